Source: an optimization exercise on an open RTL-to-GDS flow (aim: small area). Production flows keep margins and buffers that such runs may drop.
Only simulation tests tie the RTL to the original design; equivalence was not proved.
Order is by start time. A run may have started before the one above it ended, and the first run may already hold edits.
Some runs may be left out. An edit can pass the tests and still lose a function that they never use.
No driver is modelled on the clock port, so clocking that relies on it looks cheaper here than on a real chip.
Power and IR drop assume default switching activity.

`flow/config.mk`:
```
export PLATFORM = sky130hd
export DESIGN_NAME = part3_core
export DESIGN_NICKNAME = part3_core
export VERILOG_FILES = /design/flow/design.v
export SDC_FILE = /design/flow/constraint.sdc
export NUM_CORES = 4
export LEC_CHECK = 0
export CAP_MARGIN = 20
export CORE_MARGIN = 2
export CORE_UTILIZATION = 40
export PLACE_DENSITY = 0.6
export SLEW_MARGIN = 20
```
`flow/constraint.sdc`:
```
create_clock -name core_clock -period 10.0 [get_ports {CLOCK_50}]
set_input_delay 2.0000 -clock core_clock [delete_from_list [all_inputs] [get_ports {CLOCK_50}]]
set_output_delay 2.0000 -clock core_clock [all_outputs]
set_load 0.01 [all_outputs]
```
`flow/design.v`:
```
module fifo_ctrl #(parameter ADDR_WIDTH=4)
                 (clk, reset, rd, wr, empty, full, w_addr, r_addr);
	input  logic clk, reset, rd, wr;
	output logic empty, full;
	output logic [ADDR_WIDTH-1:0] w_addr, r_addr;
	logic [ADDR_WIDTH-1:0] rd_ptr, rd_ptr_next;
	logic [ADDR_WIDTH-1:0] wr_ptr, wr_ptr_next;
	logic empty_next, full_next;
	assign w_addr = wr_ptr;
	assign r_addr = rd_ptr;
	always_ff @(posedge clk) begin
		if (reset)
			begin
				wr_ptr <= 0;
				rd_ptr <= 0;
				full   <= 0;
				empty  <= 1;
			end
		else
			begin
				wr_ptr <= wr_ptr_next;
				rd_ptr <= rd_ptr_next;
				full   <= full_next;
				empty  <= empty_next;
			end
	end   
	always_comb begin
		rd_ptr_next = rd_ptr;
		wr_ptr_next = wr_ptr;
		empty_next = empty;
		full_next = full;
		case ({rd, wr})
			2'b11:   
				begin
					rd_ptr_next = rd_ptr + 1'b1;
					wr_ptr_next = wr_ptr + 1'b1;
				end
			2'b10:   
				if (~empty)
					begin
						rd_ptr_next = rd_ptr + 1'b1;
						if (rd_ptr_next == wr_ptr)
							empty_next = 1;
						full_next = 0;
					end
			2'b01:   
				if (~full)
					begin
						wr_ptr_next = wr_ptr + 1'b1;
						empty_next = 0;
						if (wr_ptr_next == rd_ptr)
							full_next = 1;
					end
			2'b00: ;  
		endcase
	end   
endmodule   
module reg_file #(parameter DATA_WIDTH=8, ADDR_WIDTH=2)
                (clk, w_data, w_en, full, w_addr, r_addr, r_data);
	input  logic clk, w_en, full;
	input  logic [ADDR_WIDTH-1:0] w_addr, r_addr;
	input  logic [DATA_WIDTH-1:0] w_data;
	output logic [DATA_WIDTH-1:0] r_data;
	logic [DATA_WIDTH-1:0] array_reg [0:2**ADDR_WIDTH-1];
	always_ff @(posedge clk) begin
	   if (w_en)
		   array_reg[w_addr] <= w_data;
		if (full)
			r_data <= array_reg[r_addr];
		else
			r_data <= 0;
	end  
endmodule   
module fifo #(parameter DATA_WIDTH=24, ADDR_WIDTH=3)
            (clk, reset, rd, wr, empty, full, w_data, r_data);
	input  logic clk, reset, rd, wr;
	output logic empty, full;
	input  logic [DATA_WIDTH-1:0] w_data;
	output logic [DATA_WIDTH-1:0] r_data;
	logic [ADDR_WIDTH-1:0] w_addr, r_addr;
	logic w_en;
	assign w_en = wr & (~full | rd);
	fifo_ctrl #(ADDR_WIDTH) c_unit (.*);
	reg_file #(DATA_WIDTH, ADDR_WIDTH) r_unit (.*);
endmodule   
module accumulator(clk, reset, en, r_data, w_data, q);
	input logic clk, reset, en; 			 
	input logic [23:0] r_data, w_data;	 
	output logic [23:0] q;
	always_ff @(posedge clk) begin
		if (reset)
			q <= 0;
		else if (en)
			q <= q + r_data * -1 + w_data;
		else
			q <= q;
	end  
endmodule  
module part3_core (CLOCK_50, reset, SW, LEDR, read_ready, write_ready,
                   readdata_left, readdata_right, read, write,
                   writedata_left, writedata_right, rom_address, rom_q);
	parameter N = 5;
	input logic CLOCK_50;
	input logic reset;                               
	input logic [9:0] SW;
	output logic [9:0] LEDR;
	input logic read_ready, write_ready;
	input logic [23:0] readdata_left, readdata_right;
	output logic read, write;
	output logic [23:0] writedata_left, writedata_right;
	output logic [15:0] rom_address;
	input logic [23:0] rom_q;
	wire [23:0] unfiltered_L, unfiltered_R;		 
	wire [23:0] fifo_in_L, fifo_in_R;				 
	wire [23:0] fifo_out_L, fifo_out_R;				 
	wire [23:0] filtered_L, filtered_R;				 
	assign LEDR[9] = SW[9];
	assign LEDR[8] = SW[8];
	assign LEDR[7:4] = 4'b0;
	assign writedata_left = SW[8] ? filtered_L : unfiltered_L;
	assign unfiltered_L 	 = SW[9] ? sound : readdata_left;
	assign fifo_in_L		 = {{N{unfiltered_L[23]}}, unfiltered_L[23:N]};
	assign writedata_right = SW[8] ? filtered_R : unfiltered_R;
	assign unfiltered_R	  = SW[9] ? sound : readdata_right;
	assign fifo_in_R		  = {{N{unfiltered_R[23]}}, unfiltered_R[23:N]};
	assign read = read_ready & write_ready;
	assign write = read_ready & write_ready;
	logic [15:0] current;	 
	logic [23:0] sound;		 
	assign rom_address = current;
	assign sound = rom_q;
	always_ff @(posedge CLOCK_50) begin
		if (current == 16'd47999 | reset)
			current <= 0;
		else if (write)
			current <= current + 1;
		else
		    current <= current;
	end  
	fifo #(24, N) bufferL(.clk(CLOCK_50), .reset, .rd(LEDR[1] & write), .wr(SW[8] & write), .empty(LEDR[0]), .full(LEDR[1]), .w_data(fifo_in_L), .r_data(fifo_out_L));
	fifo #(24, N) bufferR(.clk(CLOCK_50), .reset, .rd(LEDR[3] & write), .wr(SW[8] & write), .empty(LEDR[2]), .full(LEDR[3]), .w_data(fifo_in_R), .r_data(fifo_out_R));
	accumulator accumulateL(.clk(CLOCK_50), .reset, .w_data(fifo_in_L), .r_data(fifo_out_L), .q(filtered_L), .en(SW[8] & write));
	accumulator accumulateR(.clk(CLOCK_50), .reset, .w_data(fifo_in_R), .r_data(fifo_out_R), .q(filtered_R), .en(SW[8] & write));
endmodule  
```
`flow/run.sh`:
```
#!/bin/bash
# synth_recipe.tcl (not shown) runs the flow's synth.tcl, then flattens the netlist and writes it again
# the make line also repeats each setting of config.mk as NAME=value (left out here)
make -C /OpenROAD-flow-scripts/flow DESIGN_CONFIG=/design/flow/config.mk WORK_HOME=/design/flow/orfs CLKGATE_MAP_FILE= SYNTH_SCRIPT=/design/flow/synth_recipe.tcl finish
```
==> results of run 1 <==
## power breakdown
part / internal (mW) / switching, mW / leakage [nW] / total, mW
combinational: 0.348 / 0.592 / 10.5 / 0.940
sequential: 6.17 / 0.0235 / 11.8 / 6.20
clock: 2.99 / 2.26 / 2.28 / 5.26
total: 9.51 / 2.88 / 24.6 / 12.4
## cells in the final DEF (no fill, tap or decap), drive strengths merged, types with 5 or more instances in the layout
| cell | count |
|---|---|
| mux2 | 30 |
| o31ai | 5 |
| fa | 233 |
| maj3 | 6 |
| nor2b | 43 |
| a211oi | 18 |
| o21ai | 85 |
| nor4 | 5 |
| ha | 208 |
| nand3b | 7 |
| xnor2 | 69 |
| inv | 405 |
| buf | 95 |
| o21bai | 6 |
| bufinv | 10 |
| o21a | 7 |
| nand4 | 15 |
| clkdlybuf4s50 | 146 |
| and2 | 9 |
| xor2 | 57 |
| nor2 | 140 |
| a21oi | 81 |
| mux2i | 54 |
| a31oi | 7 |
| a21o | 24 |
| nor3 | 12 |
| nand3 | 23 |
| nand2 | 142 |
| clkinv | 62 |
| dfxtp | 126 |
| edfxtp | 1216 |
| clkbuf | 179 |
| mux4 | 375 |
## worst max-delay path: cells and delay by family
| kind | cells | cell delay (ns) |
|---|---|---|
| fa+ha+maj | 6 | 2.93 |
| compound gates | 5 | 1.76 |
| buf+inv | 3 | 1.05 |
| simple gates | 3 | 0.47 |
## area by class of cell
class | instances | area share [%]
repair buffers | 241 | 3.06
multi-input cells | 1712 | 30.4
flip-flops and latches | 1342 | 54.4
well taps | 2044 | 3.56
clock inverters | 85 | 1.18
diodes | 2 | 0.00697
clock buffers | 179 | 5.29
inverters | 394 | 2.06
## logic make-up (layout without fill, tap and decap cells)
group                      Yosys count  count (layout)  share of synthesized area [%]
DFF                               1342            1342                           62.5
buffers and inverters              547             899                           3.47
muxes                              459             459                           14.9
adders and majority gates          447             447                           11.7
and+or+nand+nor                    419             419                           3.05
AOI/OAI and AO/OA                  257             257                           2.51
xor gates and xnor gates           126             126                           1.77
other                                1               6                        0.00601
## per-stage QoR
stage	setup WS, ns	cells	power [mW]
6_report	2.35	5999	12.4
5_1_grt	2.00	5997	12.8
4_1_cts	2.47	5997	12.5
3_5_place_dp	1.61	5733	7.26
3_3_place_gp	1.68	5733	7.25
2_1_floorplan	1.35	3601	6.90
## routing by layer
layer | routed length (um) | track usage (%)
met1 | 67500 | 27.8
met2 | 76200 | 33.0
met3 | 8870 | 2.70
met4 | 2300 | 4.14
met5 | 0 | 0
## path summary, 6_finish.rpt
kind | to | cells past startpoint
hold reg to reg | accumulateL.q[19] | 2
setup reg to reg | accumulateL.q[22] | 18
hold / removal | accumulateL.q[19] | 2
setup / recovery | accumulateL.q[22] | 17
==> results.json, run 1 <==
{
  "status": "timing/DRC/antenna clean",
  "finalSetupViolCount": 0,
  "antenna_left": 0,
  "hold_class": "reg -> reg",
  "h-tree-depth": 4,
  "crit_type": "in -> reg",
  "slowest_delay_ns": 0.89,
  "synth_area_mm2": 0.0624,
  "required_ns": 10.66,
  "via_per_inst": 5.33,
  "post_dp_cell_area_mm2": 0.0671,
  "cts_hold_buf": 0,
  "clock-root-buffer": "clkbuf_16",
  "io_buffers": 149,
  "cp.arrival_ns": 8.31,
  "synth_top_cells_by_area": "edfxtp_1 (58%), mux4_2 (14%), fa_1 (7.5%)",
  "drt_iter0_markers": 3019,
  "initial_core_util_pct": 40.4,
  "grt_max_degree": 102,
  "synthCells": 3598,
  "cts_made_buffers": 144,
  "path_clk_slew_ns": 0.06,
  "ir_drop_uv": 182,
  "synth.most_common_cell": "edfxtp_1",
  "end_kind": "register",
  "antenna_found_initial": 9,
  "synth-main-ff-cell": "edfxtp_1",
  "fill_cells": 13200,
  "start_kind": "primary input",
  "r2r_setup_slack_ns": 2.61,
  "drtPass1Iterations": 7,
  "grt_pass1_wl_um": 227000,
  "fin_crit_ns": 7.65,
  "globalplace.congestion": 0.807,
  "path_cells": "buf_4, nand2_1, o21ai_2, inv_1, fa_1, fa_1, fa_1, fa_1, fa_1, inv_1, ha_1, a21o_1, a2111oi_0, nor4_1, a31o_2, a21oi_1, nand3_1",
  "stdcell_area_mm2": 0.0718,
  "worstSkewPairLatency_ns": 0.77,
  "startpoint": "SW[9]",
  "ys_seq_area_share_pct": 62.5,
  "power_leakage_nw": 24.6,
  "worstMarginPinSlew_ns": 1.05,
  "synth_area_per_cell_um2": 17.4,
  "fin_util_pct": 46.4,
  "syn2layout_area_growth_pct": 15.0,
  "synth_area_leader_cell": "edfxtp_1",
  "synth_edf_count": 1216,
  "drc": 0,
  "slew_headroom_pct": 30.0,
  "cts_tree": "done",
  "wl_um": 155000,
  "critPathSlowestCell": "a2111oi_0",
  "max_freq_mhz": 131,
  "powerDensity_mw_per_mm2": 173,
  "yosysWarnings": 4,
  "fin_nets": 4362,
  "fin_hold_ws_ns": 0.458,
  "cts_setup_buffers": 0,
  "num_vias": 32000,
  "synth-async-reset-ratio_pct": 0,
  "die_area_mm2": 0.159,
  "placementRows": 144,
  "die_h_um": 399,
  "wl_per_cell_um": 25.8,
  "r2r_start": "bufferL.r_unit.r_data[0]",
  "ys_ff_latch": 1342,
  "min_period_over_period_pct": 76.5,
  "dpl.hpwl_um": 98000,
  "rsz0062_at_grt": "false",
  "synth_common_cells": "edfxtp_1 (1216), inv_1 (393), mux4_2 (375)",
  "grt-ovfl-total": 0,
  "clock_sinks": 1342,
  "synth.top_cell.area_share_pct": 58.5,
  "grt_use_total_pct": 19.8,
  "path_max_fanout": 50,
  "register_area_mm2": 0.0391,
  "critPathMostFrequentCell": "fa_1",
  "clk_path_buf_depth": 3,
  "die_w_um": 399,
  "multi_input_area_mm2": 0.0218,
  "drive_gt1_share_pct": 21.2,
  "ys_types": 63,
  "first_global_vias": 33300,
  "fp.coreArea_mm2": 0.155,
  "fin_tns_setup_ns": 0,
  "holdCritStartpoint": "accumulateL.q[19]",
  "cts_resized": 0,
  "finClkSkew_ns": 0.0259,
  "cap_viol_max_count": 0,
  "ioPinCount": 162,
  "finalHoldViolations": 0,
  "drv_slew": 0
}
==> run 2, diff against run 1 <==
==> flow/design.v (replaced) <==
module fifo_ctrl #(parameter ADDR_WIDTH=5)
                 (clk, reset, w, en, empty, full);
	input  logic clk, reset, w, en;
	output logic empty, full;
	logic [ADDR_WIDTH:0] count;
	assign full  = count[ADDR_WIDTH];
	assign empty = (count == 0);
	always_ff @(posedge clk) begin
		if (reset)
			count <= 0;
		else if (full) begin
			if (w & ~en)
				count <= count - 1'b1;    
		end
		else if (en)
			count <= count + 1'b1;        
	end
endmodule   
module fifo #(parameter DATA_WIDTH=19, ADDR_WIDTH=5)
            (clk, en, w_data, r_data);
	input  logic clk, en;
	input  logic [DATA_WIDTH-1:0] w_data;
	output logic [DATA_WIDTH-1:0] r_data;
	logic [DATA_WIDTH-1:0] sr [0:2**ADDR_WIDTH-1];
	always_ff @(posedge clk) begin
		if (en) begin
			sr[0] <= w_data;
			for (int i = 1; i < 2**ADDR_WIDTH; i++)
				sr[i] <= sr[i-1];
		end
	end
	assign r_data = sr[2**ADDR_WIDTH-1];
endmodule   
module accumulator #(parameter W=19)
                   (clk, reset, en, full, head, w_data, q);
	input  logic clk, reset, en, full;
	input  logic [W-1:0] head, w_data;
	output logic [23:0] q;
	logic [W-1:0] r;
	always_ff @(posedge clk)
		r <= full ? head : '0;
	always_ff @(posedge clk) begin
		if (reset)
			q <= 0;
		else if (en)
			q <= q - {{(24-W){r[W-1]}}, r} + {{(24-W){w_data[W-1]}}, w_data};
	end
endmodule  
module part3_core (CLOCK_50, reset, SW, LEDR, read_ready, write_ready,
                   readdata_left, readdata_right, read, write,
                   writedata_left, writedata_right, rom_address, rom_q);
	parameter N = 5;
	input logic CLOCK_50;
	input logic reset;                               
	input logic [9:0] SW;
	output logic [9:0] LEDR;
	input logic read_ready, write_ready;
	input logic [23:0] readdata_left, readdata_right;
	output logic read, write;
	output logic [23:0] writedata_left, writedata_right;
	output logic [15:0] rom_address;
	input logic [23:0] rom_q;
	logic w, en;                        
	logic empty, full;                  
	logic [23:0] unfiltered_L, unfiltered_R;
	logic [23:0] filtered_L, filtered_R;
	logic [23-N:0] head_L, head_R;    
	assign w  = read_ready & write_ready;
	assign en = SW[8] & w;
	assign read  = w;
	assign write = w;
	assign LEDR[9] = SW[9];
	assign LEDR[8] = SW[8];
	assign LEDR[7:4] = 4'b0;
	assign LEDR[0] = empty;
	assign LEDR[1] = full;
	assign LEDR[2] = empty;
	assign LEDR[3] = full;
	assign unfiltered_L = SW[9] ? rom_q : readdata_left;
	assign unfiltered_R = SW[9] ? rom_q : readdata_right;
	assign writedata_left  = SW[8] ? filtered_L : unfiltered_L;
	assign writedata_right = SW[8] ? filtered_R : unfiltered_R;
	logic [15:0] current;
	assign rom_address = current;
	always_ff @(posedge CLOCK_50) begin
		if (current == 16'd47999 | reset)
			current <= 0;
		else if (w)
			current <= current + 1'b1;
	end
	fifo_ctrl #(N) ctrl (.clk(CLOCK_50), .reset, .w, .en, .empty, .full);
	fifo #(24-N, N) bufferL (.clk(CLOCK_50), .en, .w_data(unfiltered_L[23:N]), .r_data(head_L));
	fifo #(24-N, N) bufferR (.clk(CLOCK_50), .en, .w_data(unfiltered_R[23:N]), .r_data(head_R));
	accumulator #(24-N) accumulateL (.clk(CLOCK_50), .reset, .en, .full, .head(head_L), .w_data(unfiltered_L[23:N]), .q(filtered_L));
	accumulator #(24-N) accumulateR (.clk(CLOCK_50), .reset, .en, .full, .head(head_R), .w_data(unfiltered_R[23:N]), .q(filtered_R));
endmodule  
==> run 2 against run 1 <==
Still clean on timing, DRC and antenna. Die area shrank 27%. Via count shrank 38%. Clock power shrank 9.3%. Synthesized area shrank 28%. Critical path depth shrank 9. Routed wire length shrank 54%. Clock skew shrank 0.0080 ns. Worst hold slack lost 0.051 ns. Non-clock buffer count shrank 71. Worst setup slack gained 1.0 ns. Final cell count shrank 30%. Critical endpoint is now writedata_left[11]. Largest cell class unchanged. Highest routed layer unchanged.
==> results.json, run 2 <==
{
  "path_max_fanout": 61,
  "rsz0062_at_grt": "false",
  "n_antenna_cell": 0,
  "clock-root-buffer": "clkbuf_16",
  "initial_core_util_pct": 40.2,
  "wl_um": 71400,
  "hold_class": "reg -> reg",
  "worstSkewPairLatency_ns": 0.71,
  "slew_headroom_pct": 26.0,
  "cts_tree": "done",
  "num_vias": 19900,
  "drt_iter0_markers": 2007,
  "finalHoldViolations": 0,
  "fin_tns_setup_ns": 0,
  "synth.most_common_cell": "edfxtp_1",
  "synth_area_leader_cell": "edfxtp_1",
  "globalplace.congestion": 0.846,
  "antenna_left": 0,
  "drc": 0,
  "ys_types": 71,
  "grt_pass1_wl_um": 112000,
  "drv_slew": 0,
  "ys_seq_area_share_pct": 85.6,
  "die_area_mm2": 0.116,
  "wl_per_cell_um": 16.9,
  "die_w_um": 340,
  "path_clk_slew_ns": 0.06,
  "cts_hold_buf": 0,
  "ir_drop_uv": 149,
  "cap_viol_max_count": 0,
  "h-tree-depth": 4,
  "die_h_um": 340,
  "top_usage_layer": "met1",
  "cts_made_buffers": 130,
  "fp.coreArea_mm2": 0.112,
  "syn2layout_area_growth_pct": 16.9,
  "io_buffers": 149,
  "fin_crit_ns": 6.62,
  "start_kind": "primary input",
  "synth_edf_count": 1216,
  "via_per_inst": 4.70,
  "ys_ff_latch": 1324,
  "grt_use_met2_pct": 15.8,
  "layout_common_cells": "edfxtp_1 (1216), inv_1 (225), clkdlybuf4s50_1 (146)",
  "status": "timing/DRC/antenna clean",
  "first_global_vias": 19400,
  "worstMarginPinSlew_ns": 1.11,
  "dpl.hpwl_um": 41300,
  "synth_common_cells": "edfxtp_1 (1216), inv_1 (225), a21oi_1 (116)",
  "cts_resized": 0,
  "cts_setup_buffers": 0,
  "drive_gt1_share_pct": 8.75,
  "clock_sinks": 1324,
  "grt_use_total_pct": 12.4,
  "required_ns": 8.00,
  "cp.arrival_ns": 4.62,
  "synth_area_per_cell_um2": 19.1,
  "grt-ovfl-total": 0,
  "fin_nets": 2801,
  "power_leakage_nw": 17.9,
  "powerDensity_mw_per_mm2": 225,
  "use_met3_pct": 3.14,
  "final_common_cell": "edfxtp_1",
  "synth-main-ff-cell": "edfxtp_1",
  "min_period_over_period_pct": 66.2,
  "finalSetupViolCount": 0,
  "placementRows": 123,
  "yosysWarnings": 5,
  "finClkSkew_ns": 0.0178,
  "synth.top_cell.area_share_pct": 80.8,
  "fin_hold_ws_ns": 0.407,
  "crit_type": "in -> out",
  "end_kind": "output port",
  "drtPass1Iterations": 5,
  "grt_max_degree": 213,
  "clk_path_buf_depth": 3,
  "synth_area_mm2": 0.0452,
  "synthCells": 2364,
  "synth_top_cells_by_area": "edfxtp_1 (81%), dfxtp_1 (4.8%), fa_1 (2.0%)",
  "antenna_found_initial": 1,
  "ioPinCount": 162,
  "use_met1_pct": 20.2,
  "max_freq_mhz": 151,
  "synth-async-reset-ratio_pct": 0,
  "power_mw": 11.9,
  "fin_util_pct": 47.0
}
run 2: final cells by class:
| cell class | instances | area (um2) |
|---|---|---|
| tap | 1500 | 1880 |
| fill | 9390 | 59500 |
| multi-input combinational | 762 | 5440 |
| clock buffer | 166 | 3480 |
| clock inverter | 71 | 779 |
| inverter | 227 | 860 |
| sequential | 1324 | 38700 |
| timing repair buffer | 170 | 1720 |
run 2: power breakdown:
part           switching, mW  internal [mW]
combinational          0.561          0.334
sequential            0.0435           6.17
clock                   2.06           2.72
run 2: layer usage:
metal | share of wire, % | wire length, um
met4 | 2.4 | 1740
met1 | 51 | 36800
met2 | 39 | 28000
met5 | 0 | 0
met3 | 6.9 | 4950
run 2: logic make-up after synthesis:
| kind of cell | synth area share (%) |
|---|---|
| flops | 85.6 |
| simple gates | 3.07 |
| compound gates | 3.88 |
| buf+inv | 2.47 |
| fa+ha+maj | 3.53 |
| xor+xnor | 1.12 |
| mux | 0.365 |
| other cells | 0.00829 |
run 2: path summary, 6_finish.rpt:
| check | startpoint | endpoint | slack, ns | depth (start not counted) |
|---|---|---|---|---|
| setup / recovery | SW[9] | writedata_left[11] | 3.38 | 8 |
| hold / removal | bufferR.sr[4][9] | bufferR.sr[5][9] | 0.41 | 0 |
| setup reg to reg | accumulateL.q[1] | accumulateL.q[16] | 6.50 | 11 |
| hold reg to reg | bufferR.sr[4][9] | bufferR.sr[5][9] | 0.41 | 0 |
run 2: critical path: stages:
cell and delay (ns):
buf_2 0.16, buf_4 0.57, nand2_1 0.13, o21ai_0 0.15
buf_4 0.22, nor2_1 0.05, a21oi_1 0.58, clkdlybuf4s50_1 0.67
run 2: stage by stage:
step	area, um2	std cells	setup slack, ns
after global routing	52800	4220	3.30
final	52800	4220	3.38
after floorplan	45200	2367	0.869
after global placement	48500	3982	3.50
after detailed placement	48500	3982	3.48
after CTS	52800	4219	3.46
==> run 3, diff against run 2 <==
--- a/flow/design.v
+++ b/flow/design.v
@@ -32,17 +32,42 @@
 	assign r_data = sr[2**ADDR_WIDTH-1];
 endmodule   
-module accumulator #(parameter W=19)
+module accumulator #(parameter W=19, SPLIT=14)
                    (clk, reset, en, full, head, w_data, q);
 	input  logic clk, reset, en, full;
 	input  logic [W-1:0] head, w_data;
 	output logic [23:0] q;
-	logic [W-1:0] r;
+	logic [W-1:0] rn;    
+	logic [23:0] a, b, s, c, y, sum;
+	logic [24:0] cy, cy0, cy1;
+	logic [23:0] sum0, sum1;
 	always_ff @(posedge clk)
-		r <= full ? head : '0;
+		rn <= ~(full ? head : '0);
+	assign a = {{(24-W){rn[W-1]}}, rn};
+	assign b = {{(24-W){w_data[W-1]}}, w_data};
+	assign s = q ^ a ^ b;
+	assign c = (q & a) | (q & b) | (a & b);
+	assign y = {c[22:0], 1'b1};
+	always_comb begin
+		cy = '0; cy0 = '0; cy1 = '0;
+		sum = '0; sum0 = '0; sum1 = '0;
+		for (int i = 0; i < SPLIT; i++) begin
+			sum[i]  = s[i] ^ y[i] ^ cy[i];
+			cy[i+1] = (s[i] & y[i]) | (s[i] & cy[i]) | (y[i] & cy[i]);
+		end
+		cy0[SPLIT] = 1'b0;
+		cy1[SPLIT] = 1'b1;
+		for (int i = SPLIT; i < 24; i++) begin
+			sum0[i]  = s[i] ^ y[i] ^ cy0[i];
+			cy0[i+1] = (s[i] & y[i]) | (s[i] & cy0[i]) | (y[i] & cy0[i]);
+			sum1[i]  = s[i] ^ y[i] ^ cy1[i];
+			cy1[i+1] = (s[i] & y[i]) | (s[i] & cy1[i]) | (y[i] & cy1[i]);
+			sum[i]   = cy[SPLIT] ? sum1[i] : sum0[i];
+		end
+	end
 	always_ff @(posedge clk) begin
 		if (reset)
 			q <= 0;
 		else if (en)
-			q <= q - {{(24-W){r[W-1]}}, r} + {{(24-W){w_data[W-1]}}, w_data};
+			q <= sum;
 	end
 endmodule  
==> flow/flow/run.sh (new file) <==
#!/bin/bash
# Standard ORFS layout (standard.sh) with smaller port buffers, a
# clock tree of small buffers without dummy loads, and power recovery
# (downsizing) after global route.
set -euo pipefail
bash standard.sh \
  "BUFFER_PORTS_ARGS=-buffer_cell sky130_fd_sc_hd__buf_1" \
  "CTS_ARGS=-sink_clustering_enable -repair_clock_nets -dont_use_dummy_load -buf_list sky130_fd_sc_hd__clkbuf_4 -sink_clustering_size 10 -sink_clustering_max_diameter 30" \
  "RECOVER_POWER=100" \
  finish > flow_make.log 2>&1
==> flow/standard.sh (new file) <==
#!/bin/bash
# synth_recipe.tcl (not shown) runs the flow's synth.tcl, then flattens the netlist and writes it again
# the make line also repeats each setting of config.mk as NAME=value (left out here)
make -C /OpenROAD-flow-scripts/flow DESIGN_CONFIG=/design/flow/config.mk WORK_HOME=/design/flow/orfs CLKGATE_MAP_FILE= SYNTH_SCRIPT=/design/flow/synth_recipe.tcl "${@:-finish}"
--- a/flow/config.mk
+++ b/flow/config.mk
@@ -8,5 +8,5 @@
 export CAP_MARGIN = 20
 export CORE_MARGIN = 2
-export CORE_UTILIZATION = 40
-export PLACE_DENSITY = 0.6
+export CORE_UTILIZATION = 60
+export PLACE_DENSITY = 0.72
 export SLEW_MARGIN = 20
removed: flow/run.sh
==> run 3 against run 2 <==
The layout now fails its checks (max-capacitance violations, max-slew violations). Sequential share of layout area increased by 9.2 points. Largest cell class unchanged. Sequential power about the same. First-iteration DRC count decreased by 16%. Highest routed layer unchanged. Via count decreased by 8.9%. Critical endpoint is now accumulateL.q[22]. Final cell count decreased by 21%. Combinational power decreased by 42%. Register-to-register slack got worse by 4.9 ns.
==> results.json, run 3 <==
{
  "synth_area_mm2": 0.0437,
  "antenna_found_initial": 11,
  "yosysWarnings": 5,
  "fin_nets": 2543,
  "crit_path_end": "accumulateL.q[22]",
  "rsz0062_at_grt": "false",
  "clock-root-buffer": "clkbuf_4",
  "final_common_cell": "edfxtp_1",
  "grt_use_total_pct": 17.8,
  "start_kind": "primary input",
  "synth_area_leader_cell": "edfxtp_1",
  "worstSkewPairLatency_ns": 1.03,
  "startpoint": "SW[9]",
  "fp.coreArea_mm2": 0.0719,
  "initial_core_util_pct": 60.8,
  "synth_area_per_cell_um2": 21.7,
  "synth.top_cell.area_share_pct": 83.5,
  "die_w_um": 274,
  "fill_cells": 4778,
  "critPathSlowestCell": "fa_1",
  "r2r_end": "accumulateL.q[22]",
  "finalHoldViolations": 0,
  "num_vias": 18100,
  "cp.depth": 26,
  "synth_top_cells_by_area": "edfxtp_1 (84%), dfxtp_1 (4.9%), fa_1 (3.3%)",
  "crit_type": "in -> reg",
  "ir_drop_uv": 133,
  "dpl.hpwl_um": 36800,
  "synth_common_cells": "edfxtp_1 (1216), nand2_1 (141), dfxtp_1 (108)",
  "first_global_vias": 18200,
  "clk_path_buf_depth": 3,
  "cts_tree": "done",
  "cts_made_buffers": 192,
  "grt_pass1_wl_um": 99800,
  "synth_edf_count": 1216,
  "slew_headroom_pct": -201,
  "grt-ovfl-total": 0,
  "finalSetupViolCount": 0,
  "cts_resized": 0,
  "antenna_left": 0,
  "r2r_start": "accumulateL.rn[1]",
  "io_buffers": 149,
  "ys_seq_area_share_pct": 88.5,
  "drive_gt1_share_pct": 10.1,
  "worstMarginPinSlew_ns": 4.51,
  "required_ns": 10.91,
  "stdcell_area_mm2": 0.0470,
  "cp.arrival_ns": 10.47,
  "holdCritStartpoint": "bufferL.sr[8][3]",
  "fin_util_pct": 65.4,
  "critPathMostFrequentCell": "fa_1",
  "post_dp_cell_area_mm2": 0.0457,
  "cap_viol_max_count": 12,
  "synth-main-ff-cell": "edfxtp_1",
  "path_buf_inv": 4,
  "fin_cells": 3317,
  "wl_per_cell_um": 19.5,
  "die_area_mm2": 0.0750,
  "slowest_delay_ns": 0.49,
  "grt_max_degree": 228,
  "cts_setup_buffers": 0,
  "critical_path.top_delay_family": "adder cells",
  "hold_class": "reg -> reg",
  "synth.most_common_cell": "edfxtp_1",
  "ys_types": 50,
  "via_per_inst": 5.45,
  "globalplace.congestion": 0.782,
  "checkFailReasons": "max-capacitance violations, max-slew violations",
  "min_period_over_period_pct": 95.6,
  "layout_common_cells": "edfxtp_1 (1216), clkbuf_4 (195), buf_1 (145)",
  "drv_slew": 1034,
  "synth-async-reset-ratio_pct": 0,
  "drtPass1Iterations": 5,
  "syn2layout_area_growth_pct": 7.42,
  "ys_ff_latch": 1324,
  "powerDensity_mw_per_mm2": 196,
  "fin_crit_ns": 9.56,
  "end_kind": "register",
  "drt_iter0_markers": 1684,
  "clock_sinks": 1324,
  "synthCells": 2018,
  "place_inst": 3116,
  "placementRows": 98,
  "r2r_setup_slack_ns": 1.65,
  "ioPinCount": 162,
  "r2r_cells": 22,
  "path_clk_slew_ns": 0.10,
  "path_max_fanout": 6,
  "finClkSkew_ns": 0.118,
  "cts_hold_buf": 0,
  "status": "failed layout checks",
  "die_h_um": 274,
  "max_freq_mhz": 105,
  "power_leakage_nw": 15.1,
  "wl_um": 64700,
  "h-tree-depth": 4,
  "drc": 0
}
-- run 3: cell types whose count changed after synthesis, moves of 7 or more --
cell,change
nor2_1,-45
nand4_1,-7
a21o_1,-15
o21ai_0,-17
mux2_2,+36
a22o_1,-16
ha_1,-30
fa_1,+26
and2_1,-37
nand2_1,+44
a21oi_1,-67
xnor2_1,-13
inv_1,-166
-- run 3: area by class of cell --
cell class	count	area, um2	area share [%]
multi-input cells	589	4610	9.82
clock buffers	192	1440	3.07
diodes	8	20.0	0.0426
flip-flops and latches	1324	38700	82.4
well taps	950	1190	2.53
repair buffers	195	797	1.70
inverters	59	229	0.488
-- run 3: routing by layer --
| metal | track usage, % | share of wire (%) |
|---|---|---|
| met1 | 26.9 | 46 |
| met2 | 24.4 | 44 |
| met3 | 4.75 | 6.9 |
| met4 | 8.30 | 3.2 |
| met5 | 0 | 0 |
-- run 3: power by group --
part / internal (mW) / switching (mW) / leakage, nW
Clock: 0.877 / 1.58 / 0.883
Sequential: 6.17 / 0.0516 / 12.0
Combinational: 0.190 / 0.327 / 2.22
-- run 3: worst reg2reg max path, delay by kind of cell, from the launching register on --
family                     cells  cell delay [ns]
and+or+nand+nor                4             0.90
adders and majority gates     14             6.19
AOI/OAI and AO/OA              2             0.58
DFF                            1             0.43
buffers and inverters          2             0.16
-- run 3: how the worst min path moves through the flow --
| stage | to | slack [ns] | cells after the start |
|---|---|---|---|
| 6_report | bufferL.sr[9][3] | 0.33 | 0 |
| 5_1_grt | bufferL.sr[25][16] | 0.32 | 0 |
| 4_1_cts | bufferL.sr[25][16] | 0.31 | 0 |
| 3_5_place_dp | accumulateR.rn[11] | 0.40 | 1 |
| 3_3_place_gp | accumulateR.rn[15] | 0.39 | 1 |
| 2_1_floorplan | accumulateL.rn[18] | 0.39 | 1 |
-- run 3: cell families (layout without fill, tap and decap cells) --
kind of cell	count (synthesis)	in the layout	synth area share [%]
compound gates	141	141	1.87
xor+xnor	39	39	0.781
fa+ha+maj	96	96	3.98
buf+inv	108	446	1.02
flops	1324	1324	88.5
mux	50	50	1.26
other cells	1	12	0.00858
simple gates	259	259	2.62
-- run 3: stage by stage --
stage	hold WS, ns	power, mW	setup WS [ns]	TNS, ns
after floorplan	0.387	6.71	0.0229	0
after global placement	0.394	6.83	-0.361	-1.33
after detailed placement	0.398	6.87	-0.530	-2.24
after CTS	0.311	9.32	0.562	0
after global routing	0.318	9.60	0.132	0
final	0.332	9.19	0.439	0
==> run 4, diff against run 3 <==
==> flow/flow/run.sh (replaced) <==
#!/bin/bash
# Standard ORFS layout (standard.sh) with smaller port buffers and a
# clock tree of small buffers without dummy loads.
set -euo pipefail
bash standard.sh \
  "BUFFER_PORTS_ARGS=-buffer_cell sky130_fd_sc_hd__buf_1" \
  "CTS_ARGS=-sink_clustering_enable -repair_clock_nets -dont_use_dummy_load -buf_list sky130_fd_sc_hd__clkbuf_4 -sink_clustering_size 10 -sink_clustering_max_diameter 30" \
  finish > flow_make.log 2>&1
==> run 4 against run 3 <==
Now clean on timing, DRC and antenna. Total power barely moved. Synthesized area did not move. Worst hold slack improved by 0.0042 ns. Clock power barely moved. Sequential share of layout area fell by 0.33 points. Combinational power rose by 3%. Routed wire length rose by 0.12%. Critical endpoint unchanged. Synthesized cell count did not move. Largest power group unchanged. Highest routed layer unchanged. Global-route usage did not move. Critical path type unchanged.
==> results.json, run 4 <==
{
  "status": "timing/DRC/antenna clean",
  "cap_viol_max_count": 0,
  "h-tree-depth": 4,
  "fin_crit_ns": 9.54,
  "clock-root-buffer": "clkbuf_4",
  "ioPinCount": 162,
  "muxShareOfSynthArea_pct": 1.26,
  "slew_headroom_pct": 27.8,
  "clk_path_buf_depth": 3,
  "dpl.hpwl_um": 36800,
  "synth_compound_area_share_pct": 1.87,
  "synth_common_cells": "edfxtp_1 (1216), nand2_1 (141), dfxtp_1 (108)",
  "initial_core_util_pct": 60.8,
  "synthCells": 2018,
  "first_global_vias": 18200,
  "synth_edf_count": 1216,
  "synth_top_cells_by_area": "edfxtp_1 (84%), dfxtp_1 (4.9%), fa_1 (3.3%)",
  "synth_fa_ha_area_share_pct": 3.98,
  "synth-main-ff-cell": "edfxtp_1",
  "startpoint": "SW[9]",
  "synth_area_mm2": 0.0437,
  "drtPass1Iterations": 5,
  "grt_use_total_pct": 17.8,
  "drc": 0,
  "wl_um": 64800,
  "drv_slew": 0,
  "antenna_left": 0,
  "max_freq_mhz": 105,
  "multi_input_area_mm2": 0.00461,
  "die_h_um": 274,
  "layout_setup_ws_ns": 0.458,
  "worstMarginPinSlew_ns": 1.07,
  "finClkSkew_ns": 0.117,
  "globalplace.congestion": 0.782,
  "grt_max_degree": 228,
  "placementRows": 98,
  "register_area_mm2": 0.0387,
  "min_period_over_period_pct": 95.4,
  "powerDensity_mw_per_mm2": 195,
  "drive_gt1_share_pct": 12.3,
  "finalHoldViolations": 0,
  "required_ns": 10.92,
  "synth-async-reset-ratio_pct": 0,
  "holdCritStartpoint": "bufferL.sr[8][3]",
  "die_area_mm2": 0.0750,
  "grt-ovfl-total": 0,
  "worstSkewPairLatency_ns": 1.03,
  "fin_hold_ws_ns": 0.336,
  "path_max_fanout": 6,
  "cts_resized": 0,
  "power_leakage_nw": 15.3,
  "fp.coreArea_mm2": 0.0719,
  "fin_nets": 2543,
  "die_w_um": 274,
  "ys_seq_area_share_pct": 88.5,
  "fin_tns_setup_ns": 0,
  "cts_tree": "done",
  "cts_made_buffers": 192,
  "synthSimpleGateAreaFrac_pct": 2.62,
  "hold_class": "reg -> reg",
  "grt_pass1_wl_um": 99800,
  "wl_per_cell_um": 19.5,
  "path_clk_slew_ns": 0.10,
  "power_mw": 9.20,
  "synth_xor_area_share_pct": 0.781,
  "cts_hold_buf": 0,
  "cp.arrival_ns": 10.46,
  "r2r_start": "accumulateL.rn[1]",
  "pre_cts_ws_ns": -0.530,
  "rsz0062_at_grt": "false",
  "via_per_inst": 5.46,
  "syn2layout_area_growth_pct": 7.85,
  "fill_cells": 4724,
  "drt_iter0_markers": 1629,
  "synth_area_per_cell_um2": 21.7,
  "clock_sinks": 1324,
  "start_kind": "primary input",
  "synth.top_cell.area_share_pct": 83.5,
  "ir_drop_uv": 131,
  "io_buffers": 149,
  "synth.most_common_cell": "edfxtp_1",
  "antenna_found_initial": 11,
  "layout_common_cells": "edfxtp_1 (1216), clkbuf_4 (193), buf_1 (146)",
  "critPathSlowestCell": "fa_1",
  "cts_setup_buffers": 0,
  "synth_top_family_by_area": "adder cells",
  "slowest_delay_ns": 0.49,
  "ys_types": 50,
  "critPathMostFrequentCell": "fa_1",
  "synth_area_leader_cell": "edfxtp_1",
  "final_common_cell": "edfxtp_1",
  "ys_ff_latch": 1324,
  "crit_type": "in -> reg",
  "yosysWarnings": 5,
  "num_vias": 18100,
  "end_kind": "register",
  "finalSetupViolCount": 0
}
run 4: path summary, 6_finish.rpt:
kind                        to  slack [ns]  cells past startpoint
min reg2reg   bufferL.sr[9][3]        0.34                      0
max          accumulateL.q[22]        0.46                     25
min           bufferL.sr[9][3]        0.34                      0
max reg2reg  accumulateL.q[22]        1.64                     22
run 4: logic make-up after synthesis:
family | after synthesis
multiplexers | 50
adder cells (fa/ha/maj) | 96
other | 1
XOR/XNOR | 39
AND/OR/NAND/NOR | 259
AO/OA/AOI/OAI | 141
flip-flops | 1324
buffers and inverters | 108
run 4: where the power goes:
part | switching, mW | leakage (nW) | internal, mW | total (mW)
Sequential | 0.0515 | 12.0 | 6.16 | 6.21
Clock | 1.58 | 0.883 | 0.878 | 2.46
Combinational | 0.329 | 2.36 | 0.201 | 0.530
Total | 1.96 | 15.3 | 7.24 | 9.20
run 4: layout make-up:
class,instances,share of cell area (%)
timing repair buffer,195,2.08
clock buffer,192,3.06
multi-input combinational,589,9.79
tap,950,2.52
inverter,59,0.486
antenna,8,0.0425
sequential,1324,82.0
run 4: per-stage QoR:
| step | instance area [um2] | util, % | std cells |
|---|---|---|---|
| after floorplan | 43700 | - | 2021 |
| after global placement | 45700 | 63.5 | 3116 |
| after detailed placement | 45700 | 63.5 | 3116 |
| after CTS | 47100 | 65.6 | 3308 |
| after global routing | 47200 | 65.6 | 3316 |
| final | 47200 | 65.6 | 3317 |
run 4: layer usage:
| layer | GRT usage (%) | up-vias | wire (um) |
|---|---|---|---|
| li1 | - | 8286 | - |
| met1 | 26.9 | 9107 | 29700 |
| met2 | 24.4 | 565 | 28200 |
| met3 | 4.75 | 162 | 4740 |
| met4 | 8.30 | 0 | 2120 |
| met5 | 0 | - | 0 |
run 4: worst max-delay path: cells and delay by family:
kind	cells	cell delay, ns
fa+ha+maj	14	6.20
simple gates	4	0.91
compound gates	3	0.88
buf+inv	4	0.47
==> run 5, diff against run 4 <==
==> flow/flow/run.sh (replaced) <==
#!/bin/bash
# Standard ORFS layout (standard.sh) with smaller port buffers and a
# clock tree of small buffers without dummy loads.
set -euo pipefail
bash standard.sh \
  "BUFFER_PORTS_ARGS=-buffer_cell sky130_fd_sc_hd__buf_1" \
  "CTS_ARGS=-sink_clustering_enable -repair_clock_nets -dont_use_dummy_load -buf_list sky130_fd_sc_hd__clkbuf_4 -sink_clustering_size 11 -sink_clustering_max_diameter 35" \
  finish > flow_make.log 2>&1
--- a/flow/config.mk
+++ b/flow/config.mk
@@ -6,7 +6,7 @@
 export NUM_CORES = 4
 export LEC_CHECK = 0
-export CAP_MARGIN = 20
+export CAP_MARGIN = 0
 export CORE_MARGIN = 2
 export CORE_UTILIZATION = 60
 export PLACE_DENSITY = 0.72
-export SLEW_MARGIN = 20
+export SLEW_MARGIN = 0
==> run 5 against run 4 <==
Final area is 0.48% lower. Total power shrank 1.6%. Register-to-register slack better by 0.11 ns. Count of clock-buffer cells in the layout decreased by 25. Worst hold slack improved by 0.014 ns. Maximum frequency is 0.83% higher. Clock skew is 0.023 ns lower. Largest cell class unchanged. Final cell count fell by 0.87%. Highest routed layer unchanged. Core utilization is 0.32 points lower. Routed wire length decreased by 0.44%.
==> results.json, run 5 <==
{
  "status": "timing/DRC/antenna clean",
  "pre_cts_ws_ns": -0.485,
  "syn2layout_area_growth_pct": 7.33,
  "grt_use_total_pct": 17.6,
  "finalHoldViolations": 0,
  "initial_core_util_pct": 60.8,
  "fin_cells": 3288,
  "min_period_over_period_pct": 94.6,
  "drt_iter0_markers": 1771,
  "startpoint": "SW[9]",
  "r2r_end": "accumulateL.q[22]",
  "synth_common_cells": "edfxtp_1 (1216), nand2_1 (141), dfxtp_1 (108)",
  "cts_resized": 0,
  "drtPass1Iterations": 5,
  "globalplace.congestion": 0.782,
  "register_area_mm2": 0.0387,
  "die_area_mm2": 0.0750,
  "antenna_found_initial": 9,
  "dpl.hpwl_um": 36700,
  "synth_area_mm2": 0.0437,
  "drive_gt1_share_pct": 11.3,
  "yosysWarnings": 5,
  "start_kind": "primary input",
  "fin_tns_setup_ns": 0,
  "die_w_um": 274,
  "critPathMostFrequentCell": "fa_1",
  "slew_headroom_pct": 18.4,
  "muxShareOfSynthArea_pct": 1.26,
  "placementRows": 98,
  "fill_cells": 4733,
  "ys_types": 50,
  "synth_xor_area_share_pct": 0.781,
  "synth-async-reset-ratio_pct": 0,
  "cap_viol_max_count": 0,
  "power_leakage_nw": 15.1,
  "holdCritStartpoint": "bufferR.sr[12][8]",
  "layout_setup_ws_ns": 0.537,
  "path_max_fanout": 6,
  "rsz0062_at_grt": "false",
  "clock-root-buffer": "clkbuf_4",
  "clk_path_buf_depth": 3,
  "r2r_cells": 22,
  "wl_per_cell_um": 19.6,
  "hold_path_end": "bufferR.sr[13][8]",
  "final_common_cell": "edfxtp_1",
  "wl_um": 64500,
  "drc": 0,
  "grt_max_degree": 228,
  "drv_slew": 0,
  "crit_type": "in -> reg",
  "worstMarginPinSlew_ns": 1.22,
  "finClkSkew_ns": 0.0938,
  "via_per_inst": 5.45,
  "r2r_start": "accumulateL.rn[1]",
  "critPathSlowestCell": "fa_1",
  "synth_area_leader_cell": "edfxtp_1",
  "hold_class": "reg -> reg",
  "h-tree-depth": 4,
  "synth_top_cells_by_area": "edfxtp_1 (84%), dfxtp_1 (4.9%), fa_1 (3.3%)",
  "synth.top_cell.area_share_pct": 83.5,
  "synth.most_common_cell": "edfxtp_1",
  "cts_setup_buffers": 0,
  "max_freq_mhz": 106,
  "synth_area_per_cell_um2": 21.7,
  "die_h_um": 274,
  "grt-ovfl-total": 0,
  "powerDensity_mw_per_mm2": 193,
  "clock_sinks": 1324,
  "multi_input_area_mm2": 0.00461,
  "num_vias": 17900,
  "synth_top_family_by_area": "adder cells",
  "place_inst": 3116,
  "io_buffers": 149,
  "grt_pass1_wl_um": 99500,
  "antenna_left": 0,
  "power_mw": 9.05,
  "ir_drop_uv": 117,
  "cts_tree": "done",
  "path_clk_slew_ns": 0.11,
  "required_ns": 10.93,
  "r2r_setup_slack_ns": 1.75,
  "cts_made_buffers": 167,
  "synthSimpleGateAreaFrac_pct": 2.62,
  "ioPinCount": 162,
  "cts_hold_buf": 0,
  "worstSkewPairLatency_ns": 0.99,
  "end_kind": "register",
  "synthCells": 2018,
  "slowest_delay_ns": 0.49,
  "synth-main-ff-cell": "edfxtp_1",
  "synth_edf_count": 1216,
  "ys_seq_area_share_pct": 88.5,
  "fin_util_pct": 65.3,
  "layout_common_cells": "edfxtp_1 (1216), clkbuf_4 (168), buf_1 (146)",
  "fin_crit_ns": 9.46,
  "fin_nets": 2517,
  "synth_compound_area_share_pct": 1.87,
  "first_global_vias": 17900,
  "ys_ff_latch": 1324,
  "min_path_cells": 0,
  "fp.coreArea_mm2": 0.0719,
  "cp.arrival_ns": 10.39,
  "finalSetupViolCount": 0,
  "synth_fa_ha_area_share_pct": 3.98
}
## run 5: cell counts after synthesis
No cell type changed its count.
## run 5: report_power, final
group	switching (mW)	internal [mW]	total (mW)	leakage, nW
clock	1.54	0.768	2.31	0.768
sequential	0.0515	6.16	6.21	12.0
combinational	0.330	0.200	0.530	2.34
total	1.92	7.13	9.05	15.1
## run 5: kinds of logic after synthesis
kind of cell	after synthesis
AND/OR/NAND/NOR	259
flip-flops	1324
AO/OA/AOI/OAI	141
multiplexers	50
buffers and inverters	108
XOR/XNOR	39
adder cells (fa/ha/maj)	96
other	1
## run 5: stage by stage
step                hold slack, ns  instance area [um2]
global placement             0.394                45700
CTS                          0.354                46900
floorplan                    0.387                43700
global route                 0.347                46900
finish                       0.349                46900
detailed placement           0.397                45700
## run 5: how the worst max path moves through the flow
stage	depth (start not counted)	slack [ns]	endpoint
floorplan	26	0.02	accumulateL.q[21]
global placement	25	-0.36	accumulateL.q[22]
detailed placement	25	-0.49	accumulateL.q[22]
CTS	25	0.62	accumulateL.q[22]
global route	24	0.24	accumulateL.q[22]
finish	25	0.54	accumulateL.q[22]
## run 5: worst max-delay path: cells and delay by family
| kind | cells | cell delay (ns) |
|---|---|---|
| AOI/OAI and AO/OA | 3 | 0.84 |
| and+or+nand+nor | 4 | 0.88 |
| adders and majority gates | 14 | 6.18 |
| buffers and inverters | 4 | 0.47 |
## run 5: area by class of cell
| type | instances | share of cell area (%) |
|---|---|---|
| sequential | 1324 | 82.4 |
| multi-input combinational | 589 | 9.83 |
| clock buffer | 167 | 2.67 |
| tap | 950 | 2.53 |
| timing repair buffer | 194 | 2.03 |
| inverter | 59 | 0.488 |
| antenna | 5 | 0.0267 |
## run 5: per-layer routing
metal | global-route usage [%] | share of wire, %
met2 | 24.5 | 44
met4 | 6.84 | 2.1
met5 | 0 | 0
met3 | 3.99 | 6.0
met1 | 27.6 | 48
==> run 6, diff against run 5 <==
--- a/flow/design.v
+++ b/flow/design.v
@@ -3,16 +3,21 @@
 	input  logic clk, reset, w, en;
 	output logic empty, full;
-	logic [ADDR_WIDTH:0] count;
-	assign full  = count[ADDR_WIDTH];
-	assign empty = (count == 0);
+	logic [ADDR_WIDTH-1:0] c;
+	assign empty = (c == 0);
 	always_ff @(posedge clk) begin
-		if (reset)
-			count <= 0;
+		if (reset) begin
+			c    <= 0;
+			full <= 0;
+		end
 		else if (full) begin
 			if (w & ~en)
-				count <= count - 1'b1;    
+				full <= 0;                
 		end
-		else if (en)
-			count <= count + 1'b1;        
+		else if (en) begin
+			if (&c)
+				full <= 1;
+			else
+				c <= c + 1'b1;
+		end
 	end
 endmodule   
==> flow/flow/run.sh (replaced) <==
#!/bin/bash
# Standard ORFS layout (standard.sh) with smaller port buffers and a
# clock tree of small buffers without dummy loads; after CTS the leaf buffers
# whose flip-flops see a high clock slew are upsized (flow/post_cts.tcl).
set -euo pipefail
export CLK_SLEW_FIX=0.115
bash standard.sh \
  "BUFFER_PORTS_ARGS=-buffer_cell sky130_fd_sc_hd__buf_1" \
  "CTS_ARGS=-sink_clustering_enable -repair_clock_nets -dont_use_dummy_load -buf_list sky130_fd_sc_hd__clkbuf_4 -sink_clustering_size 14 -sink_clustering_max_diameter 50" \
  "POST_CTS_TCL=$PWD/flow/post_cts.tcl" \
  finish > flow_make.log 2>&1
==> flow/flow/post_cts.tcl (new file) <==
# Upsize the clock buffers that drive flip-flop clock pins with a high
# estimated slew, then legalize the placement again.
estimate_parasitics -placement
set thr [expr {[info exists ::env(CLK_SLEW_FIX)] ? $::env(CLK_SLEW_FIX) : 0.100}]
set drivers {}
foreach pin [get_pins -hierarchical */CLK] {
  if {[get_property $pin slew_max] > $thr} {
    set net [get_nets -of_objects $pin]
    foreach d [get_pins -of_objects $net -filter "direction==output"] {
      lappend drivers [get_full_name [get_cells -of_objects $d]]
    }
  }
}
set drivers [lsort -unique $drivers]
puts "clock slew fix: upsizing [llength $drivers] clock buffers"
foreach i $drivers {
  set master [get_property [get_cells $i] ref_name]
  if {$master eq "sky130_fd_sc_hd__clkbuf_4"} {
    replace_cell [get_cells $i] sky130_fd_sc_hd__clkbuf_8
  }
}
detailed_placement
check_placement -verbose
estimate_parasitics -placement
==> run 6 against run 5 <==
Non-clock buffer count decreased by 7. Critical endpoint is now accumulateL.q[20]. Highest routed layer is now met5. Still clean. Sequential share of layout area is essentially flat. Clock power up 2%.
==> results.json, run 6 <==
{
  "ir_drop_uv": 131,
  "status": "timing/DRC/antenna clean",
  "min_path_cells": 1,
  "required_ns": 10.83,
  "multi_input_area_mm2": 0.00457,
  "first_global_vias": 17300,
  "path_max_fanout": 5,
  "synth_common_cells": "edfxtp_1 (1216), nand2_1 (145), dfxtp_1 (108)",
  "rsz0062_at_grt": "false",
  "clkPwrFrac_pct": 26.0,
  "placementRows": 98,
  "drive_gt1_share_pct": 8.99,
  "ys_ff_latch": 1324,
  "power_leakage_nw": 15.0,
  "finalSetupViolCount": 0,
  "antenna_left": 0,
  "fp.coreArea_mm2": 0.0717,
  "synth_area_per_cell_um2": 21.9,
  "synth.most_common_cell": "edfxtp_1",
  "worstSkewPairLatency_ns": 0.93,
  "register_area_mm2": 0.0387,
  "layout_common_cells": "edfxtp_1 (1216), buf_1 (146), nand2_1 (145)",
  "power.net_switching_mw": 1.86,
  "ys_seq_area_share_pct": 88.6,
  "fin_cells": 3200,
  "wl_um": 63500,
  "clock_sinks": 1324,
  "intPower_mw": 7.19,
  "synth.top_cell.area_share_pct": 83.6,
  "wl_per_cell_um": 19.8,
  "synth_area_mm2": 0.0437,
  "num_vias": 17500,
  "die_w_um": 274,
  "initial_core_util_pct": 60.9,
  "max_freq_mhz": 110,
  "grt_use_total_pct": 17.4,
  "ys_types": 62,
  "p_comb_share_pct": 5.5,
  "drtPass1Iterations": 5,
  "grt-ovfl-total": 0,
  "r2r_cells": 21,
  "finClkSkew_ns": 0.0948,
  "cts_tree": "done",
  "path_clk_slew_ns": 0.11,
  "ioPinCount": 162,
  "die_area_mm2": 0.0750,
  "layout_setup_ws_ns": 0.924,
  "slew_headroom_pct": 11.7,
  "die_h_um": 274,
  "end_kind": "register",
  "grt_pass1_wl_um": 98000,
  "cp.arrival_ns": 9.90,
  "drv_slew": 0,
  "powerDensity_mw_per_mm2": 193,
  "drc": 0,
  "fill_cells": 4583,
  "globalplace.congestion": 0.836,
  "fin_nets": 2431,
  "synthCells": 1993,
  "start_kind": "primary input",
  "place_inst": 3088,
  "io_buffers": 149,
  "final_common_cell": "edfxtp_1",
  "via_per_inst": 5.48,
  "syn2layout_area_growth_pct": 7.48,
  "synth-main-ff-cell": "edfxtp_1",
  "fin_crit_ns": 9.08,
  "min_period_over_period_pct": 90.8,
  "sw_frac_of_total_pct": 20.6,
  "worstMarginPinSlew_ns": 1.31,
  "hold_class": "reg -> reg",
  "drt_iter0_markers": 1849,
  "synth-async-reset-ratio_pct": 0,
  "cap_viol_max_count": 0,
  "grt_max_degree": 194,
  "antenna_found_initial": 4,
  "synth_top_cells_by_area": "edfxtp_1 (84%), dfxtp_1 (5.0%), fa_1 (3.3%)",
  "synth_area_leader_cell": "edfxtp_1",
  "synth_edf_count": 1216,
  "dpl.hpwl_um": 37100,
  "yosysWarnings": 5,
  "finalHoldViolations": 0,
  "pwr-share-seq_pct": 68.5,
  "pre_cts_ws_ns": -0.0658,
  "crit_type": "in -> reg"
}
run 6: cell types whose count changed after synthesis, sizes merged, moves of 4 or more:
cell | previous run | this run
or3 | 2 | 8
and3 | 8 | 3
nor3b | 7 | 2
nand2 | 141 | 145
a21oi | 49 | 37
nor2 | 53 | 47
xnor2 | 22 | 17
o22a | 0 | 5
clkbuf | 32 | 24
buf | 17 | 21
xor2 | 17 | 13
run 6: kinds of logic (layout without fill, tap and decap cells):
| kind of cell | after synthesis | count (layout) | synth area share, % |
|---|---|---|---|
| XOR/XNOR | 31 | 31 | 0.653 |
| flip-flops | 1324 | 1324 | 88.6 |
| other | 1 | 7 | 0.00859 |
| adder cells (fa/ha/maj) | 96 | 96 | 3.99 |
| buffers and inverters | 103 | 354 | 0.986 |
| multiplexers | 54 | 54 | 1.36 |
| AND/OR/NAND/NOR | 243 | 243 | 2.39 |
| AO/OA/AOI/OAI | 141 | 141 | 2.04 |
run 6: worst max-delay path, cell delays in order:
cell,delay (ns)
buf_2,0.20
o21ai_0,0.51
inv_1,0.14
fa_1,0.61
fa_1,0.19
inv_1,0.05
fa_1,0.38
fa_1,0.38
fa_1,0.39
fa_1,0.40
fa_1,0.41
fa_1,0.40
fa_1,0.40
fa_1,0.40
fa_1,0.41
fa_1,0.41
fa_1,0.39
fa_1,0.42
or2_1,0.31
a311oi_4,0.32
a211oi_1,0.16
or3_1,0.36
a32o_1,0.25
run 6: power groups by stage:
| stage | combinational, mW | clock [mW] | sequential (mW) |
|---|---|---|---|
| after floorplan | 0.341 | 0 | 6.34 |
| after global placement | 0.472 | 0 | 6.33 |
| after detailed placement | 0.499 | 0 | 6.33 |
| after global routing | 0.558 | 2.64 | 6.22 |
| final | 0.500 | 2.35 | 6.20 |
run 6: layer usage:
layer  wire length (um)  up-vias  GRT usage, %
met4               1450        2          5.05
met2              27800      470          24.3
met3               4340      131          4.06
met5                 13        -             0
li1                   -     7991             -
met1              29900     8939          27.7
run 6: final timing paths:
kind / end / start / slack (ns)
setup / recovery: accumulateL.q[20] / SW[9] / 0.92
hold / removal: accumulateL.rn[10] / bufferL.sr[31][10] / 0.35
setup reg to reg: accumulateR.q[18] / accumulateR.rn[0] / 2.50
hold reg to reg: accumulateL.rn[10] / bufferL.sr[31][10] / 0.35
run 6: stage by stage:
stage / TNS [ns] / hold WS [ns] / util, % / area, um2 / power [mW]
after floorplan: 0 / 0.387 / - / 43700 / 6.69
after global placement: 0 / 0.393 / 63.5 / 45600 / 6.80
after detailed placement: -0.0700 / 0.399 / 63.5 / 45600 / 6.83
after global routing: 0 / 0.363 / 65.4 / 46900 / 9.41
final: 0 / 0.345 / 65.4 / 46900 / 9.06
run 6: cell type report:
type                       count  area share, %
inverter                      58          0.480
clock buffer                 109           2.86
timing repair buffer         187           1.95
multi-input combinational    569           9.75
tap                          950           2.53
antenna                        3         0.0160
sequential                  1324           82.4
==> run 7, diff against run 6 <==
--- a/flow/flow/run.sh
+++ b/flow/flow/run.sh
@@ -7,5 +7,5 @@
 bash standard.sh \
   "BUFFER_PORTS_ARGS=-buffer_cell sky130_fd_sc_hd__buf_1" \
-  "CTS_ARGS=-sink_clustering_enable -repair_clock_nets -dont_use_dummy_load -buf_list sky130_fd_sc_hd__clkbuf_4 -sink_clustering_size 14 -sink_clustering_max_diameter 50" \
+  "CTS_ARGS=-sink_clustering_enable -repair_clock_nets -dont_use_dummy_load -buf_list sky130_fd_sc_hd__clkbuf_4 -sink_clustering_size 11 -sink_clustering_max_diameter 50" \
   "POST_CTS_TCL=$PWD/flow/post_cts.tcl" \
   finish > flow_make.log 2>&1
==> run 7 against run 6 <==
Highest routed layer unchanged. First-iteration DRC count decreased by 6.1%. Synthesized area did not move. Final cell count increased by 1.1%. Clock power shrank 6%.
==> results.json, run 7 <==
{
  "status": "timing/DRC/antenna clean",
  "stdcell_area_mm2": 0.0467,
  "synth_top_cells_by_area": "edfxtp_1 (84%), dfxtp_1 (5.0%), fa_1 (3.3%)",
  "power_leakage_nw": 15.0,
  "cts_tree": "done",
  "min_path_cells": 0,
  "use_met3_pct": 4.46,
  "fin_util_pct": 65.1,
  "cp.arrival_ns": 9.92,
  "grt_use_met2_pct": 24.2,
  "fin_tns_setup_ns": 0,
  "grt_max_degree": 194,
  "holdCritStartpoint": "bufferL.sr[14][17]",
  "critPathSlowestCell": "fa_1",
  "intPower_mw": 7.04,
  "layout_setup_ws_ns": 0.923,
  "clock_sinks": 1324,
  "drive_gt1_share_pct": 10.2,
  "worstMarginPinSlew_ns": 1.20,
  "synth.most_common_cell": "edfxtp_1",
  "fin_crit_ns": 9.08,
  "drt_iter0_markers": 1737,
  "first_global_vias": 17600,
  "yosysWarnings": 5,
  "synth.top_cell.area_share_pct": 83.6,
  "cap_viol_max_count": 0,
  "finalSetupViolCount": 0,
  "ys_types": 62,
  "die_h_um": 274,
  "fp.coreArea_mm2": 0.0717,
  "ir_drop_uv": 120,
  "r2r_setup_slack_ns": 2.37,
  "synth-main-ff-cell": "edfxtp_1",
  "slowest_delay_ns": 0.61,
  "path_buf_inv": 3,
  "die_w_um": 274,
  "path_cells": "buf_2, o21ai_0, inv_1, fa_1, fa_1, inv_1, fa_1, fa_1, fa_1, fa_1, fa_1, fa_1, fa_1, fa_1, fa_1, fa_1, fa_1, fa_1, or2_1, a311oi_4, a211oi_1, or3_1, a32o_1",
  "fin_cells": 3235,
  "powerDensity_mw_per_mm2": 191,
  "critical_path.top_delay_family": "adder cells",
  "power_mw": 8.92,
  "pwr-share-seq_pct": 69.5,
  "finClkSkew_ns": 0.0800,
  "path_clk_slew_ns": 0.11,
  "num_vias": 17800,
  "ioPinCount": 162,
  "synth_common_cells": "edfxtp_1 (1216), nand2_1 (145), dfxtp_1 (108)",
  "synth_edf_count": 1216,
  "min_period_over_period_pct": 90.8,
  "required_ns": 10.85,
  "drtPass1Iterations": 6,
  "fin_nets": 2462,
  "layout_common_cells": "edfxtp_1 (1216), buf_1 (146), nand2_1 (145)",
  "top_usage_layer": "met1",
  "drc": 0,
  "synth_area_leader_cell": "edfxtp_1",
  "synth-async-reset-ratio_pct": 0,
  "slew_headroom_pct": 18.8,
  "rsz0062_at_grt": "false",
  "p_comb_share_pct": 5.6,
  "wl_um": 64300,
  "fill_cells": 4675,
  "r2r_end": "accumulateR.q[18]",
  "synthCells": 1993,
  "final_common_cell": "edfxtp_1",
  "hold_class": "reg -> reg",
  "grt-ovfl-total": 0,
  "io_buffers": 149,
  "ys_ff_latch": 1324,
  "wl_per_cell_um": 19.9,
  "via_per_inst": 5.51,
  "initial_core_util_pct": 60.9,
  "critPathMostFrequentCell": "fa_1",
  "syn2layout_area_growth_pct": 7.00,
  "start_kind": "primary input",
  "globalplace.congestion": 0.836,
  "max_freq_mhz": 110,
  "antenna_left": 0,
  "dpl.hpwl_um": 37100,
  "antenna_found_initial": 4,
  "sw_frac_of_total_pct": 21.1,
  "crit_type": "in -> reg",
  "die_area_mm2": 0.0750,
  "synth_area_mm2": 0.0437,
  "path_max_fanout": 5,
  "r2r_cells": 21,
  "hold_path_end": "bufferL.sr[15][17]",
  "power.net_switching_mw": 1.88,
  "end_kind": "register",
  "placementRows": 98,
  "finalHoldViolations": 0,
  "use_met1_pct": 27.8,
  "ys_seq_area_share_pct": 88.6,
  "fin_hold_ws_ns": 0.349,
  "place_inst": 3088,
  "synth_area_per_cell_um2": 21.9,
  "post_dp_cell_area_mm2": 0.0456,
  "grt_pass1_wl_um": 99000,
  "pre_cts_ws_ns": -0.0658,
  "grt_use_total_pct": 17.8,
  "drv_slew": 0,
  "worstSkewPairLatency_ns": 0.99,
  "clkPwrFrac_pct": 24.9,
  "r2r_start": "accumulateR.rn[0]"
}
==> run 7: cell types whose count changed in the layout (fill, tap and decap cells not counted) <==
| cell | previous run | this run |
|---|---|---|
| diode_2 | 3 | 7 |
| clkbuf_4 | 26 | 129 |
| clkbuf_8 | 84 | 12 |
==> run 7: cells by family (layout without fill, tap and decap cells) <==
kind of cell | count (synthesis) | count (layout) | synth area share, %
and+or+nand+nor | 243 | 243 | 2.39
muxes | 54 | 54 | 1.36
DFF | 1324 | 1324 | 88.6
adders and majority gates | 96 | 96 | 3.99
xor gates and xnor gates | 31 | 31 | 0.653
other | 1 | 11 | 0.00859
buffers and inverters | 103 | 385 | 0.986
AOI/OAI and AO/OA | 141 | 141 | 2.04
==> run 7: how the worst max path moves through the flow <==
stage	endpoint	cells after the start	start	slack (ns)
after global routing	accumulateL.q[20]	23	SW[9]	0.63
final	accumulateL.q[20]	23	SW[9]	0.92
after detailed placement	accumulateL.q[20]	23	SW[9]	-0.07
after floorplan	accumulateR.q[19]	25	SW[9]	0.54
after global placement	accumulateL.q[20]	23	SW[9]	0.06
==> run 7: worst reg2reg max path, stage by stage (launching register included) <==
cell	delay, ns
dfxtp_1	0.44
inv_1	0.09
fa_1	0.57
fa_1	0.18
inv_1	0.05
fa_1	0.37
fa_1	0.38
fa_1	0.38
fa_1	0.38
fa_1	0.38
fa_1	0.40
fa_1	0.41
fa_1	0.47
fa_1	0.49
fa_1	0.41
fa_1	0.42
fa_1	0.44
nor2b_1	0.20
o21a_1	0.26
o22a_1	0.20
or3_1	0.31
a32o_1	0.24
==> run 7: final cells by class <==
| class | count | area (um2) | area share [%] |
|---|---|---|---|
| diodes | 7 | 17.5 | 0.0375 |
| clock buffers | 140 | 1130 | 2.41 |
| inverters | 58 | 225 | 0.482 |
| multi-input cells | 569 | 4570 | 9.79 |
| flip-flops and latches | 1324 | 38700 | 82.8 |
| well taps | 950 | 1190 | 2.54 |
| repair buffers | 187 | 913 | 1.95 |
==> run 7: layer usage <==
metal / wire length, um / vias to the layer above
met3: 4530 / 132
met5: 13 / -
met4: 1550 / 2
met2: 28000 / 506
met1: 30200 / 9091
li1: - / 8101
==> run 7: power by group through the flow <==
stage               Clock (mW)  Sequential [mW]  Combinational, mW
finish                    2.22             6.20              0.500
global route              2.51             6.22              0.558
detailed placement           0             6.33              0.499
global placement             0             6.33              0.472
floorplan                    0             6.34              0.341
==> run 8, diff against run 7 <==
--- a/flow/design.v
+++ b/flow/design.v
@@ -37,5 +37,5 @@
 	assign r_data = sr[2**ADDR_WIDTH-1];
 endmodule   
-module accumulator #(parameter W=19, SPLIT=14)
+module accumulator #(parameter W=19, SPLIT=16)
                    (clk, reset, en, full, head, w_data, q);
 	input  logic clk, reset, en, full;
--- a/flow/flow/run.sh
+++ b/flow/flow/run.sh
@@ -4,5 +4,5 @@
 # whose flip-flops see a high clock slew are upsized (flow/post_cts.tcl).
 set -euo pipefail
-export CLK_SLEW_FIX=0.115
+export CLK_SLEW_FIX=0.108
 bash standard.sh \
   "BUFFER_PORTS_ARGS=-buffer_cell sky130_fd_sc_hd__buf_1" \
==> run 8 against run 7 <==
Still clean. Synthesized cell count decreased by 0.90%. Routed wire length increased by 0.98%. Synthesized area decreased by 0.38%. Non-clock buffer count increased by 7. Worst hold slack got worse by 0.0067 ns. Count of clock-buffer cells in the layout increased by 1. First-iteration DRC count increased by 7.3%. Register-to-register slack got worse by 0.65 ns. Combinational power decreased by 2%. Clock skew increased by 0.013 ns. Largest power group unchanged.
==> results.json, run 8 <==
{
  "syn2layout_area_growth_pct": 7.94,
  "yosysWarnings": 5,
  "placementRows": 98,
  "r2r_start": "accumulateL.q[0]",
  "slew_headroom_pct": 12.8,
  "critPathSlowestCell": "fa_1",
  "path_max_fanout": 10,
  "ys_seq_area_share_pct": 88.9,
  "synth.most_common_cell": "edfxtp_1",
  "grt_pass1_wl_um": 99700,
  "worstMarginPinSlew_ns": 1.29,
  "ioPinCount": 162,
  "synth.top_cell.area_share_pct": 83.9,
  "stdcell_area_mm2": 0.0470,
  "synth_area_leader_cell": "edfxtp_1",
  "power_leakage_nw": 15.1,
  "fill_cells": 4646,
  "first_global_vias": 17500,
  "required_ns": 10.89,
  "layout_common_cells": "edfxtp_1 (1216), nand2_1 (156), buf_1 (146)",
  "cap_viol_max_count": 0,
  "r2r_end": "accumulateL.q[23]",
  "fin_hold_ws_ns": 0.343,
  "io_buffers": 149,
  "min_period_over_period_pct": 96.6,
  "grt_max_degree": 227,
  "fin_crit_ns": 9.66,
  "finalHoldViolations": 0,
  "ys_types": 53,
  "worstSkewPairLatency_ns": 1.02,
  "synth-async-reset-ratio_pct": 0,
  "r2r_setup_slack_ns": 1.72,
  "synth_edf_count": 1216,
  "grt_use_total_pct": 17.9,
  "hold_class": "reg -> reg",
  "fin_tns_setup_ns": 0,
  "end_kind": "register",
  "rsz0062_at_grt": "false",
  "synth_top_cells_by_area": "edfxtp_1 (84%), dfxtp_1 (5.0%), fa_1 (3.5%)",
  "wl_per_cell_um": 20.1,
  "max_freq_mhz": 104,
  "die_h_um": 273,
  "path_clk_slew_ns": 0.10,
  "crit_path_end": "accumulateL.q[23]",
  "r2r_cells": 24,
  "power_mw": 9.20,
  "post_dp_cell_area_mm2": 0.0455,
  "drc": 0,
  "antenna_found_initial": 5,
  "fin_nets": 2452,
  "cts_tree": "done",
  "num_vias": 17500,
  "fin_util_pct": 65.6,
  "cp.arrival_ns": 10.55,
  "die_area_mm2": 0.0747,
  "synth_area_per_cell_um2": 22.0,
  "synth-main-ff-cell": "edfxtp_1",
  "grt-ovfl-total": 0,
  "finalSetupViolCount": 0,
  "slowest_delay_ns": 0.49,
  "initial_core_util_pct": 60.7,
  "place_inst": 3077,
  "fp.coreArea_mm2": 0.0716,
  "drv_slew": 0,
  "critPathMostFrequentCell": "fa_1",
  "pre_cts_ws_ns": -0.661,
  "wl_um": 64900,
  "finClkSkew_ns": 0.0926,
  "final_common_cell": "edfxtp_1",
  "drt_iter0_markers": 1864,
  "antenna_left": 0,
  "drtPass1Iterations": 5,
  "synthCells": 1975,
  "status": "timing/DRC/antenna clean",
  "synth_area_mm2": 0.0435,
  "dpl.hpwl_um": 37100,
  "ys_ff_latch": 1324,
  "drive_gt1_share_pct": 10.9,
  "synth_common_cells": "edfxtp_1 (1216), nand2_1 (157), dfxtp_1 (108)",
  "powerDensity_mw_per_mm2": 196,
  "startpoint": "SW[9]",
  "clock_sinks": 1324,
  "via_per_inst": 5.43,
  "crit_type": "in -> reg",
  "globalplace.congestion": 0.780,
  "die_w_um": 273,
  "start_kind": "primary input",
  "ir_drop_uv": 152,
  "layout_setup_ws_ns": 0.341,
  "fin_cells": 3228
}
## run 8: cell count changes after synthesis, moves of 5 or more
cell,change
xor2_1,+5
nand2_1,+12
or2_2,+5
nand3_1,-6
a21oi_1,+9
buf_2,+7
or3_1,-8
## run 8: layer usage
layer	vias to the layer above	track usage (%)	routed length [um]
met2	476	24.1	27900
li1	7947	-	-
met1	8960	28.5	30500
met5	-	0	0
met4	0	7.13	1760
met3	144	4.27	4800
## run 8: cell families after synthesis
logic type / share of synthesized area (%)
compound gates: 1.61
xor+xnor: 0.765
fa+ha+maj: 4.07
buf+inv: 1.05
flops: 88.9
mux: 1.26
other cells: 0.00862
simple gates: 2.32
## run 8: worst min-delay path by stage
stage | from | endpoint | slack (ns) | cells past startpoint
2_1_floorplan | bufferL.sr[31][18] | accumulateL.rn[18] | 0.39 | 1
3_3_place_gp | bufferR.sr[31][8] | accumulateR.rn[8] | 0.39 | 1
3_5_place_dp | bufferL.sr[31][5] | accumulateL.rn[5] | 0.40 | 1
5_1_grt | bufferL.sr[30][15] | bufferL.sr[31][15] | 0.34 | 0
6_report | bufferL.sr[27][14] | bufferL.sr[28][14] | 0.34 | 0
## run 8: report_power, final
group / internal [mW] / switching (mW)
clock network: 0.933 / 1.57
logic: 0.184 / 0.308
registers: 6.16 / 0.0489
## run 8: layout make-up
class,count,area [um2],share of cell area [%]
inverter,60,233,0.496
tap,950,1190,2.53
antenna,10,25.0,0.0533
sequential,1324,38700,82.4
clock buffer,141,1480,3.15
timing repair buffer,194,963,2.05
multi-input combinational,549,4390,9.35
## run 8: critical path: cells and delay by family
family	cells	cell delay (ns)
buffers and inverters	4	0.50
adder cells (fa/ha/maj)	16	6.46
AND/OR/NAND/NOR	1	0.18
AO/OA/AOI/OAI	6	1.39
==> run 9, diff against run 8 <==
--- a/flow/config.mk
+++ b/flow/config.mk
@@ -8,5 +8,5 @@
 export CAP_MARGIN = 0
 export CORE_MARGIN = 2
-export CORE_UTILIZATION = 60
-export PLACE_DENSITY = 0.72
+export CORE_UTILIZATION = 70
+export PLACE_DENSITY = 0.8
 export SLEW_MARGIN = 0
==> run 9 against run 8 <==
Critical path type unchanged. Synthesized area stayed put. Via count is 0.88% lower. First-iteration DRC count fell by 16%. Worst setup slack got worse by 0.021 ns. Die area is 14% lower. Clock skew down 0.0082 ns. Worst hold slack got worse by 0.0091 ns.
==> results.json, run 9 <==
{
  "worstMarginPinSlew_ns": 1.28,
  "synth_common_cells": "edfxtp_1 (1216), nand2_1 (157), dfxtp_1 (108)",
  "drv_slew": 0,
  "fin_util_pct": 75.7,
  "cts_tree": "done",
  "drc": 0,
  "antenna_found_initial": 3,
  "start_kind": "primary input",
  "synth_edf_count": 1216,
  "dpl.hpwl_um": 36100,
  "finClkSkew_ns": 0.0844,
  "die_h_um": 253,
  "powerDensity_mw_per_mm2": 195,
  "max_freq_mhz": 103,
  "critPathSlowestCell": "fa_1",
  "slowest_delay_ns": 0.60,
  "first_global_vias": 17200,
  "synth_top_cells_by_area": "edfxtp_1 (84%), dfxtp_1 (5.0%), fa_1 (3.5%)",
  "finalSetupViolCount": 0,
  "initial_core_util_pct": 70.6,
  "layout_setup_ws_ns": 0.320,
  "worstSkewPairLatency_ns": 1.02,
  "fin_tns_setup_ns": 0,
  "fp.coreArea_mm2": 0.0616,
  "min_period_over_period_pct": 96.8,
  "ioPinCount": 162,
  "fin_crit_ns": 9.68,
  "fill_cells": 3160,
  "num_vias": 17400,
  "layout_common_cells": "edfxtp_1 (1216), nand2_1 (156), buf_1 (146)",
  "holdCritStartpoint": "bufferL.sr[31][4]",
  "io_buffers": 149,
  "required_ns": 10.88,
  "power_leakage_nw": 15.0,
  "synth_area_leader_cell": "edfxtp_1",
  "synth_area_mm2": 0.0435,
  "grt_max_degree": 232,
  "synth.top_cell.area_share_pct": 83.9,
  "synth-main-ff-cell": "edfxtp_1",
  "r2r_cells": 24,
  "ys_seq_area_share_pct": 88.9,
  "drive_gt1_share_pct": 10.6,
  "cp.arrival_ns": 10.56,
  "r2r_setup_slack_ns": 1.53,
  "yosysWarnings": 5,
  "power_mw": 9.09,
  "placementRows": 91,
  "cap_viol_max_count": 0,
  "drt_iter0_markers": 1568,
  "rsz0062_at_grt": "false",
  "clock_sinks": 1324,
  "via_per_inst": 5.60,
  "end_kind": "register",
  "status": "timing/DRC/antenna clean",
  "path_clk_slew_ns": 0.11,
  "wl_um": 63500,
  "slew_headroom_pct": 13.8,
  "grt_pass1_wl_um": 96600,
  "min_path_cells": 1,
  "pre_cts_ws_ns": -0.702,
  "fin_nets": 2445,
  "ys_types": 53,
  "globalplace.congestion": 0.777,
  "ys_ff_latch": 1324,
  "register_area_mm2": 0.0387,
  "die_area_mm2": 0.0642,
  "r2r_start": "accumulateL.rn[1]",
  "r2r_end": "accumulateL.q[23]",
  "antenna_left": 0,
  "synth_area_per_cell_um2": 22.0,
  "multi_input_area_mm2": 0.00439,
  "grt-ovfl-total": 0,
  "critPathMostFrequentCell": "fa_1",
  "crit_type": "in -> reg",
  "wl_per_cell_um": 20.5,
  "hold_class": "reg -> reg",
  "synth-async-reset-ratio_pct": 0,
  "finalHoldViolations": 0,
  "final_common_cell": "edfxtp_1",
  "path_max_fanout": 9,
  "ir_drop_uv": 158,
  "drtPass1Iterations": 5,
  "synthCells": 1975,
  "die_w_um": 253,
  "hold_path_end": "accumulateL.rn[4]",
  "synth.most_common_cell": "edfxtp_1",
  "grt_use_total_pct": 20.5,
  "syn2layout_area_growth_pct": 7.20
}
[run 9: cell counts after synthesis]
Identical to the previous run, type by type.
[run 9: per-stage QoR]
stage          area (um2)  cells  hold WS, ns
2_1_floorplan       43500   1978        0.387
3_3_place_gp        45300   2958        0.393
3_5_place_dp        45300   2958        0.396
5_1_grt             46600   3100        0.327
6_report            46600   3102        0.334
[run 9: worst max-delay path by stage]
stage	startpoint	to	slack (ns)	cells past startpoint
after floorplan	SW[9]	accumulateL.q[21]	0.04	27
after detailed placement	SW[9]	accumulateL.q[23]	-0.70	26
after global routing	SW[9]	accumulateL.q[23]	0.1	26
after global placement	SW[9]	accumulateL.q[23]	-0.40	26
final	SW[9]	accumulateL.q[23]	0.32	26
[run 9: area by class of cell]
| class | instances | area share (%) |
|---|---|---|
| Sequential cell | 1324 | 82.9 |
| Multi-Input combinational cell | 549 | 9.41 |
| Clock buffer | 140 | 2.91 |
| Tap cell | 837 | 2.25 |
| Timing Repair Buffer | 188 | 1.97 |
| Inverter | 60 | 0.499 |
| Antenna cell | 4 | 0.0215 |
[run 9: logic make-up (layout without fill, tap and decap cells)]
| group | Yosys count | after routing | synth area share, % |
|---|---|---|---|
| buf+inv | 105 | 388 | 1.05 |
| compound gates | 124 | 124 | 1.61 |
| mux | 50 | 50 | 1.26 |
| fa+ha+maj | 96 | 96 | 4.07 |
| xor+xnor | 38 | 38 | 0.765 |
| flops | 1324 | 1324 | 88.9 |
| simple gates | 237 | 237 | 2.32 |
| other cells | 1 | 8 | 0.00862 |
[run 9: metal layers]
layer	share of wire, %	vias to the layer above	track usage [%]
met1	47	8827	32.4
met2	45	481	28.5
met4	2.7	2	8.64
li1	-	7929	-
met5	0.019	-	0
met3	5.6	134	4.30
[run 9: critical path: cells and delay by family]
kind	cells	cell delay [ns]
fa+ha+maj	16	6.70
compound gates	6	1.34
simple gates	1	0.18
buf+inv	3	0.35
[run 9: report_power, final]
group,switching (mW),leakage (nW),internal (mW)
Sequential,0.0511,12.0,6.16
Clock,1.53,0.771,0.854
Combinational,0.305,2.22,0.187
Total,1.89,15.0,7.20
==> run 10, diff against run 9 <==
--- a/flow/flow/run.sh
+++ b/flow/flow/run.sh
@@ -4,5 +4,5 @@
 # whose flip-flops see a high clock slew are upsized (flow/post_cts.tcl).
 set -euo pipefail
-export CLK_SLEW_FIX=0.108
+export CLK_SLEW_FIX=0.115
 bash standard.sh \
   "BUFFER_PORTS_ARGS=-buffer_cell sky130_fd_sc_hd__buf_1" \
--- a/flow/config.mk
+++ b/flow/config.mk
@@ -8,5 +8,5 @@
 export CAP_MARGIN = 0
 export CORE_MARGIN = 2
-export CORE_UTILIZATION = 70
-export PLACE_DENSITY = 0.8
+export CORE_UTILIZATION = 60
+export PLACE_DENSITY = 0.72
 export SLEW_MARGIN = 0
==> run 10 against run 9 <==
Sequential share of layout area about the same. Clock skew decreased by 0.0091 ns. Worst setup slack improved by 0.048 ns. Critical path type unchanged. Largest power group unchanged.
==> results.json, run 10 <==
{
  "layout_setup_ws_ns": 0.368,
  "first_global_vias": 17500,
  "antenna_found_initial": 5,
  "sw_frac_of_total_pct": 21.1,
  "die_area_mm2": 0.0747,
  "hold_class": "reg -> reg",
  "ir_drop_uv": 133,
  "via_per_inst": 5.44,
  "start_kind": "primary input",
  "wl_um": 64700,
  "initial_core_util_pct": 60.7,
  "slew_headroom_pct": 15.6,
  "grt_use_total_pct": 17.8,
  "synthCells": 1975,
  "finClkSkew_ns": 0.0752,
  "synth_edf_count": 1216,
  "path_clk_slew_ns": 0.12,
  "multi_input_area_mm2": 0.00439,
  "fp.coreArea_mm2": 0.0716,
  "ioPinCount": 162,
  "critPathMostFrequentCell": "fa_1",
  "clkPwrFrac_pct": 25.1,
  "synth_area_per_cell_um2": 22.0,
  "crit_type": "in -> reg",
  "fin_crit_ns": 9.63,
  "die_h_um": 273,
  "drive_gt1_share_pct": 10.9,
  "synth_common_cells": "edfxtp_1 (1216), nand2_1 (157), dfxtp_1 (108)",
  "fin_nets": 2452,
  "pre_cts_ws_ns": -0.661,
  "end_kind": "register",
  "final_common_cell": "edfxtp_1",
  "status": "timing/DRC/antenna clean",
  "r2r_setup_slack_ns": 1.70,
  "drc": 0,
  "placementRows": 98,
  "yosysWarnings": 5,
  "cp.arrival_ns": 10.53,
  "drtPass1Iterations": 5,
  "required_ns": 10.89,
  "synth.top_cell.area_share_pct": 83.9,
  "power_leakage_nw": 15.0,
  "fill_cells": 4722,
  "layout_common_cells": "edfxtp_1 (1216), nand2_1 (156), buf_1 (146)",
  "synth-main-ff-cell": "edfxtp_1",
  "path_max_fanout": 10,
  "grt_pass1_wl_um": 99500,
  "cts_tree": "done",
  "worstSkewPairLatency_ns": 1.00,
  "worstMarginPinSlew_ns": 1.25,
  "path_buf_inv": 4,
  "finalHoldViolations": 0,
  "die_w_um": 273,
  "antenna_left": 0,
  "dpl.hpwl_um": 37100,
  "clock_sinks": 1324,
  "p_comb_share_pct": 5.5,
  "num_vias": 17500,
  "grt_max_degree": 227,
  "ys_types": 53,
  "synth.most_common_cell": "edfxtp_1",
  "grt-ovfl-total": 0,
  "power_mw": 8.94,
  "ys_ff_latch": 1324,
  "synth_area_mm2": 0.0435,
  "synth_top_cells_by_area": "edfxtp_1 (84%), dfxtp_1 (5.0%), fa_1 (3.5%)",
  "ys_seq_area_share_pct": 88.9,
  "slowest_delay_ns": 0.50,
  "wl_per_cell_um": 20.0,
  "critical_path.top_delay_family": "adder cells",
  "cap_viol_max_count": 0,
  "intPower_mw": 7.05,
  "min_period_over_period_pct": 96.3,
  "syn2layout_area_growth_pct": 7.18,
  "synth-async-reset-ratio_pct": 0,
  "register_area_mm2": 0.0387,
  "drv_slew": 0,
  "io_buffers": 149,
  "powerDensity_mw_per_mm2": 192,
  "power.net_switching_mw": 1.89,
  "max_freq_mhz": 104,
  "drt_iter0_markers": 1770,
  "rsz0062_at_grt": "false",
  "synth_area_leader_cell": "edfxtp_1",
  "globalplace.congestion": 0.780,
  "pwr-share-seq_pct": 69.4,
  "finalSetupViolCount": 0,
  "critPathSlowestCell": "fa_1"
}
run 10: cell types whose count changed in the layout (fill, tap and decap cells not counted):
cell | previous run | this run
clkbuf_4 | 91 | 127
clkbuf_8 | 49 | 14
buf_4 | 34 | 40
diode_2 | 4 | 10
o21ai_0 | 50 | 52
o21ai_1 | 6 | 4
buf_2 | 1 | 2
clkbuf_2 | 2 | 1
run 10: cell type report:
| class | instances | share of cell area (%) |
|---|---|---|
| antenna | 10 | 0.0537 |
| tap | 950 | 2.55 |
| sequential | 1324 | 83.0 |
| inverter | 60 | 0.499 |
| multi-input combinational | 549 | 9.42 |
| clock buffer | 141 | 2.46 |
| timing repair buffer | 194 | 2.07 |
run 10: cell families (layout without fill, tap and decap cells):
group / count (synthesis) / in the layout / share of synthesized area [%]
compound gates: 124 / 124 / 1.61
xor+xnor: 38 / 38 / 0.765
fa+ha+maj: 96 / 96 / 4.07
buf+inv: 105 / 395 / 1.05
flops: 1324 / 1324 / 88.9
mux: 50 / 50 / 1.26
other cells: 1 / 14 / 0.00862
simple gates: 237 / 237 / 2.32
run 10: power groups by stage:
stage | Sequential [mW] | Combinational, mW | Clock [mW]
floorplan | 6.35 | 0.326 | 0
global placement | 6.33 | 0.468 | 0
detailed placement | 6.33 | 0.495 | 0
global route | 6.22 | 0.551 | 2.54
finish | 6.21 | 0.492 | 2.25
run 10: worst paths after layout:
path                startpoint           endpoint  depth (start not counted)
max                      SW[9]  accumulateL.q[23]                         27
min          bufferL.sr[19][6]  bufferL.sr[20][6]                          0
max reg2reg   accumulateL.q[0]  accumulateL.q[23]                         24
min reg2reg  bufferL.sr[19][6]  bufferL.sr[20][6]                          0
run 10: layer usage:
layer  routed length (um)  part of all wire, %  vias up  GRT usage, %
li1                     -                    -     7982             -
met1                30500                   47     8973          28.5
met2                27600                   43      449          24.0
met3                 4660                  7.2      144          4.26
met4                 1840                  2.8        0          7.08
met5                    0                    0        -             0
run 10: through the flow:
step           setup TNS [ns]  area (um2)  hold WS, ns  cells  utilization (%)
2_1_floorplan               0       43500        0.387   1978                -
3_3_place_gp            -4.24       45500        0.394   3077             63.5
3_5_place_dp            -6.08       45500        0.400   3077             63.5
5_1_grt                     0       46600        0.352   3226             65.1
6_report                    0       46600        0.355   3228             65.1
==> run 11, diff against run 10 <==
--- a/flow/flow/run.sh
+++ b/flow/flow/run.sh
@@ -7,5 +7,5 @@
 bash standard.sh \
   "BUFFER_PORTS_ARGS=-buffer_cell sky130_fd_sc_hd__buf_1" \
-  "CTS_ARGS=-sink_clustering_enable -repair_clock_nets -dont_use_dummy_load -buf_list sky130_fd_sc_hd__clkbuf_4 -sink_clustering_size 11 -sink_clustering_max_diameter 50" \
+  "CTS_ARGS=-sink_clustering_enable -repair_clock_nets -dont_use_dummy_load -buf_list sky130_fd_sc_hd__clkbuf_4 -sink_clustering_size 10 -sink_clustering_max_diameter 50" \
   "POST_CTS_TCL=$PWD/flow/post_cts.tcl" \
   finish > flow_make.log 2>&1
==> run 11 against run 10 <==
Critical path depth is the same. Synthesized area is the same. Flip-flop and latch count is the same. Still clean on timing, DRC and antenna. Synthesized cell count is the same. Sequential power is essentially flat. Final cell count grew 0.22%. Global-route usage grew 0.11 points. Register-to-register slack is essentially flat.
==> results.json, run 11 <==
{
  "synth_area_per_cell_um2": 22.0,
  "layout_common_cells": "edfxtp_1 (1216), nand2_1 (156), clkbuf_4 (151)",
  "synth.top_cell.area_share_pct": 83.9,
  "antenna_found_initial": 4,
  "synth-async-reset-ratio_pct": 0,
  "fp.coreArea_mm2": 0.0716,
  "grt_use_met2_pct": 24.1,
  "final_common_cell": "edfxtp_1",
  "antenna_left": 0,
  "synth-main-ff-cell": "edfxtp_1",
  "cts_tree": "done",
  "drt_iter0_markers": 1799,
  "dpl.hpwl_um": 37100,
  "hold_class": "reg -> reg",
  "holdCritStartpoint": "bufferL.sr[0][9]",
  "globalplace.congestion": 0.780,
  "worstMarginPinSlew_ns": 1.26,
  "synth_area_mm2": 0.0435,
  "fin_util_pct": 65.1,
  "ys_types": 53,
  "fin_cells": 3235,
  "placementRows": 98,
  "fin_crit_ns": 9.68,
  "stdcell_area_mm2": 0.0466,
  "synth_area_leader_cell": "edfxtp_1",
  "use_met3_pct": 4.97,
  "r2r_start": "accumulateL.q[0]",
  "ys_seq_area_share_pct": 88.9,
  "use_met1_pct": 28.6,
  "min_period_over_period_pct": 96.8,
  "cp.arrival_ns": 10.54,
  "top_usage_layer": "met1",
  "die_area_mm2": 0.0747,
  "min_path_cells": 0,
  "wl_um": 65000,
  "end_kind": "register",
  "r2r_end": "accumulateL.q[23]",
  "drc": 0,
  "finalHoldViolations": 0,
  "die_w_um": 273,
  "num_vias": 17600,
  "fin_hold_ws_ns": 0.353,
  "slew_headroom_pct": 15.0,
  "grt-ovfl-total": 0,
  "r2r_cells": 24,
  "finalSetupViolCount": 0,
  "worstSkewPairLatency_ns": 1.00,
  "drtPass1Iterations": 7,
  "layout_setup_ws_ns": 0.315,
  "clock_sinks": 1324,
  "finClkSkew_ns": 0.0881,
  "fin_nets": 2463,
  "required_ns": 10.86,
  "fill_cells": 4724,
  "initial_core_util_pct": 60.7,
  "pre_cts_ws_ns": -0.661,
  "ioPinCount": 162,
  "die_h_um": 273,
  "first_global_vias": 17500,
  "io_buffers": 149,
  "synthCells": 1975,
  "status": "timing/DRC/antenna clean",
  "synth_common_cells": "edfxtp_1 (1216), nand2_1 (157), dfxtp_1 (108)",
  "post_dp_cell_area_mm2": 0.0455,
  "ys_ff_latch": 1324,
  "hold_path_end": "bufferL.sr[1][9]",
  "place_inst": 3077,
  "power_leakage_nw": 15.0,
  "power_mw": 8.95,
  "path_clk_slew_ns": 0.10,
  "grt_max_degree": 227,
  "rsz0062_at_grt": "false",
  "crit_type": "in -> reg",
  "synth_top_cells_by_area": "edfxtp_1 (84%), dfxtp_1 (5.0%), fa_1 (3.5%)",
  "synth_edf_count": 1216,
  "path_max_fanout": 10,
  "powerDensity_mw_per_mm2": 192,
  "cap_viol_max_count": 0,
  "grt_use_total_pct": 17.9,
  "fin_tns_setup_ns": 0,
  "ir_drop_uv": 158,
  "drive_gt1_share_pct": 11.3,
  "synth.most_common_cell": "edfxtp_1",
  "drv_slew": 0,
  "max_freq_mhz": 103,
  "wl_per_cell_um": 20.1,
  "r2r_setup_slack_ns": 1.70,
  "start_kind": "primary input",
  "grt_pass1_wl_um": 100000,
  "yosysWarnings": 5,
  "via_per_inst": 5.44,
  "syn2layout_area_growth_pct": 7.16
}
[run 11: power breakdown]
group	switching (mW)	internal [mW]	total (mW)	leakage, nW
logic	0.308	0.184	0.492	2.25
registers	0.0489	6.16	6.21	12.0
clock network	1.54	0.706	2.25	0.702
[run 11: kinds of logic (layout without fill, tap and decap cells)]
family          Yosys count  after routing  share of synthesized area, %
flops                  1324           1324                          88.9
simple gates            237            237                          2.32
compound gates          124            124                          1.61
buf+inv                 105            406                          1.05
fa+ha+maj                96             96                          4.07
mux                      50             50                          1.26
xor+xnor                 38             38                         0.765
other cells               1             10                       0.00862
[run 11: layer usage]
metal | wire [um] | up-vias
li1 | - | 8011
met1 | 30500 | 8955
met2 | 28100 | 481
met3 | 4900 | 148
met4 | 1510 | 0
met5 | 0 | -
[run 11: final cells by class]
class,count,area (um2),area share (%)
Antenna cell,6,15.0,0.0322
Clock buffer,152,1150,2.46
Inverter,60,233,0.499
Multi-Input combinational cell,549,4390,9.42
Sequential cell,1324,38700,83.0
Tap cell,950,1190,2.55
Timing Repair Buffer,194,963,2.07
[run 11: worst max-delay path, cell delays in order]
cell	delay, ns
buf_2	0.17
buf_4	0.19
o21ai_1	0.35
fa_1	0.47
inv_1	0.10
fa_1	0.17
inv_1	0.05
fa_1	0.37
fa_1	0.42
fa_1	0.41
fa_1	0.41
fa_1	0.40
fa_1	0.40
fa_1	0.40
fa_1	0.40
fa_1	0.40
fa_1	0.40
fa_1	0.40
fa_1	0.44
fa_1	0.48
fa_1	0.49
nor2b_1	0.18
o221ai_1	0.22
a31oi_1	0.20
a21oi_1	0.26
o21ai_0	0.15
a22o_1	0.21
[run 11: worst max-delay path by stage]
stage	startpoint	to	slack, ns
2_1_floorplan	SW[9]	accumulateL.q[21]	0.04
3_3_place_gp	SW[9]	accumulateL.q[23]	-0.53
3_5_place_dp	SW[9]	accumulateL.q[23]	-0.66
5_1_grt	SW[9]	accumulateL.q[23]	0.04
6_report	SW[9]	accumulateL.q[23]	0.32
==> run 12, diff against run 11 <==
--- a/flow/config.mk
+++ b/flow/config.mk
@@ -8,5 +8,5 @@
 export CAP_MARGIN = 0
 export CORE_MARGIN = 2
-export CORE_UTILIZATION = 60
-export PLACE_DENSITY = 0.72
+export CORE_UTILIZATION = 50
+export PLACE_DENSITY = 0.62
 export SLEW_MARGIN = 0
==> run 12 against run 11 <==
Worst hold slack improved by 0.010 ns. Clock power barely moved. Final cell count rose by 6.7%. Clock skew rose by 0.0039 ns. Core utilization fell by 11 points. Maximum frequency rose by 0.83%. First-iteration DRC count fell by 20%. Synthesized area did not move. Count of clock-buffer cells in the layout rose by 2. Sequential power barely moved. Combinational power barely moved. Sequential share of layout area fell by 0.67 points. Critical endpoint unchanged. Largest cell class unchanged.
==> results.json, run 12 <==
{
  "fin_crit_ns": 9.60,
  "min_period_over_period_pct": 96.0,
  "max_freq_mhz": 104,
  "ys_types": 53,
  "fin_util_pct": 54.3,
  "die_h_um": 299,
  "drtPass1Iterations": 5,
  "drive_gt1_share_pct": 11.9,
  "r2r_cells": 24,
  "die_w_um": 299,
  "cap_viol_max_count": 0,
  "wl_per_cell_um": 18.9,
  "synthCells": 1975,
  "synth_area_mm2": 0.0435,
  "antenna_found_initial": 2,
  "end_kind": "register",
  "startpoint": "SW[9]",
  "cp.arrival_ns": 10.46,
  "drv_slew": 0,
  "required_ns": 10.86,
  "fin_nets": 2478,
  "r2r_start": "accumulateL.q[0]",
  "multi_input_area_mm2": 0.00439,
  "grt_max_degree": 212,
  "cts_tree": "done",
  "synth.most_common_cell": "edfxtp_1",
  "finalHoldViolations": 0,
  "path_max_fanout": 10,
  "synth_common_cells": "edfxtp_1 (1216), nand2_1 (157), dfxtp_1 (108)",
  "powerDensity_mw_per_mm2": 191,
  "hold_class": "reg -> reg",
  "synth_top_cells_by_area": "edfxtp_1 (84%), dfxtp_1 (5.0%), fa_1 (3.5%)",
  "fill_cells": 6597,
  "synth-async-reset-ratio_pct": 0,
  "grt-ovfl-total": 0,
  "power_mw": 8.98,
  "ys_ff_latch": 1324,
  "slew_headroom_pct": 18.5,
  "first_global_vias": 17600,
  "placementRows": 108,
  "final_common_cell": "edfxtp_1",
  "clock_sinks": 1324,
  "worstMarginPinSlew_ns": 1.22,
  "syn2layout_area_growth_pct": 8.04,
  "drt_iter0_markers": 1437,
  "drc": 0,
  "register_area_mm2": 0.0387,
  "power_leakage_nw": 15.0,
  "synth_edf_count": 1216,
  "crit_path_end": "accumulateL.q[23]",
  "num_vias": 17500,
  "rsz0062_at_grt": "false",
  "ys_seq_area_share_pct": 88.9,
  "r2r_setup_slack_ns": 1.53,
  "synth_area_leader_cell": "edfxtp_1",
  "initial_core_util_pct": 50.3,
  "grt_use_total_pct": 14.9,
  "via_per_inst": 5.07,
  "crit_type": "in -> reg",
  "path_clk_slew_ns": 0.11,
  "io_buffers": 149,
  "grt_pass1_wl_um": 101000,
  "synth-main-ff-cell": "edfxtp_1",
  "fp.coreArea_mm2": 0.0865,
  "layout_common_cells": "edfxtp_1 (1216), nand2_1 (156), clkbuf_4 (155)",
  "yosysWarnings": 5,
  "ir_drop_uv": 108,
  "fin_hold_ws_ns": 0.363,
  "antenna_left": 0,
  "r2r_end": "accumulateL.q[23]",
  "synth.top_cell.area_share_pct": 83.9,
  "globalplace.congestion": 0.751,
  "wl_um": 65300,
  "ioPinCount": 162,
  "die_area_mm2": 0.0894,
  "finClkSkew_ns": 0.0921,
  "status": "timing/DRC/antenna clean",
  "finalSetupViolCount": 0,
  "dpl.hpwl_um": 37200,
  "worstSkewPairLatency_ns": 0.99,
  "start_kind": "primary input",
  "synth_area_per_cell_um2": 22.0
}
run 12: stage by stage:
stage / cell area, um2 / setup TNS, ns / setup WS (ns) / std cells
floorplan: 43500 / 0 / 0.0359 / 1978
global placement: 45800 / -3.71 / -0.464 / 3295
detailed placement: 45800 / -5.18 / -0.572 / 3295
global route: 47000 / 0 / 0.194 / 3453
finish: 47000 / 0 / 0.395 / 3453
run 12: how the worst min path moves through the flow:
stage	start	to	cells after the start	slack, ns
finish	bufferR.sr[17][16]	bufferR.sr[18][16]	0	0.36
global route	bufferL.sr[3][15]	bufferL.sr[4][15]	0	0.35
floorplan	bufferL.sr[31][18]	accumulateL.rn[18]	1	0.39
global placement	bufferL.sr[31][7]	accumulateL.rn[7]	1	0.39
detailed placement	bufferR.sr[31][9]	accumulateR.rn[9]	1	0.40
run 12: layout make-up:
type / count / area share, %
clock buffers: 154 / 2.47
well taps: 1155 / 3.07
flip-flops and latches: 1324 / 82.3
repair buffers: 207 / 2.29
multi-input cells: 549 / 9.34
diodes: 4 / 0.0213
inverters: 60 / 0.495
run 12: routing by layer:
metal / track usage [%] / up-vias / part of all wire [%]
met3: 4.08 / 133 / 6.5
li1: - / 8037 / -
met4: 5.86 / 0 / 2.4
met2: 19.9 / 413 / 42
met1: 23.5 / 8936 / 49
met5: 0 / - / 0
run 12: cell families after synthesis:
group	count (synthesis)	share of synthesized area (%)
buffers and inverters	105	1.05
adder cells (fa/ha/maj)	96	4.07
multiplexers	50	1.26
AND/OR/NAND/NOR	237	2.32
XOR/XNOR	38	0.765
AO/OA/AOI/OAI	124	1.61
other	1	0.00862
flip-flops	1324	88.9
run 12: worst max-delay path, stage by stage:
cell      delay, ns
clkbuf_4       0.14
buf_12         0.15
buf_4          0.14
nand2_1        0.06
o21ai_0        0.12
buf_4          0.20
fa_1           0.51
fa_1           0.46
fa_1           0.39
fa_1           0.43
fa_1           0.41
fa_1           0.40
fa_1           0.39
fa_1           0.41
fa_1           0.41
fa_1           0.40
fa_1           0.42
fa_1           0.40
fa_1           0.44
fa_1           0.47
fa_1           0.49
nor2b_1        0.16
o221ai_1       0.14
a31oi_1        0.37
nand2_1        0.11
a41o_1         0.26
a22o_1         0.18
run 12: power by group:
group / internal (mW) / switching [mW] / leakage, nW
Clock: 0.715 / 1.56 / 0.711
Combinational: 0.190 / 0.303 / 2.32
Sequential: 6.16 / 0.0510 / 12.0

==> separate check: timing with driven ports <==
In the flow no input, the clock included, has a driving cell. The finished layouts below were timed again as built, in two steps.
Step 1 (the two cells are an assumption about what drives the block):
set clk [get_ports {CLOCK_50}]
set_driving_cell -lib_cell sky130_fd_sc_hd__clkbuf_16 $clk
set_driving_cell -lib_cell sky130_fd_sc_hd__buf_2 [delete_from_list [all_inputs] $clk]
Step 2 adds t to the input delays and takes it off the output delays; t is the mean of the earliest and latest rising clock arrival at the registers after step 1. Input paths then give back, and output paths get back, about the clock's delay inside the block.
Slacks: no drivers / after step 1 / after step 2; pairs: no drivers / after step 1.
run	shift t [ns]	setup slack, ns	worst setup path after step 2	latest minus earliest clock arrival (ns)	worst register clock-pin slew, ns
run 1	0.851	2.353 / 2.413 / 1.562	input to register	0.037 / 0.036	0.07 / 0.07
run 2	0.768	3.384 / 3.360 / 3.360	input to output	0.026 / 0.025	0.07 / 0.07
run 3	1.028	0.439 / 0.299 / -0.729	input to register	0.141 / 0.141	0.11 / 0.11
run 4	1.027	0.458 / 0.352 / -0.675	input to register	0.140 / 0.140	0.10 / 0.10
run 5	0.998	0.537 / 0.453 / -0.545	input to register	0.131 / 0.131	0.11 / 0.11
run 6	0.956	0.924 / 0.957 / 0.001	input to register	0.127 / 0.127	0.12 / 0.12
run 7	1.021	0.923 / 0.958 / -0.063	input to register	0.093 / 0.094	0.11 / 0.11
run 8	1.036	0.341 / 0.254 / -0.782	input to register	0.104 / 0.104	0.11 / 0.11
run 9	1.031	0.320 / 0.260 / -0.771	input to register	0.091 / 0.090	0.11 / 0.11
run 10	1.027	0.368 / 0.278 / -0.749	input to register	0.084 / 0.083	0.12 / 0.12
run 11	1.013	0.315 / 0.219 / -0.794	input to register	0.091 / 0.090	0.11 / 0.11
run 12	1.016	0.395 / 0.423 / -0.592	input to register	0.109 / 0.109	0.11 / 0.11
The setup slack of run 3, which loses most, moves by -0.140 ns with the drivers and by -1.168 ns with both steps.
